This design comes from an exercise in tuning for small area on the open sky130 flow, not from production work.
RTL that was checked went through simulation tests only; none was proved equivalent to the original.
The runs stand in the order in which they began. Some may have run side by side, so a run need not build on the results above it, and the first need not be the original design.
The series may have gaps, and a smaller design here may also do less where the tests do not look.
For run 1, only the layout was checked, not whether the RTL still works.
The flow treats the clock pin as an ideal source, which a real chip does not have.
Power and IR drop assume default switching activity.

File: constraint.sdc
create_clock -name core_clock -period 11.0 [get_ports {clk}]
set_input_delay 2.2000 -clock core_clock [delete_from_list [all_inputs] [get_ports {clk}]]
set_output_delay 2.2000 -clock core_clock [all_outputs]
set_load 0.01 [all_outputs]
File: design.v
module alu(
    input wire[31:0]src_a, src_b,
    input wire[2:0]alucontrol,
    output reg[31:0]result
);
always @(*) begin
    case (alucontrol)
        3'b000: result = src_a;
        3'b001: result = src_a + src_b;
        3'b100: result = src_a ^ src_b;
        3'b110: result = src_a | src_b;
        3'b111: result = src_a & src_b;
        default: result = 0;
    endcase
end
endmodule
module control(
    input [31:0]instr,
    output reg [11:0]imm12,
    output reg rf_we,
    output reg [2:0]alu_op,
    output reg alu_src,
    output reg mem_we,
    output reg branch,
    output reg jump,
    output reg jump_reg
);
wire [6:0]opcode = instr[6:0];
wire [2:0]funct3 = instr[14:12];
wire [1:0]funct2 = instr[26:25];
wire [4:0]funct5 = instr[31:27];
always @(*) begin
    rf_we = 1'b0;
    alu_op = 3'b0;
    imm12 = 12'b0;
    alu_src = 1'b0;
    mem_we = 1'b0;
    branch = 1'b0;
    jump   = 1'b0;
    jump_reg = 1'b0;
    casez ({funct5, funct2, funct3, opcode})
        17'b?????_??_000_0010011: begin  
            rf_we = 1'b1;
            alu_op = 3'b001;
            imm12 = instr[31:20];
            alu_src = 1'b1;
        end
        17'b?????_??_100_0010011: begin  
            rf_we = 1'b1;
            alu_op = 3'b100;
            imm12 = instr[31:20];
            alu_src = 1'b1;
        end
        17'b?????_??_110_0010011: begin  
            rf_we = 1'b1;
            alu_op = 3'b110;
            imm12 = instr[31:20];
            alu_src = 1'b1;
        end
        17'b?????_??_111_0010011: begin  
            rf_we = 1'b1;
            alu_op = 3'b111;
            imm12 = instr[31:20];
            alu_src = 1'b1;
        end
        17'b00000_00_000_0110011: begin  
            rf_we = 1'b1;
            alu_op = 3'b001;
            alu_src = 1'b0;
        end
        17'b00000_00_100_0110011: begin  
            rf_we = 1'b1;
            alu_op = 3'b100;
            alu_src = 1'b0;
        end
        17'b00000_00_110_0110011: begin  
            rf_we = 1'b1;
            alu_op = 3'b110;
            alu_src = 1'b0;
        end
        17'b00000_00_111_0110011: begin  
            rf_we = 1'b1;
            alu_op = 3'b111;
            alu_src = 1'b0;
        end
        17'b?????_??_010_0100011: begin  
            rf_we = 1'b0;
            alu_op = 3'b001;
            imm12 = {instr[31:25], instr[11:7]};
            alu_src = 1'b1;
            mem_we = 1'b1;
        end
        17'b?????_??_001_1100011: begin  
            imm12 = {instr[31], instr[31], instr[7], instr[30:25], instr[11:9]};
            alu_op = 3'b100;
            branch = 1'b1;
        end
        17'b?????_??_000_1100011: begin  
            imm12 = {instr[31], instr[31], instr[7], instr[30:25], instr[11:9]};
            alu_op = 3'b111;
            branch = 1'b1;
        end
        17'b?????_??_???_1101111: begin  
            rf_we = 1'b1;
            jump = 1'b1;  
            imm12 = {instr[31],instr[19:12],instr[20],instr[30:21], 1'b0};  
        end
        17'b?????_??_???_1100111: begin  
            rf_we = 1'b1;
            jump_reg = 1'b1;  
            imm12 = {instr[31],instr[19:12],instr[20],instr[30:21], 1'b0};  
        end
        default: begin
        end
    endcase
end
endmodule
module reg_file(
    input clk,
    input [4:0]raddr0,    
    input [4:0]raddr1,    
    input [4:0]waddr,     
    input [31:0]wdata,    
    input we,             
    output [31:0]rdata0,  
    output [31:0]rdata1   
);
reg [31:0]x[31:0];
assign rdata0 = (raddr0 != 5'b0) ? x[raddr0] : 32'b0;
assign rdata1 = (raddr1 != 5'b0) ? x[raddr1] : 32'b0;
always @(posedge clk) begin
    if (we) begin
        x[waddr] <= wdata;
    end
end
endmodule
module mem_ctrl(
    input clk,
    input rst,
    input [31:0]addr,
    input [31:0]data,
    input we,
    output reg [15:0]data_out
);
always @(posedge clk) begin
    if (rst) begin
        data_out <= 16'b0;
    end else if (we) begin
        if (addr == 32'h20)
            data_out <= data[15:0];
    end
end
endmodule
module core(
    input clk,
    input rst,
    input [31:0]instr_data,
    input [31:0]last_pc,
    output [31:0]instr_addr,
    output [31:0]mem_addr,
    output [31:0]mem_data,
    output mem_we
);
wire branch;
wire jump;
wire jump_reg;
wire has_imm;
wire [2:0]alu_op;
wire [11:0]imm12;
wire [31:0]alu_result;
wire [31:0]rf_rdata0;
wire [31:0]rf_rdata1;
wire rf_we;
wire [31:0]imm32 = {{20{imm12[11]}}, imm12};
wire cmp_res = alu_result != 0;
wire branch_taken = branch & cmp_res;
reg [31:0]pc;
wire [31:0]branch_target = pc + imm32;
wire [31:0]jump_target = pc + (imm32 >> 2);
wire [31:0]jump_reg_target = rf_rdata0 + (imm32 >> 2);
wire [31:0]pc_target = branch_taken ? branch_target : jump ? jump_target: jump_reg ? jump_reg_target : pc + 1;
wire [31:0]pc_next = (pc == last_pc) ? pc : pc_target;
always @(posedge clk) begin
    if (rst)
        pc <= 32'b0;
    else
        pc <= pc_next;
end
wire [31:0]instr = instr_data;
assign instr_addr = rst ? 32'b0 : pc_next;
wire [4:0]rd = instr[11:7];
wire [4:0]rs1 = instr[19:15];
wire [4:0]rs2 = instr[24:20];
wire [4:0]rf_raddr0 = rs1;
wire [4:0]rf_raddr1 = rs2;
wire [31:0]rf_wdata = alu_result;
wire [4:0]rf_waddr = rd;
assign mem_addr = alu_result;
assign mem_data = rf_rdata1;
wire [31:0]alu_b_src = has_imm ? imm32 : rf_rdata1;
alu alu(
    .src_a(rf_rdata0), .src_b(alu_b_src),
    .alucontrol(alu_op),
    .result(alu_result)
);
reg_file rf(
    .clk(clk),
    .raddr0(rf_raddr0), .rdata0(rf_rdata0),
    .raddr1(rf_raddr1), .rdata1(rf_rdata1),
    .waddr(rf_waddr), .wdata(rf_wdata), .we(rf_we)
);
control control(
    .instr(instr),
    .imm12(imm12),
    .rf_we(rf_we),
    .alu_op(alu_op),
    .alu_src(has_imm),
    .mem_we(mem_we),
    .branch(branch),
    .jump(jump),
    .jump_reg(jump_reg)
);
endmodule
module cpu_top(
    input clk,
    input rst,
    output [31:0]instr_addr,
    input [31:0]instr_data,
    output mem_we,
    output [31:0]mem_addr,
    output [31:0]mem_data,
    output [15:0]data_out
);
mem_ctrl mem_ctrl(
    .clk(clk), .rst(rst), .addr(mem_addr), .data(mem_data),
    .we(mem_we), .data_out(data_out)
);
core core(
    .clk(clk), .rst(rst),
    .instr_data(instr_data), .last_pc(32'd255),
    .instr_addr(instr_addr),
    .mem_addr(mem_addr), .mem_data(mem_data),
    .mem_we(mem_we)
);
endmodule
File: run.sh
#!/bin/bash
# synth_recipe.tcl (not shown) runs the flow's synth.tcl, then flattens the netlist and writes it again
# the make line also repeats each setting of config.mk as NAME=value (left out here)
make -C /OpenROAD-flow-scripts/flow DESIGN_CONFIG=/design/flow/config.mk WORK_HOME=/design/flow/orfs CLKGATE_MAP_FILE= SYNTH_SCRIPT=/design/flow/synth_recipe.tcl finish
File: config.mk
export PLATFORM = sky130hd
export DESIGN_NAME = cpu_top
export DESIGN_NICKNAME = cpu_top
export VERILOG_FILES = /design/flow/design.v
export SDC_FILE = /design/flow/constraint.sdc
export NUM_CORES = 4
export LEC_CHECK = 0
export CAP_MARGIN = 20
export CORE_MARGIN = 2
export CORE_UTILIZATION = 40
export SETUP_SLACK_MARGIN = 0.15
export SLEW_MARGIN = 20
==> flow_metrics.py, run 1 <==
metrics = {
    "run_status": {
        "status": "timing/DRC/antenna clean",
    },
    "floorplanning": {
        "die_height_um": 385,
        "core-area_mm2": 0.144,
        "num_io_pins": 147,
        "die_x_um": 385,
        "dieArea_mm2": 0.149,
        "rows": 139,
        "start_util_pct": 40.4,
    },
    "timing": {
        "hold_viol": 0,
        "fin_crit_sh_pct": 97.8,
        "layout_setup_ws_ns": 0.239,
        "clock.fmax_mhz": 92.9,
        "timing.final.crit_period_ns": 10.76,
        "maxSlewViolCount": 0,
        "rsz0062_at_grt": "yes",
        "worst_pin_slew_ns": 1.14,
        "fin_skew_ns": 0.0525,
        "setup_viol": 0,
        "slew_headroom_pct": 23.9,
    },
    "run": {
        "drv_cap": 0,
    },
    "finish": {
        "multi_input_area_mm2": 0.0256,
        "design_area_mm2": 0.0704,
        "fin_util_pct": 48.9,
        "final_cell_mix": "edfxtp_1 (1024), mux4_2 (547), buf_4 (496), nor2_1 (171), nand2_1 (170)",
        "final_common_cell": "edfxtp_1",
        "regArea_mm2": 0.0317,
        "nNetsFinal": 4554,
        "area_delta_synth_final_pct": 20.9,
        "fill_cells": 12211,
        "drive_gt1_share_pct": 33.3,
    },
    "power_and_ir_drop": {
        "ir_drop_mv": 0.137,
        "leakage_uw": 0.0244,
        "power_density_mw_per_mm2": 145,
    },
    "clocking": {
        "cts_tree": "yes",
        "clock_tree.buffer_depth": 3,
        "root_buffer": "clkbuf_16",
        "path_clk_slew_ns": 0.06,
        "h-tree-depth": 3,
        "clock_latency_ns": 0.76,
        "clock-sinks": 1072,
        "cts_buffers": 113,
    },
    "logic_synthesis": {
        "ys_ff_latch": 1072,
        "syn_avg_cell_area_um2": 15.2,
        "synth-edff-count": 1024,
        "synth_area_mm2": 0.0582,
        "synth_top_family_by_area": "multiplexers",
        "synth_seq_area_share_pct": 54.5,
        "async_reset_ff_share_pct": 0,
        "synth_compound_area_share_pct": 8.18,
        "ys_types": 88,
        "synth-simple-area-share_pct": 5.98,
        "synth_xor_area_share_pct": 1.78,
        "synth_mux_area_share_pct": 23.9,
        "yosysWarnings": 5,
        "synthCells": 3822,
        "synth-adder-area-share_pct": 3.08,
        "ys.flop_type": "edfxtp_1",
    },
    "worst_setup_path": {
        "crit_fanout": 7,
        "worstSetupStartpointType": "input pin",
        "arrival_ns": 8.56,
        "crit_required_ns": 8.80,
        "end_kind": "primary output",
        "cp_slowest_stage_delay_ns": 0.52,
        "critPathKind": "input pin to primary output",
        "slowest_stage": "mux4_2",
        "cp_common_cell": "buf_4",
    },
    "placement": {
        "place_hpwl_um": 136000,
        "post-place-ws_ns": -0.492,
        "gp_congestion": 0.935,
        "place_area_mm2": 0.0658,
        "io_buffers": 146,
    },
    "routing": {
        "num_vias": 40348,
        "postRouteWirelength_um": 209000,
        "avgRoutedWirePerCell_um": 32.7,
        "drt_iter0_drc": 4967,
        "vias_per_cell": 6.32,
        "dr.pass1.iters": 6,
        "final_antenna_net_count": 0,
        "drc": 0,
    },
    "global_route": {
        "antenna_found_initial": 4,
        "grt_first_pass_wirelength_um": 291000,
        "track_usage_pct": 27.7,
        "grt_pass1_vias": 39778,
        "grt_overflow": 0,
        "grt_max_degree": 62,
    },
    "min_path": {
        "hp-class": "flip-flop to flip-flop",
    },
}
==> through the flow <==
step           std cells  total power (uW)  TNS [ns]  hold slack (ns)
2_1_floorplan       3822              5520         0            0.536
3_3_place_gp        6137              6290    -11.01            0.477
3_5_place_dp        6137              6290    -11.53            0.486
4_1_cts             6356             10200         0            0.504
5_1_grt             6378             10500         0            0.529
6_report            6381             10200         0            0.495
==> worst paths after layout <==
kind	from	end	slack, ns	cells after the start
max	instr_data[20]	instr_addr[17]	0.24	27
min reg2reg	mem_ctrl.data_out[2]$_SDFFE_PP0P_	mem_ctrl.data_out[2]$_SDFFE_PP0P_	0.50	2
min	mem_ctrl.data_out[2]$_SDFFE_PP0P_	mem_ctrl.data_out[2]$_SDFFE_PP0P_	0.50	2
max reg2reg	core.rf.x[27][1]$_DFFE_PP_	mem_ctrl.data_out[3]$_SDFFE_PP0P_	3.91	25
==> synthesized netlist by cell type (41+ instances only) <==
master / n / share of area, %
buf_1: 53 / 0.34
clkbuf_1: 153 / 0.99
xor2_1: 51 / 0.77
mux4_2: 547 / 21
a22oi_1: 65 / 0.84
a21oi_1: 176 / 1.5
nor2_1: 209 / 1.3
mux2i_1: 129 / 2.2
ha_1: 137 / 2.9
dfxtp_1: 48 / 1.7
o21ai_0: 107 / 0.92
xnor2_1: 67 / 1.0
inv_1: 118 / 0.76
edfxtp_1: 1024 / 53
nand3_1: 59 / 0.51
a211oi_1: 41 / 0.53
nand2_1: 171 / 1.1
buf_2: 44 / 0.38
==> worst max-delay path: cells and delay by family <==
kind,cells,cell delay (ns)
mux,3,1.20
compound gates,9,1.60
simple gates,6,1.73
buf+inv,8,1.39
fa+ha+maj,1,0.40
==> flip-flops by register name (all words and copies together), names as in the netlist <==
signal	flops
core.pc	32
core.rf.x	1024
mem_ctrl.data_out	16
==> per-layer routing <==
layer  global-route usage, %  vias up  wire length, um
met1                    35.4    20837            78300
met4                    10.7        2             9680
li1                        -    16894                -
met5                       0        -               12
met3                    6.27      440            20700
met2                    45.8     2175            99900
==> kinds of logic after synthesis <==
group | Yosys count
AOI/OAI and AO/OA | 703
buffers and inverters | 379
muxes | 701
adders and majority gates | 141
DFF | 1072
and+or+nand+nor | 708
xor gates and xnor gates | 118
==> area by class of cell <==
cell class	instances	share of cell area, %
sequential	1072	45.1
multi-input combinational	2371	36.5
timing repair buffer	702	9.02
clock buffer	124	4.14
tap	1903	3.38
clock inverter	87	1.29
inverter	119	0.635
antenna	3	0.0107
==> what timing repair did <==
action                                  4_1_cts  5_1_grt
setup buffers                                 5       17
hold buffers                                  0        0
cloned                                        3        5
endpoints found under the setup margin       32       32
resized for setup                            75      109
pin swaps                                     8       24
==> power by group <==
part	switching, uW	total (uW)	leakage, uW	internal, uW
Combinational	974	1700	0.0130	731
Clock	1690	3940	0.00185	2250
Sequential	4.71	4570	0.00959	4570
Total	2670	10200	0.0244	7550
==> inputs of run 2 (changes only) <==
==> design.v (replaced) <==
module bk_add32(
    input [31:0] a,
    input [31:0] b,
    input ci,
    output [31:0] s,
    output [31:0] p,
    output [31:0] g
);
assign p = a ^ b;
assign g = a & b;
wire [31:0] G0, P0, G1, P1, G2, P2, G3, P3, G4, P4, G5, P5, G6, P6, G7, P7, G8, P8;
assign G0 = {g[31:1], g[0] | (p[0] & ci)};
assign P0 = p;
genvar i;
generate
    for (i = 0; i < 32; i = i + 1) begin : up
        if (i % 2 == 1) begin : l0
            assign G1[i] = G0[i] | (P0[i] & G0[i-1]);
            assign P1[i] = P0[i] & P0[i-1];
        end else begin : l0n
            assign G1[i] = G0[i];
            assign P1[i] = P0[i];
        end
        if (i % 4 == 3) begin : l1
            assign G2[i] = G1[i] | (P1[i] & G1[i-2]);
            assign P2[i] = P1[i] & P1[i-2];
        end else begin : l1n
            assign G2[i] = G1[i];
            assign P2[i] = P1[i];
        end
        if (i % 8 == 7) begin : l2
            assign G3[i] = G2[i] | (P2[i] & G2[i-4]);
            assign P3[i] = P2[i] & P2[i-4];
        end else begin : l2n
            assign G3[i] = G2[i];
            assign P3[i] = P2[i];
        end
        if (i % 16 == 15) begin : l3
            assign G4[i] = G3[i] | (P3[i] & G3[i-8]);
            assign P4[i] = P3[i] & P3[i-8];
        end else begin : l3n
            assign G4[i] = G3[i];
            assign P4[i] = P3[i];
        end
        if (i % 16 == 7 && i > 16) begin : d3
            assign G5[i] = G4[i] | (P4[i] & G4[i-8]);
            assign P5[i] = P4[i] & P4[i-8];
        end else begin : d3n
            assign G5[i] = G4[i];
            assign P5[i] = P4[i];
        end
        if (i % 8 == 3 && i > 8) begin : d2
            assign G6[i] = G5[i] | (P5[i] & G5[i-4]);
            assign P6[i] = P5[i] & P5[i-4];
        end else begin : d2n
            assign G6[i] = G5[i];
            assign P6[i] = P5[i];
        end
        if (i % 4 == 1 && i > 4) begin : d1
            assign G7[i] = G6[i] | (P6[i] & G6[i-2]);
            assign P7[i] = P6[i] & P6[i-2];
        end else begin : d1n
            assign G7[i] = G6[i];
            assign P7[i] = P6[i];
        end
        if (i % 2 == 0 && i > 1) begin : d0
            assign G8[i] = G7[i] | (P7[i] & G7[i-1]);
            assign P8[i] = P7[i] & P7[i-1];
        end else begin : d0n
            assign G8[i] = G7[i];
            assign P8[i] = P7[i];
        end
    end
endgenerate
assign s = p ^ {G8[30:0], ci};
endmodule
module alu(
    input [31:0] instr,
    input [31:0] a,
    input [31:0] b,
    output [31:0] sum,
    output [31:0] wdata,
    output cmp_ne,      
    output cmp_and      
);
wire [6:0] op = instr[6:0];
wire [2:0] f3 = instr[14:12];
wire [31:0] immI = {{20{instr[31]}}, instr[31:20]};
wire [31:0] immS = {{20{instr[31]}}, instr[31:25], instr[11:7]};
wire [31:0] immJ2 = {2'b00, {21{instr[20]}}, instr[30:22]};
wire sel_b = op[5] & ~op[2] & (op[4] | op[6]);
wire [31:0] imm = ~op[5] ? immI : (op[6] ? immJ2 : immS);
wire [31:0] opb = sel_b ? b : imm;
wire [31:0] x, n;
bk_add32 add(.a(a), .b(opb), .ci(1'b0), .s(sum), .p(x), .g(n));
wire [31:0] o = x | n;
assign cmp_ne = |x;
assign cmp_and = |n;
assign wdata = op[2] ? a :
               ~f3[2] ? sum :
               ~f3[1] ? x :
               f3[0] ? n : o;
endmodule
module control(
    input [31:0] instr,
    output rf_we,
    output mem_we,
    output bne,
    output beq,
    output jal,
    output jalr
);
wire [6:0] op = instr[6:0];
wire [2:0] f3 = instr[14:12];
wire f3_alu = (f3 == 3'b000) | (f3 == 3'b100) | (f3 == 3'b110) | (f3 == 3'b111);
wire is_opimm = (op == 7'b0010011) & f3_alu;
wire is_op = (op == 7'b0110011) & (instr[31:25] == 7'b0) & f3_alu;
wire is_br = (op == 7'b1100011);
assign mem_we = (op == 7'b0100011) & (f3 == 3'b010);
assign bne = is_br & (f3 == 3'b001);
assign beq = is_br & (f3 == 3'b000);
assign jal = (op == 7'b1101111);
assign jalr = (op == 7'b1100111);
assign rf_we = is_opimm | is_op | jal | jalr;
endmodule
module rf_word(
    input clk,
    input we,
    input we_n,
    input [31:0] d,
    output reg [31:0] q
);
always @(posedge clk)
    q <= (d & {32{we}}) | (q & {32{we_n}});
endmodule
module rf_aoi3(
    input [2:0] s,
    input [95:0] d,
    output [31:0] y
);
assign y = ~((d[31:0] & {32{s[0]}}) | (d[63:32] & {32{s[1]}}) | (d[95:64] & {32{s[2]}}));
endmodule
module rf_nand11(
    input [11*32-1:0] z,
    output [31:0] y
);
assign y = ~(z[31:0] & z[63:32] & z[95:64] & z[127:96] & z[159:128] & z[191:160] &
             z[223:192] & z[255:224] & z[287:256] & z[319:288] & z[351:320]);
endmodule
module rf_rd(
    input [31:1] sel,           
    input [32*32-1:32] regs,    
    output [31:0] rdata
);
wire [11*32-1:0] z;
genvar i;
generate
    for (i = 0; i < 10; i = i + 1) begin : g
        rf_aoi3 a(.s(sel[3*i+3:3*i+1]), .d(regs[96*i+127:96*i+32]), .y(z[32*i +: 32]));
    end
endgenerate
assign z[351:320] = ~(regs[1023:992] & {32{sel[31]}});
rf_nand11 n(.z(z), .y(rdata));
endmodule
module reg_file(
    input clk,
    input [4:0]raddr0,    
    input [4:0]raddr1,    
    input [4:0]waddr,     
    input [31:0]wdata,    
    input we,             
    output [31:0]rdata0,  
    output [31:0]rdata1   
);
wire [32*32-1:32] regs;
wire [31:1] sel0, sel1, wsel;
genvar k;
generate
    for (k = 1; k < 32; k = k + 1) begin : g
        assign sel0[k] = (raddr0 == k);
        assign sel1[k] = (raddr1 == k);
        assign wsel[k] = we & (waddr == k);
        rf_word w(.clk(clk), .we(wsel[k]), .we_n(~wsel[k]), .d(wdata), .q(regs[32*k +: 32]));
    end
endgenerate
rf_rd rd0(.sel(sel0), .regs(regs), .rdata(rdata0));
rf_rd rd1(.sel(sel1), .regs(regs), .rdata(rdata1));
endmodule
module dout_reg(
    input clk,
    input ld,
    input keep,
    input [15:0] d,
    output reg [15:0] q
);
always @(posedge clk)
    q <= (d & {16{ld}}) | (q & {16{keep}});
endmodule
module mem_ctrl(
    input clk,
    input rst,
    input [31:0]addr,
    input [31:0]data,
    input we,
    output [15:0]data_out
);
wire st = we & (addr == 32'h20);
dout_reg r(.clk(clk), .ld(~rst & st), .keep(~rst & ~st), .d(data[15:0]), .q(data_out));
endmodule
module core(
    input clk,
    input rst,
    input [31:0]instr_data,
    output [31:0]instr_addr,
    output [31:0]mem_addr,
    output [31:0]mem_data,
    output mem_we
);
wire [31:0] instr = instr_data;
wire [31:0] a, b, sum, wdata;
wire rf_we, bne, beq, jal, jalr, cmp_ne, cmp_and;
control control(
    .instr(instr), .rf_we(rf_we), .mem_we(mem_we),
    .bne(bne), .beq(beq), .jal(jal), .jalr(jalr)
);
reg_file rf(
    .clk(clk),
    .raddr0(instr[19:15]), .rdata0(a),
    .raddr1(instr[24:20]), .rdata1(b),
    .waddr(instr[11:7]), .wdata(wdata), .we(rf_we)
);
alu alu(
    .instr(instr), .a(a), .b(b),
    .sum(sum), .wdata(wdata), .cmp_ne(cmp_ne), .cmp_and(cmp_and)
);
assign mem_addr = sum;
assign mem_data = b;
reg [31:0] pc;
wire [31:0] immB = {{20{instr[31]}}, instr[31], instr[31], instr[7], instr[30:25], instr[11:9]};
wire [31:0] immJ2 = {2'b00, {21{instr[20]}}, instr[30:22]};
wire take_br = (bne & cmp_ne) | (beq & cmp_and);
wire [31:0] pc_inc, pc_off;
inc32 pcinc(.a(pc), .s(pc_inc));
bk_add32 pcadd(.a(pc), .b(jal ? immJ2 : immB), .ci(1'b0), .s(pc_off), .p(), .g());
wire [31:0] pc_t = (jal | take_br) ? pc_off : pc_inc;
wire halt = (pc == 32'd255);
wire [31:0] pc_next = halt ? 32'd255 : jalr ? sum : pc_t;
assign instr_addr = rst ? 32'b0 : pc_next;
always @(posedge clk)
    pc <= instr_addr;
endmodule
module ha_bit(
    input a,
    input c,
    output s,
    output co
);
assign s = a ^ c;
assign co = a & c;
endmodule
module inc32(
    input [31:0] a,
    output [31:0] s
);
wire [32:0] c;
assign c[0] = 1'b1;
genvar i;
generate
    for (i = 0; i < 32; i = i + 1) begin : b
        ha_bit h(.a(a[i]), .c(c[i]), .s(s[i]), .co(c[i+1]));
    end
endgenerate
endmodule
module cpu_top(
    input clk,
    input rst,
    output [31:0]instr_addr,
    input [31:0]instr_data,
    output mem_we,
    output [31:0]mem_addr,
    output [31:0]mem_data,
    output [15:0]data_out
);
mem_ctrl mem_ctrl(
    .clk(clk), .rst(rst), .addr(mem_addr), .data(mem_data),
    .we(mem_we), .data_out(data_out)
);
core core(
    .clk(clk), .rst(rst),
    .instr_data(instr_data),
    .instr_addr(instr_addr),
    .mem_addr(mem_addr), .mem_data(mem_data),
    .mem_we(mem_we)
);
endmodule
--- a/config.mk
+++ b/config.mk
@@ -9,4 +9,6 @@
 export CORE_MARGIN = 2
-export CORE_UTILIZATION = 40
+export CORE_UTILIZATION = 55
+export GPL_TIMING_DRIVEN = 0
 export SETUP_SLACK_MARGIN = 0.15
 export SLEW_MARGIN = 20
+export SYNTH_HIERARCHICAL = 1
==> run 2 against run 1 <==
Critical path depth fell by 3. Sequential share of layout area fell by 8.4 points. Worst hold slack worse by 0.024 ns. Clock-buffer cell count grew 22. Non-clock buffer count is 51 lower. Cell area is 19% lower. Setup slack got worse by 0.097 ns. Global-route usage rose by 17 points. Critical endpoint is now instr_addr[28]. Clock skew fell by 0.016 ns. Largest cell class is now multi-input gates. Still clean on timing, DRC and antenna.
==> flow_metrics.py, run 2 <==
metrics = {
    "clocking": {
        "clock_tree.buffer_depth": 3,
        "hold_buffers": 0,
        "clock_latency_ns": 0.74,
        "root_buffer": "clkbuf_16",
        "clock-sinks": 1040,
        "path_clk_slew_ns": 0.06,
        "cts_buffers": 108,
        "cts_tree": "yes",
        "h-tree-depth": 3,
    },
    "global_route": {
        "grt_use_met3_pct": 17.4,
        "met2_usage_pct": 64.8,
        "use_met1_pct": 55.8,
        "track_usage_pct": 44.3,
        "grt_max_degree": 31,
        "grt_overflow": 0,
        "antenna_found_initial": 14,
        "grt_first_pass_wirelength_um": 298000,
        "grt-busiest-layer": "met2",
        "grt_pass1_vias": 42536,
    },
    "run_status": {
        "status": "timing/DRC/antenna clean",
    },
    "routing": {
        "vias_per_cell": 7.70,
        "avgRoutedWirePerCell_um": 35.5,
        "final_antenna_net_count": 0,
        "num_vias": 45648,
        "drt_iter0_drc": 9975,
        "drc": 0,
        "dr.pass1.iters": 14,
        "postRouteWirelength_um": 211000,
    },
    "power_and_ir_drop": {
        "ir_drop_mv": 0.162,
        "leakage_uw": 0.0223,
        "p_sw_share_pct": 25.1,
        "p_seq_share_pct": 46.3,
        "p_sw_uw": 2080,
        "combinationalPowerShare_pct": 7.7,
        "pwr-share-clk_pct": 46.0,
        "p_int_uw": 6210,
        "power_density_mw_per_mm2": 146,
    },
    "finish": {
        "reg_top3": "core.rf.g.w.q (992), core.pc (32), mem_ctrl.r.q (16)",
        "final_common_cell": "dfxtp_1",
        "largest_reg_flops": 992,
        "top_register": "core.rf.g.w.q",
        "instances_no_fill": 5925,
        "final_cell_mix": "dfxtp_1 (1040), a22o_1 (946), a222oi_1 (640), buf_6 (352), nand2_1 (176)",
        "drive_gt1_share_pct": 17.8,
        "nNetsFinal": 4828,
        "area_delta_synth_final_pct": 16.6,
        "design_area_mm2": 0.0568,
        "fill_cells": 7188,
    },
    "floorplanning": {
        "num_io_pins": 147,
        "start_util_pct": 55.3,
        "rows": 109,
        "dieArea_mm2": 0.0910,
        "core-area_mm2": 0.0881,
        "die_height_um": 302,
        "die_x_um": 302,
    },
    "worst_setup_path": {
        "worstSetupStartpointType": "input pin",
        "arrival_ns": 8.66,
        "slowest_stage": "fa_1",
        "crit_chain": "clkdlybuf4s15_2, nand3b_1, buf_4, nor2_2, buf_2, a222oi_1, nand4_1, or3_4, mux2_2, inv_1, fa_1, inv_1, fa_1, a211o_1, a211oi_4, o22ai_4, o31ai_4, inv_2, a31o_1, fa_1, nand2_1, o21ai_0, and2_1, clkdlybuf4s50_1",
        "cp_slowest_stage_delay_ns": 0.79,
        "cp_common_cell": "fa_1",
        "path_buf_inv": 7,
        "end_kind": "primary output",
        "crit_required_ns": 8.80,
        "crit_fanout": 11,
        "crit_family": "compound AO/OA/AOI/OAI gates",
        "critPathKind": "input pin to primary output",
    },
    "timing": {
        "hold_viol": 0,
        "clock.fmax_mhz": 92.1,
        "rsz0062_at_grt": "no",
        "fin_crit_sh_pct": 98.7,
        "worst_pin_slew_ns": 1.23,
        "setup_tns_ns": 0,
        "slew_headroom_pct": 17.9,
        "hold_ws_ns": 0.471,
        "setup_viol": 0,
        "maxSlewViolCount": 0,
        "fin_skew_ns": 0.0367,
        "timing.final.crit_period_ns": 10.86,
    },
    "logic_synthesis": {
        "synth_area_mm2": 0.0487,
        "synthCells": 4340,
        "syn_avg_cell_area_um2": 11.2,
        "yosysWarnings": 9,
    },
    "placement": {
        "placed_cells": 5710,
        "place_area_mm2": 0.0529,
        "place_hpwl_um": 159000,
        "gp_congestion": 1.10,
        "io_buffers": 146,
    },
    "run": {
        "drv_cap": 0,
    },
    "min_path": {
        "hp-class": "flip-flop to flip-flop",
    },
}
run 2: metrics by stage:
| stage | util (%) | setup slack (ns) | power (uW) |
|---|---|---|---|
| 4_1_cts | 64.3 | 0.142 | 8260 |
| 3_5_place_dp | 60.0 | -1.32 | 4510 |
| 3_3_place_gp | 58.6 | -2.49 | 4450 |
| 5_1_grt | 64.5 | 0.106 | 8460 |
| 6_report | 64.5 | 0.142 | 8300 |
| 2_1_floorplan | - | 1.96 | 4210 |
run 2: cell type report:
class | count | area, um2 | area share, %
flip-flops and latches | 1040 | 20800 | 36.6
repair buffers | 219 | 2320 | 4.09
multi-input cells | 2810 | 24200 | 42.7
diodes | 9 | 22.5 | 0.0396
inverters | 56 | 210 | 0.370
clock buffers | 146 | 3050 | 5.36
plain buffers | 432 | 4130 | 7.27
clock inverters | 48 | 582 | 1.02
well taps | 1165 | 1460 | 2.56
run 2: final timing paths:
kind | from | end | slack (ns) | cells past startpoint
max | instr_data[22] | instr_addr[28] | 0.14 | 24
min reg2reg | mem_ctrl.r.q[11]$_DFF_P_ | mem_ctrl.r.q[11]$_DFF_P_ | 0.47 | 1
min | mem_ctrl.r.q[11]$_DFF_P_ | mem_ctrl.r.q[11]$_DFF_P_ | 0.47 | 1
max reg2reg | core.pc[0]$_DFF_P_ | core.pc[31]$_DFF_P_ | 4.15 | 35
run 2: what timing repair did:
action                     CTS  global route
gates resized for setup     41            28
setup endpoints to repair   48            29
pin swaps                    2            12
setup buffers                2            12
run 2: power groups by stage:
stage / combinational [uW] / clock, uW / sequential, uW
floorplan: 298 / 0 / 3910
global placement: 525 / 0 / 3920
detailed placement: 593 / 0 / 3920
CTS: 601 / 3820 / 3840
global route: 652 / 3970 / 3840
finish: 637 / 3820 / 3840
run 2: layer usage:
metal / up-vias / wire [um] / share of wire [%]
li1: 19090 / - / -
met1: 22247 / 78900 / 37
met2: 3592 / 88500 / 42
met3: 701 / 30000 / 14
met4: 18 / 12700 / 6.0
met5: - / 410 / 0.19
==> inputs of run 3 (changes only) <==
--- a/design.v
+++ b/design.v
@@ -98,6 +98,20 @@
 assign cmp_and = |n;
-assign wdata = op[2] ? a :
-               ~f3[2] ? sum :
-               ~f3[1] ? x :
-               f3[0] ? n : o;
+wire s_a = op[2];
+wire s_sum = ~op[2] & ~f3[2];
+wire s_x = ~op[2] & f3[2] & ~(f3[1] & f3[0]);
+wire s_n = ~op[2] & f3[2] & f3[1];
+wb_sel wsel(.a(a), .sum(sum), .x(x), .n(n), .s_a(s_a), .s_sum(s_sum), .s_x(s_x), .s_n(s_n), .y(wdata));
+endmodule
+module wb_sel(
+    input [31:0] a,
+    input [31:0] sum,
+    input [31:0] x,
+    input [31:0] n,
+    input s_a,
+    input s_sum,
+    input s_x,
+    input s_n,
+    output [31:0] y
+);
+assign y = (a & {32{s_a}}) | (sum & {32{s_sum}}) | (x & {32{s_x}}) | (n & {32{s_n}});
 endmodule
@@ -129,7 +143,7 @@
     input we_n,
-    input [31:0] d,
-    output reg [31:0] q
+    input [15:0] d,
+    output reg [15:0] q
 );
 always @(posedge clk)
-    q <= (d & {32{we}}) | (q & {32{we_n}});
+    q <= (d & {16{we}}) | (q & {16{we_n}});
 endmodule
@@ -137,13 +151,13 @@
     input [2:0] s,
-    input [95:0] d,
-    output [31:0] y
+    input [47:0] d,
+    output [15:0] y
 );
-assign y = ~((d[31:0] & {32{s[0]}}) | (d[63:32] & {32{s[1]}}) | (d[95:64] & {32{s[2]}}));
+assign y = ~((d[15:0] & {16{s[0]}}) | (d[31:16] & {16{s[1]}}) | (d[47:32] & {16{s[2]}}));
 endmodule
 module rf_nand11(
-    input [11*32-1:0] z,
-    output [31:0] y
+    input [11*16-1:0] z,
+    output [15:0] y
 );
-assign y = ~(z[31:0] & z[63:32] & z[95:64] & z[127:96] & z[159:128] & z[191:160] &
-             z[223:192] & z[255:224] & z[287:256] & z[319:288] & z[351:320]);
+assign y = ~(z[15:0] & z[31:16] & z[47:32] & z[63:48] & z[79:64] & z[95:80] &
+             z[111:96] & z[127:112] & z[143:128] & z[159:144] & z[175:160]);
 endmodule
@@ -151,6 +165,6 @@
     input [31:1] sel,           
-    input [32*32-1:32] regs,    
-    output [31:0] rdata
+    input [32*16-1:16] regs,    
+    output [15:0] rdata
 );
-wire [11*32-1:0] z;
+wire [11*16-1:0] z;
 genvar i;
@@ -158,19 +172,19 @@
     for (i = 0; i < 10; i = i + 1) begin : g
-        rf_aoi3 a(.s(sel[3*i+3:3*i+1]), .d(regs[96*i+127:96*i+32]), .y(z[32*i +: 32]));
+        rf_aoi3 a(.s(sel[3*i+3:3*i+1]), .d(regs[48*i+63:48*i+16]), .y(z[16*i +: 16]));
     end
 endgenerate
-assign z[351:320] = ~(regs[1023:992] & {32{sel[31]}});
+assign z[175:160] = ~(regs[511:496] & {16{sel[31]}});
 rf_nand11 n(.z(z), .y(rdata));
 endmodule
-module reg_file(
+module rf_half(
     input clk,
-    input [4:0]raddr0,    
-    input [4:0]raddr1,    
-    input [4:0]waddr,     
-    input [31:0]wdata,    
-    input we,             
-    output [31:0]rdata0,  
-    output [31:0]rdata1   
+    input [4:0]raddr0,
+    input [4:0]raddr1,
+    input [4:0]waddr,
+    input [15:0]wdata,
+    input we,
+    output [15:0]rdata0,
+    output [15:0]rdata1
 );
-wire [32*32-1:32] regs;
+wire [32*16-1:16] regs;
 wire [31:1] sel0, sel1, wsel;
@@ -182,3 +196,3 @@
         assign wsel[k] = we & (waddr == k);
-        rf_word w(.clk(clk), .we(wsel[k]), .we_n(~wsel[k]), .d(wdata), .q(regs[32*k +: 32]));
+        rf_word w(.clk(clk), .we(wsel[k]), .we_n(~wsel[k]), .d(wdata), .q(regs[16*k +: 16]));
     end
@@ -188,2 +202,21 @@
 endmodule
+module reg_file(
+    input clk,
+    input [4:0]raddr0,    
+    input [4:0]raddr1,    
+    input [4:0]waddr,     
+    input [31:0]wdata,    
+    input we,             
+    output [31:0]rdata0,  
+    output [31:0]rdata1   
+);
+rf_half lo(
+    .clk(clk), .raddr0(raddr0), .raddr1(raddr1), .waddr(waddr),
+    .wdata(wdata[15:0]), .we(we), .rdata0(rdata0[15:0]), .rdata1(rdata1[15:0])
+);
+rf_half hi(
+    .clk(clk), .raddr0(raddr0), .raddr1(raddr1), .waddr(waddr),
+    .wdata(wdata[31:16]), .we(we), .rdata0(rdata0[31:16]), .rdata1(rdata1[31:16])
+);
+endmodule
 module dout_reg(
@@ -244,6 +277,11 @@
 bk_add32 pcadd(.a(pc), .b(jal ? immJ2 : immB), .ci(1'b0), .s(pc_off), .p(), .g());
-wire [31:0] pc_t = (jal | take_br) ? pc_off : pc_inc;
 wire halt = (pc == 32'd255);
-wire [31:0] pc_next = halt ? 32'd255 : jalr ? sum : pc_t;
-assign instr_addr = rst ? 32'b0 : pc_next;
+wire go = ~rst & ~halt;
+wire tk = jal | take_br;
+pc_sel psel(
+    .off(pc_off), .inc(pc_inc), .jr(sum),
+    .s_off(go & ~jalr & tk), .s_inc(go & ~jalr & ~tk), .s_jr(go & jalr),
+    .s_255(~rst & halt),
+    .y(instr_addr)
+);
 always @(posedge clk)
@@ -273,2 +311,14 @@
 endmodule
+module pc_sel(
+    input [31:0] off,
+    input [31:0] inc,
+    input [31:0] jr,
+    input s_off,
+    input s_inc,
+    input s_jr,
+    input s_255,
+    output [31:0] y
+);
+assign y = (off & {32{s_off}}) | (inc & {32{s_inc}}) | (jr & {32{s_jr}}) | {24'b0, {8{s_255}}};
+endmodule
 module cpu_top(
==> flow/run.sh (new file) <==
#!/bin/bash
# Own flow: the standard layout (standard.sh, standard synthesis unchanged)
# with a few ORFS settings changed:
#  - buffers that ABC inserted during synthesis are removed at floorplan and
#    every gate is set to its smallest drive strength there (downsize.tcl);
#    the resizer's repair steps later size up only what timing, slew and
#    capacitance need
#  - ports are buffered with sky130_fd_sc_hd__buf_1 instead of a delay cell
#  - repair uses buffers up to buf_6 only (dontuse.tcl)
#  - CTS uses small sink clusters driven by clkbuf_4 and no dummy loads
# Each tool's output goes to standard.log (make) and ORFS's own logs under
# orfs/logs.
set -euo pipefail
WORK=$(cd "$(dirname "${BASH_SOURCE[0]}")/.." && pwd)
cd "$WORK"
export REMOVE_ABC_BUFFERS=1
export POST_FLOORPLAN_TCL="$WORK/flow/downsize.tcl"
export PRE_RESIZE_TCL="$WORK/flow/dontuse.tcl"
export PRE_CTS_TCL="$WORK/flow/dontuse.tcl"
export PRE_GLOBAL_ROUTE_TCL="$WORK/flow/dontuse.tcl"
export BUFFER_PORTS_ARGS="-buffer_cell sky130_fd_sc_hd__buf_1"
export CTS_ARGS="-sink_clustering_enable -repair_clock_nets -dont_use_dummy_load -sink_clustering_size ${OF_CTS_SIZE:-11} -sink_clustering_max_diameter ${OF_CTS_DIAM:-40} -buf_list {sky130_fd_sc_hd__clkbuf_4}"
bash standard.sh > "$WORK/standard.log" 2>&1
==> flow/dontuse.tcl (new file) <==
set_dont_use [get_lib_cells {sky130_fd_sc_hd__buf_8 sky130_fd_sc_hd__buf_12 sky130_fd_sc_hd__buf_16 sky130_fd_sc_hd__bufbuf_8 sky130_fd_sc_hd__bufbuf_16 sky130_fd_sc_hd__bufinv_8 sky130_fd_sc_hd__bufinv_16}]
==> flow/downsize.tcl (new file) <==
# Set every combinational gate to the smallest drive strength of its kind
# (same function, same footprint). Flip-flops, taps and tie cells are left.
set db [ord::get_db]
set block [ord::get_db_block]
set n 0
foreach inst [$block getInsts] {
  set m [$inst getMaster]
  set name [$m getName]
  if {![regexp {^(sky130_fd_sc_hd__[a-z0-9]+)_([0-9]+)$} $name -> base size]} { continue }
  if {[regexp {^sky130_fd_sc_hd__(df|edf|sdf|dl|tap|conb|fill|decap|clk)} $base]} { continue }
  foreach s {1 2} {
    if {$s >= $size} { break }
    set nm [$db findMaster "${base}_$s"]
    if {$nm != "NULL" && [$nm getWidth] < [$m getWidth]} {
      $inst swapMaster $nm
      incr n
      break
    }
  }
}
puts "downsize.tcl: downsized $n instances"
==> standard.sh (new file) <==
#!/bin/bash
# synth_recipe.tcl (not shown) runs the flow's synth.tcl, then flattens the netlist and writes it again
# the make line also repeats each setting of config.mk as NAME=value (left out here)
make -C /OpenROAD-flow-scripts/flow DESIGN_CONFIG=/design/flow/config.mk WORK_HOME=/design/flow/orfs CLKGATE_MAP_FILE= SYNTH_SCRIPT=/design/flow/synth_recipe.tcl "${@:-finish}"
--- a/config.mk
+++ b/config.mk
@@ -7,3 +7,3 @@
 export LEC_CHECK = 0
-export CAP_MARGIN = 20
+export CAP_MARGIN = 5
 export CORE_MARGIN = 2
@@ -11,4 +11,4 @@
 export GPL_TIMING_DRIVEN = 0
-export SETUP_SLACK_MARGIN = 0.15
-export SLEW_MARGIN = 20
+export SETUP_SLACK_MARGIN = 0.4
+export SLEW_MARGIN = 5
 export SYNTH_HIERARCHICAL = 1
removed: run.sh
==> run 3 against run 2 <==
The layout now fails its checks (capacitance limit, slew limit). Synthesized cell count rose by 2.5%. Worst hold slack improved by 0.010 ns. Die area rose by 1.2%. Fmax rose by 2.3%. Core utilization fell by 9.2 points. First-iteration DRC count rose by 1.6%. Cell count fell by 6.4%. Via count fell by 3.3%. Global-route usage fell by 2.5 points. Largest cell class unchanged.
==> flow_metrics.py, run 3 <==
metrics = {
    "finish": {
        "reg_top3": "core.rf.hi.g.w.q (496), core.rf.lo.g.w.q (496), core.pc (32)",
        "drive_gt1_share_pct": 9.10,
        "nNetsFinal": 4526,
        "final_common_cell": "dfxtp_1",
        "instances_no_fill": 5546,
        "final_cell_mix": "dfxtp_1 (1039), a22o_1 (1008), a222oi_1 (664), nand2_1 (161), clkbuf_4 (151)",
        "area_delta_synth_final_pct": -0.634,
    },
    "run_status": {
        "violations": "capacitance limit, slew limit",
        "status": "failed layout checks",
    },
    "global_route": {
        "grt_pass1_vias": 39883,
        "antenna_found_initial": 21,
        "track_usage_pct": 41.9,
        "grt_overflow": 0,
        "grt_first_pass_wirelength_um": 285000,
        "grt_max_degree": 39,
    },
    "floorplanning": {
        "dieArea_mm2": 0.0921,
        "rows": 109,
        "die_height_um": 304,
        "core-area_mm2": 0.0886,
        "die_x_um": 304,
        "num_io_pins": 147,
        "start_util_pct": 55.7,
    },
    "routing": {
        "postRouteWirelength_um": 200000,
        "drc": 0,
        "drt_iter0_drc": 10134,
        "final_antenna_net_count": 0,
        "dr.pass1.iters": 17,
        "num_vias": 44158,
        "avgRoutedWirePerCell_um": 36.1,
        "vias_per_cell": 7.96,
    },
    "placement": {
        "place_hpwl_um": 133000,
        "post-place-ws_ns": -0.931,
        "placed_cells": 5367,
        "gp_congestion": 1.02,
        "io_buffers": 146,
    },
    "timing": {
        "hold_viol": 0,
        "worst_pin_slew_ns": 1.57,
        "layout_setup_ws_ns": 0.384,
        "timing.final.crit_period_ns": 10.62,
        "fin_skew_ns": 0.171,
        "fin_crit_sh_pct": 96.5,
        "rsz0062_at_grt": "yes",
        "clock.fmax_mhz": 94.2,
        "setup_viol": 0,
        "setup_tns_ns": 0,
        "maxSlewViolCount": 9,
        "slew_headroom_pct": -5.18,
    },
    "clocking": {
        "clock-sinks": 1040,
        "clock_latency_ns": 1.19,
        "cts_buffers": 149,
        "cts_tree": "yes",
        "hold_buffers": 0,
        "path_clk_slew_ns": 0.08,
    },
    "worst_setup_path": {
        "crit_chain": "buf_4, nand3b_1, nor2_2, a222oi_1, nand4_1, or3_4, mux2_2, inv_1, fa_1, inv_1, fa_1, a211o_1, a211oi_4, o22ai_4, o31ai_4, inv_2, a31o_1, fa_1, xor2_4, a222oi_1, inv_1, buf_1",
        "path_buf_inv": 6,
        "slowest_stage": "a222oi_1",
        "crit_fanout": 19,
        "crit_required_ns": 8.80,
        "worstSetupStartpointType": "input pin",
        "cp_slowest_stage_delay_ns": 0.58,
        "critPathKind": "input pin to primary output",
        "reg2reg_slack_ns": 3.93,
        "end_kind": "primary output",
        "arrival_ns": 8.42,
        "crit_family": "compound AO/OA/AOI/OAI gates",
    },
    "power_and_ir_drop": {
        "ir_drop_mv": 0.104,
        "leakage_uw": 0.0184,
        "power_density_mw_per_mm2": 128,
        "power.total_uw": 6260,
    },
    "logic_synthesis": {
        "syn_avg_cell_area_um2": 11.1,
        "yosysWarnings": 9,
        "synth_area_mm2": 0.0493,
        "synthCells": 4447,
    },
    "run": {
        "drv_cap": 2,
    },
    "min_path": {
        "hp-class": "flip-flop to flip-flop",
    },
}
[run 3: cell types whose count changed in the layout (fill, tap and decap cells not counted), moves of 72 or more]
cell / previous run / this run
a22oi_1: 0 / 72
clkdlybuf4s50_1: 141 / 0
buf_1: 1 / 131
nor2_2: 13 / 86
clkbuf_4: 1 / 151
clkbuf_16: 108 / 0
buf_6: 352 / 42
[run 3: layout make-up]
| type | instances | area (um2) |
|---|---|---|
| sequential | 1040 | 20800 |
| clock buffer | 149 | 1120 |
| fill | 7918 | 39600 |
| inverter | 79 | 297 |
| multi-input combinational | 2888 | 24100 |
| timing repair buffer | 207 | 1180 |
| antenna | 18 | 45.0 |
| tap | 1165 | 1460 |
[run 3: path summary, 6_finish.rpt]
kind / startpoint / endpoint / cells after the start
setup / recovery: instr_data[23] / instr_addr[29] / 22
hold / removal: mem_ctrl.r.q[15]$_DFF_P_ / mem_ctrl.r.q[15]$_DFF_P_ / 1
setup reg to reg: core.rf.lo.g[1].w.q[0]$_DFF_P_ / mem_ctrl.r.q[7]$_DFF_P_ / 21
hold reg to reg: mem_ctrl.r.q[15]$_DFF_P_ / mem_ctrl.r.q[15]$_DFF_P_ / 1
[run 3: what timing repair did]
item,4_1_cts,5_1_grt
setup buffers,0,1
hold endpoints to repair,0,0
gates resized for setup,42,25
endpoints found under the setup margin,53,37
cloned,0,1
pin swaps,4,9
[run 3: per-stage QoR]
step           hold WS (ns)  utilization [%]  cell area, um2
6_report              0.482             55.3           49000
3_3_place_gp          0.452             52.7           46700
3_5_place_dp          0.456             53.6           47500
4_1_cts               0.479             54.9           48700
2_1_floorplan         0.461                -           44900
5_1_grt               0.497             55.3           49000
[run 3: routing by layer]
metal / GRT usage, % / wire length, um / up-vias
li1: - / - / 18576
met1: 55.7 / 75900 / 21475
met2: 59.6 / 82500 / 3454
met3: 12.3 / 26600 / 627
met4: 25.6 / 14700 / 26
met5: 0 / 214 / -
[run 3: worst reg2reg max path: stages, from the launching register on]
cell	delay (ns)
dfxtp_1	0.34
a222oi_1	0.72
nand4_1	0.50
or3_4	0.55
mux2_2	0.30
inv_1	0.08
fa_1	0.18
inv_1	0.05
fa_1	0.42
a211o_1	0.33
a211oi_4	0.32
o22ai_4	0.18
o31ai_4	0.25
inv_2	0.09
a31o_1	0.23
fa_1	0.55
nor4_1	0.37
nand4_1	0.21
nor4_2	0.55
buf_2	0.34
buf_2	0.29
a22o_1	0.18
[run 3: power breakdown]
| group | leakage [uW] | internal, uW | switching [uW] | total (uW) |
|---|---|---|---|---|
| sequential | 0.00838 | 3790 | 25.7 | 3820 |
| clock | 0.000686 | 621 | 1310 | 1930 |
| combinational | 0.00937 | 115 | 393 | 508 |
| total | 0.0184 | 4530 | 1730 | 6260 |
==> inputs of run 4 (changes only) <==
--- a/design.v
+++ b/design.v
@@ -143,7 +143,7 @@
     input we_n,
-    input [15:0] d,
-    output reg [15:0] q
+    input [31:0] d,
+    output reg [31:0] q
 );
 always @(posedge clk)
-    q <= (d & {16{we}}) | (q & {16{we_n}});
+    q <= (d & {32{we}}) | (q & {32{we_n}});
 endmodule
@@ -151,13 +151,13 @@
     input [2:0] s,
-    input [47:0] d,
-    output [15:0] y
+    input [95:0] d,
+    output [31:0] y
 );
-assign y = ~((d[15:0] & {16{s[0]}}) | (d[31:16] & {16{s[1]}}) | (d[47:32] & {16{s[2]}}));
+assign y = ~((d[31:0] & {32{s[0]}}) | (d[63:32] & {32{s[1]}}) | (d[95:64] & {32{s[2]}}));
 endmodule
 module rf_nand11(
-    input [11*16-1:0] z,
-    output [15:0] y
+    input [11*32-1:0] z,
+    output [31:0] y
 );
-assign y = ~(z[15:0] & z[31:16] & z[47:32] & z[63:48] & z[79:64] & z[95:80] &
-             z[111:96] & z[127:112] & z[143:128] & z[159:144] & z[175:160]);
+assign y = ~(z[31:0] & z[63:32] & z[95:64] & z[127:96] & z[159:128] & z[191:160] &
+             z[223:192] & z[255:224] & z[287:256] & z[319:288] & z[351:320]);
 endmodule
@@ -165,6 +165,6 @@
     input [31:1] sel,           
-    input [32*16-1:16] regs,    
-    output [15:0] rdata
+    input [32*32-1:32] regs,    
+    output [31:0] rdata
 );
-wire [11*16-1:0] z;
+wire [11*32-1:0] z;
 genvar i;
@@ -172,19 +172,19 @@
     for (i = 0; i < 10; i = i + 1) begin : g
-        rf_aoi3 a(.s(sel[3*i+3:3*i+1]), .d(regs[48*i+63:48*i+16]), .y(z[16*i +: 16]));
+        rf_aoi3 a(.s(sel[3*i+3:3*i+1]), .d(regs[96*i+127:96*i+32]), .y(z[32*i +: 32]));
     end
 endgenerate
-assign z[175:160] = ~(regs[511:496] & {16{sel[31]}});
+assign z[351:320] = ~(regs[1023:992] & {32{sel[31]}});
 rf_nand11 n(.z(z), .y(rdata));
 endmodule
-module rf_half(
+module reg_file(
     input clk,
-    input [4:0]raddr0,
-    input [4:0]raddr1,
-    input [4:0]waddr,
-    input [15:0]wdata,
-    input we,
-    output [15:0]rdata0,
-    output [15:0]rdata1
+    input [4:0]raddr0,    
+    input [4:0]raddr1,    
+    input [4:0]waddr,     
+    input [31:0]wdata,    
+    input we,             
+    output [31:0]rdata0,  
+    output [31:0]rdata1   
 );
-wire [32*16-1:16] regs;
+wire [32*32-1:32] regs;
 wire [31:1] sel0, sel1, wsel;
@@ -196,3 +196,3 @@
         assign wsel[k] = we & (waddr == k);
-        rf_word w(.clk(clk), .we(wsel[k]), .we_n(~wsel[k]), .d(wdata), .q(regs[16*k +: 16]));
+        rf_word w(.clk(clk), .we(wsel[k]), .we_n(~wsel[k]), .d(wdata), .q(regs[32*k +: 32]));
     end
@@ -202,21 +202,2 @@
 endmodule
-module reg_file(
-    input clk,
-    input [4:0]raddr0,    
-    input [4:0]raddr1,    
-    input [4:0]waddr,     
-    input [31:0]wdata,    
-    input we,             
-    output [31:0]rdata0,  
-    output [31:0]rdata1   
-);
-rf_half lo(
-    .clk(clk), .raddr0(raddr0), .raddr1(raddr1), .waddr(waddr),
-    .wdata(wdata[15:0]), .we(we), .rdata0(rdata0[15:0]), .rdata1(rdata1[15:0])
-);
-rf_half hi(
-    .clk(clk), .raddr0(raddr0), .raddr1(raddr1), .waddr(waddr),
-    .wdata(wdata[31:16]), .we(we), .rdata0(rdata0[31:16]), .rdata1(rdata1[31:16])
-);
-endmodule
 module dout_reg(
--- a/flow/run.sh
+++ b/flow/run.sh
@@ -9,3 +9,3 @@
 #  - repair uses buffers up to buf_6 only (dontuse.tcl)
-#  - CTS uses small sink clusters driven by clkbuf_4 and no dummy loads
+#  - CTS uses larger sink clusters with clkbuf_8 and no dummy loads
 # Each tool's output goes to standard.log (make) and ORFS's own logs under
@@ -21,3 +21,3 @@
 export BUFFER_PORTS_ARGS="-buffer_cell sky130_fd_sc_hd__buf_1"
-export CTS_ARGS="-sink_clustering_enable -repair_clock_nets -dont_use_dummy_load -sink_clustering_size ${OF_CTS_SIZE:-11} -sink_clustering_max_diameter ${OF_CTS_DIAM:-40} -buf_list {sky130_fd_sc_hd__clkbuf_4}"
+export CTS_ARGS="-sink_clustering_enable -repair_clock_nets -dont_use_dummy_load -sink_clustering_size ${OF_CTS_SIZE:-18} -sink_clustering_max_diameter ${OF_CTS_DIAM:-50} -buf_list {sky130_fd_sc_hd__clkbuf_8}"
 bash standard.sh > "$WORK/standard.log" 2>&1
==> run 4 against run 3 <==
The run now finishes clean. Clock-buffer cell count shrank 34. Highest routed layer unchanged. Worst hold slack lost 0.0096 ns. Sequential power is essentially flat. Critical path depth shrank 2. Critical endpoint is now instr_addr[21]. Flip-flop and latch count is the same.
==> flow_metrics.py, run 4 <==
metrics = {
    "run_status": {
        "status": "timing/DRC/antenna clean",
    },
    "finish": {
        "fill_cells": 7343,
        "drive_gt1_share_pct": 12.0,
        "nNetsFinal": 4419,
        "fin_util_pct": 58.0,
        "area_delta_synth_final_pct": 4.40,
        "final_common_cell": "dfxtp_1",
        "reg_top3": "core.rf.g.w.q (992), core.pc (32), mem_ctrl.r.q (16)",
        "final_cell_mix": "dfxtp_1 (1040), a22o_1 (1008), a222oi_1 (664), nand4_1 (145), buf_1 (140)",
        "top_register": "core.rf.g.w.q",
        "largest_reg_flops": 992,
    },
    "logic_synthesis": {
        "synthCells": 4255,
        "syn_avg_cell_area_um2": 11.3,
        "synth_area_mm2": 0.0483,
        "yosysWarnings": 9,
    },
    "global_route": {
        "grt_use_met3_pct": 25.1,
        "grt_first_pass_wirelength_um": 321000,
        "antenna_found_initial": 37,
        "track_usage_pct": 48.9,
        "use_met1_pct": 57.4,
        "grt_overflow": 0,
        "grt_pass1_vias": 44265,
        "grt-busiest-layer": "met2",
        "grt_max_degree": 39,
        "met2_usage_pct": 68.1,
    },
    "routing": {
        "dr.pass1.iters": 14,
        "num_vias": 46538,
        "drc": 0,
        "avgRoutedWirePerCell_um": 42.1,
        "final_antenna_net_count": 0,
        "postRouteWirelength_um": 229000,
        "vias_per_cell": 8.56,
        "drt_iter0_drc": 10758,
    },
    "placement": {
        "gp_congestion": 1.02,
        "io_buffers": 146,
        "place_hpwl_um": 149000,
    },
    "min_path": {
        "hp-class": "flip-flop to flip-flop",
    },
    "timing": {
        "slew_headroom_pct": 13.9,
        "hold_viol": 0,
        "maxSlewViolCount": 0,
        "setup_tns_ns": 0,
        "timing.final.crit_period_ns": 10.77,
        "fin_crit_sh_pct": 97.9,
        "rsz0062_at_grt": "no",
        "setup_viol": 0,
        "worst_pin_slew_ns": 1.29,
        "clock.fmax_mhz": 92.8,
        "hold_ws_ns": 0.472,
        "fin_skew_ns": 0.123,
    },
    "worst_setup_path": {
        "slowest_stage": "xor2_2",
        "reg2reg_depth": 18,
        "crit_fanout": 19,
        "end_kind": "primary output",
        "cp-endpoint": "instr_addr[21]",
        "arrival_ns": 8.57,
        "cp_slowest_stage_delay_ns": 0.68,
        "crit_required_ns": 8.80,
        "crit_chain": "clkbuf_4, or3b_4, nor2_4, buf_6, a222oi_1, nand4_1, or3_1, inv_1, a21oi_1, ha_1, and2_1, a221oi_1, o22ai_4, nor2_1, o21ai_0, fa_1, xor2_2, a222oi_1, inv_1, buf_1",
        "reg2reg_from": "core.rf.g[7].w.q[14]$_DFF_P_",
        "critPathKind": "input pin to primary output",
        "r2r_end": "mem_ctrl.r.q[6]$_DFF_P_",
        "worstSetupStartpointType": "input pin",
        "reg2reg_slack_ns": 3.96,
        "timing.critical_path.from": "instr_data[22]",
    },
    "floorplanning": {
        "die_x_um": 300,
        "num_io_pins": 147,
        "core-area_mm2": 0.0869,
        "dieArea_mm2": 0.0901,
        "start_util_pct": 55.5,
        "die_height_um": 300,
        "rows": 108,
    },
    "clocking": {
        "hold_buffers": 0,
        "clock_latency_ns": 0.89,
        "path_clk_slew_ns": 0.05,
        "cts_buffers": 115,
        "clock-sinks": 1040,
        "cts_tree": "yes",
    },
    "power_and_ir_drop": {
        "ir_drop_mv": 0.102,
        "leakage_uw": 0.0189,
        "power_density_mw_per_mm2": 131,
    },
    "run": {
        "drv_cap": 0,
    },
}
## run 4: final cells by class
type                            instances  area [um2]  share of cell area (%)
Antenna cell                           24        60.1                   0.119
Sequential cell                      1040       20800                    41.3
Tap cell                             1155        1450                    2.87
Inverter                               79         297                   0.588
Multi-Input combinational cell       2715       24000                    47.6
Clock buffer                          115        1580                    3.14
Timing Repair Buffer                  307        2220                    4.41
## run 4: report_power, final
part | internal [uW] | switching, uW
combinational | 117 | 419
clock | 919 | 1350
sequential | 3800 | 26.6
## run 4: timing repair
item	in CTS	in global routing
buffers inserted	14	19
endpoints found under the hold margin	0	0
resized for setup	35	37
endpoints found under the setup margin	83	46
pin swaps	6	25
cloned	0	1
## run 4: metal layers
layer	wire length [um]	up-vias
met3	41100	1253
met1	76200	22569
met2	90700	4605
met5	542	-
li1	-	18071
met4	20500	40
## run 4: worst min-delay path by stage
stage                            startpoint                           end  slack [ns]  cells after the start
3_5_place_dp        mem_ctrl.r.q[8]$_DFF_P_       mem_ctrl.r.q[8]$_DFF_P_        0.46                      1
5_1_grt             mem_ctrl.r.q[8]$_DFF_P_       mem_ctrl.r.q[8]$_DFF_P_        0.50                      1
6_report            mem_ctrl.r.q[5]$_DFF_P_       mem_ctrl.r.q[5]$_DFF_P_        0.47                      1
4_1_cts             mem_ctrl.r.q[5]$_DFF_P_       mem_ctrl.r.q[5]$_DFF_P_        0.47                      1
2_1_floorplan  core.rf.g[11].w.q[0]$_DFF_P_  core.rf.g[11].w.q[0]$_DFF_P_        0.46                      1
3_3_place_gp        mem_ctrl.r.q[2]$_DFF_P_       mem_ctrl.r.q[2]$_DFF_P_        0.45                      1
## run 4: critical path: cells and delay by family
family,cells,cell delay (ns)
adder cells (fa/ha/maj),2,0.75
AND/OR/NAND/NOR,6,2.34
XOR/XNOR,1,0.68
buffers and inverters,5,1.00
AO/OA/AOI/OAI,6,1.52
## run 4: per-stage QoR
stage                     instances  power, uW  setup slack [ns]  instance area [um2]
final                          5435       6630             0.229                50400
after detailed placement       5262       4390             -1.60                48200
after floorplan                3834       4140              1.56                44100
after CTS                      5391       6560             0.400                50000
after global placement         5135       4340             -3.28                45800
after global routing           5414       6760             0.358                50300
==> inputs of run 5 (changes only) <==
--- a/design.v
+++ b/design.v
@@ -143,7 +143,7 @@
     input we_n,
-    input [31:0] d,
-    output reg [31:0] q
+    input [15:0] d,
+    output reg [15:0] q
 );
 always @(posedge clk)
-    q <= (d & {32{we}}) | (q & {32{we_n}});
+    q <= (d & {16{we}}) | (q & {16{we_n}});
 endmodule
@@ -151,13 +151,13 @@
     input [2:0] s,
-    input [95:0] d,
-    output [31:0] y
+    input [47:0] d,
+    output [15:0] y
 );
-assign y = ~((d[31:0] & {32{s[0]}}) | (d[63:32] & {32{s[1]}}) | (d[95:64] & {32{s[2]}}));
+assign y = ~((d[15:0] & {16{s[0]}}) | (d[31:16] & {16{s[1]}}) | (d[47:32] & {16{s[2]}}));
 endmodule
 module rf_nand11(
-    input [11*32-1:0] z,
-    output [31:0] y
+    input [11*16-1:0] z,
+    output [15:0] y
 );
-assign y = ~(z[31:0] & z[63:32] & z[95:64] & z[127:96] & z[159:128] & z[191:160] &
-             z[223:192] & z[255:224] & z[287:256] & z[319:288] & z[351:320]);
+assign y = ~(z[15:0] & z[31:16] & z[47:32] & z[63:48] & z[79:64] & z[95:80] &
+             z[111:96] & z[127:112] & z[143:128] & z[159:144] & z[175:160]);
 endmodule
@@ -165,6 +165,6 @@
     input [31:1] sel,           
-    input [32*32-1:32] regs,    
-    output [31:0] rdata
+    input [32*16-1:16] regs,    
+    output [15:0] rdata
 );
-wire [11*32-1:0] z;
+wire [11*16-1:0] z;
 genvar i;
@@ -172,8 +172,34 @@
     for (i = 0; i < 10; i = i + 1) begin : g
-        rf_aoi3 a(.s(sel[3*i+3:3*i+1]), .d(regs[96*i+127:96*i+32]), .y(z[32*i +: 32]));
+        rf_aoi3 a(.s(sel[3*i+3:3*i+1]), .d(regs[48*i+63:48*i+16]), .y(z[16*i +: 16]));
     end
 endgenerate
-assign z[351:320] = ~(regs[1023:992] & {32{sel[31]}});
+assign z[175:160] = ~(regs[511:496] & {16{sel[31]}});
 rf_nand11 n(.z(z), .y(rdata));
 endmodule
+module rf_half(
+    input clk,
+    input [3:0] r0_lo_n,
+    input [7:0] r0_hi_n,
+    input [3:0] r1_lo_n,
+    input [7:0] r1_hi_n,
+    input [3:0] w_lo_n,
+    input [7:0] w_hi_n,
+    input [15:0]wdata,
+    output [15:0]rdata0,
+    output [15:0]rdata1
+);
+wire [32*16-1:16] regs;
+wire [31:1] sel0, sel1, wsel;
+genvar k;
+generate
+    for (k = 1; k < 32; k = k + 1) begin : g
+        assign sel0[k] = ~(r0_hi_n[k/4] | r0_lo_n[k%4]);
+        assign sel1[k] = ~(r1_hi_n[k/4] | r1_lo_n[k%4]);
+        assign wsel[k] = ~(w_hi_n[k/4] | w_lo_n[k%4]);
+        rf_word w(.clk(clk), .we(wsel[k]), .we_n(~wsel[k]), .d(wdata), .q(regs[16*k +: 16]));
+    end
+endgenerate
+rf_rd rd0(.sel(sel0), .regs(regs), .rdata(rdata0));
+rf_rd rd1(.sel(sel1), .regs(regs), .rdata(rdata1));
+endmodule
 module reg_file(
@@ -188,15 +214,29 @@
 );
-wire [32*32-1:32] regs;
-wire [31:1] sel0, sel1, wsel;
-genvar k;
+wire [3:0] r0_lo_n, r1_lo_n, w_lo_n;
+wire [7:0] r0_hi_n, r1_hi_n, w_hi_n;
+genvar i;
 generate
-    for (k = 1; k < 32; k = k + 1) begin : g
-        assign sel0[k] = (raddr0 == k);
-        assign sel1[k] = (raddr1 == k);
-        assign wsel[k] = we & (waddr == k);
-        rf_word w(.clk(clk), .we(wsel[k]), .we_n(~wsel[k]), .d(wdata), .q(regs[32*k +: 32]));
+    for (i = 0; i < 4; i = i + 1) begin : pd_lo
+        assign r0_lo_n[i] = ~(raddr0[1:0] == i);
+        assign r1_lo_n[i] = ~(raddr1[1:0] == i);
+        assign w_lo_n[i] = ~(we & (waddr[1:0] == i));
+    end
+    for (i = 0; i < 8; i = i + 1) begin : pd_hi
+        assign r0_hi_n[i] = ~(raddr0[4:2] == i);
+        assign r1_hi_n[i] = ~(raddr1[4:2] == i);
+        assign w_hi_n[i] = ~(waddr[4:2] == i);
     end
 endgenerate
-rf_rd rd0(.sel(sel0), .regs(regs), .rdata(rdata0));
-rf_rd rd1(.sel(sel1), .regs(regs), .rdata(rdata1));
+rf_half lo(
+    .clk(clk),
+    .r0_lo_n(r0_lo_n), .r0_hi_n(r0_hi_n), .r1_lo_n(r1_lo_n), .r1_hi_n(r1_hi_n),
+    .w_lo_n(w_lo_n), .w_hi_n(w_hi_n),
+    .wdata(wdata[15:0]), .rdata0(rdata0[15:0]), .rdata1(rdata1[15:0])
+);
+rf_half hi(
+    .clk(clk),
+    .r0_lo_n(r0_lo_n), .r0_hi_n(r0_hi_n), .r1_lo_n(r1_lo_n), .r1_hi_n(r1_hi_n),
+    .w_lo_n(w_lo_n), .w_hi_n(w_hi_n),
+    .wdata(wdata[31:16]), .rdata0(rdata0[31:16]), .rdata1(rdata1[31:16])
+);
 endmodule
--- a/flow/run.sh
+++ b/flow/run.sh
@@ -9,3 +9,3 @@
 #  - repair uses buffers up to buf_6 only (dontuse.tcl)
-#  - CTS uses larger sink clusters with clkbuf_8 and no dummy loads
+#  - CTS uses larger sink clusters driven by clkbuf_8 and no dummy loads
 # Each tool's output goes to standard.log (make) and ORFS's own logs under
--- a/config.mk
+++ b/config.mk
@@ -7,8 +7,9 @@
 export LEC_CHECK = 0
-export CAP_MARGIN = 5
+export CAP_MARGIN = 15
 export CORE_MARGIN = 2
-export CORE_UTILIZATION = 55
+export CORE_UTILIZATION = 62
 export GPL_TIMING_DRIVEN = 0
+export PLACE_DENSITY = 0.68
 export SETUP_SLACK_MARGIN = 0.4
-export SLEW_MARGIN = 5
+export SLEW_MARGIN = 15
 export SYNTH_HIERARCHICAL = 1
==> run 5 against run 4 <==
Still clean on timing, DRC and antenna. Sequential share of layout area increased by 0.93 points. Clock skew decreased by 0.027 ns. Die area decreased by 9.8%. Critical path depth increased by 2. Register-to-register slack improved by 0.19 ns. Cell count decreased by 1.5%. Non-clock buffer count decreased by 68.
==> flow_metrics.py, run 5 <==
metrics = {
    "placement": {
        "place_area_mm2": 0.0471,
        "place_hpwl_um": 124000,
        "io_buffers": 146,
        "gp_congestion": 1.02,
    },
    "floorplanning": {
        "start_util_pct": 62.3,
        "die_height_um": 285,
        "rows": 103,
        "core-area_mm2": 0.0786,
        "num_io_pins": 147,
        "dieArea_mm2": 0.0813,
        "die_x_um": 285,
    },
    "routing": {
        "drt_iter0_drc": 9273,
        "num_vias": 43895,
        "postRouteWirelength_um": 189000,
        "drc": 0,
        "dr.pass1.iters": 14,
        "avgRoutedWirePerCell_um": 35.2,
        "final_antenna_net_count": 0,
        "vias_per_cell": 8.20,
    },
    "worst_setup_path": {
        "slowest_stage": "a222oi_1",
        "worstSetupStartpointType": "input pin",
        "crit_chain": "buf_1, or3b_4, nor2_1, clkbuf_4, a222oi_1, nand4_1, or3_1, inv_1, fa_1, inv_1, fa_1, a211o_1, a211oi_2, o22ai_1, o31ai_2, inv_2, a31o_1, fa_1, xor2_4, a222oi_1, inv_1, buf_1",
        "crit_required_ns": 8.80,
        "timing.critical_path.from": "instr_data[17]",
        "crit_fanout": 13,
        "critPathKind": "input pin to primary output",
        "arrival_ns": 8.38,
        "cp_slowest_stage_delay_ns": 0.74,
        "end_kind": "primary output",
        "reg2reg_from": "core.pc[0]$_DFF_P_",
    },
    "power_and_ir_drop": {
        "power_density_mw_per_mm2": 132,
        "p_sw_uw": 1710,
        "combinationalPowerShare_pct": 7.8,
        "pwr-share-clk_pct": 33.7,
        "ir_drop_mv": 0.110,
        "p_sw_share_pct": 26.2,
        "leakage_uw": 0.0185,
        "p_int_uw": 4810,
        "p_seq_share_pct": 58.6,
    },
    "global_route": {
        "grt_overflow": 0,
        "grt_first_pass_wirelength_um": 274000,
        "track_usage_pct": 44.5,
        "grt_pass1_vias": 40220,
        "use_met1_pct": 57.6,
        "grt-busiest-layer": "met2",
        "grt_max_degree": 39,
        "antenna_found_initial": 9,
        "met2_usage_pct": 63.8,
        "grt_use_met3_pct": 12.7,
    },
    "finish": {
        "area_delta_synth_final_pct": 0.580,
        "drive_gt1_share_pct": 10.8,
        "nNetsFinal": 4460,
        "reg_top3": "core.rf.hi.g.w.q (496), core.rf.lo.g.w.q (496), core.pc (32)",
        "final_cell_mix": "dfxtp_1 (1040), a22o_1 (1008), a222oi_1 (664), nor2_2 (153), nand4_1 (144)",
        "design_area_mm2": 0.0493,
        "final_common_cell": "dfxtp_1",
    },
    "timing": {
        "hold_viol": 0,
        "slew_headroom_pct": 12.9,
        "setup_tns_ns": 0,
        "clock.fmax_mhz": 94.5,
        "timing.final.crit_period_ns": 10.58,
        "worst_pin_slew_ns": 1.30,
        "fin_skew_ns": 0.0956,
        "rsz0062_at_grt": "yes",
        "fin_crit_sh_pct": 96.2,
        "maxSlewViolCount": 0,
        "setup_viol": 0,
    },
    "logic_synthesis": {
        "syn_avg_cell_area_um2": 11.2,
        "synth_area_mm2": 0.0490,
        "yosysWarnings": 9,
        "synthCells": 4375,
    },
    "clocking": {
        "clock_latency_ns": 0.83,
        "clock-sinks": 1040,
        "cts_buffers": 112,
        "cts_tree": "yes",
        "path_clk_slew_ns": 0.06,
    },
    "min_path": {
        "hp-start": "mem_ctrl.r.q[7]$_DFF_P_",
        "hp-class": "flip-flop to flip-flop",
    },
    "run_status": {
        "status": "timing/DRC/antenna clean",
    },
    "run": {
        "drv_cap": 0,
    },
}
[run 5: timing repair]
action                     4_1_cts  5_1_grt
hold endpoints to repair         0        0
cloned                           0        0
hold buffers                     0        0
pin swaps                        8       16
buffers inserted                29        9
setup endpoints to repair       43       30
resized for setup               32       19
[run 5: final timing paths]
check	cells past startpoint	slack, ns	to
min	1	0.48	mem_ctrl.r.q[7]$_DFF_P_
max reg2reg	34	4.15	core.pc[31]$_DFF_P_
min reg2reg	1	0.48	mem_ctrl.r.q[7]$_DFF_P_
max	22	0.42	instr_addr[29]
[run 5: worst max-delay path, delay by kind of cell]
kind / cells / cell delay (ns)
adders and majority gates: 3 / 1.03
xor gates and xnor gates: 1 / 0.31
buffers and inverters: 7 / 1.23
and+or+nand+nor: 4 / 1.31
AOI/OAI and AO/OA: 7 / 2.27
[run 5: area by class of cell]
cell class | instances | area (um2)
inverters | 79 | 297
flip-flops and latches | 1040 | 20800
repair buffers | 239 | 1360
well taps | 1050 | 1310
clock buffers | 112 | 1540
fillers | 6570 | 29300
multi-input cells | 2827 | 23900
diodes | 6 | 15.0
[run 5: layer usage]
metal / wire length (um) / up-vias
met4: 16700 / 10
li1: - / 18252
met5: 105 / -
met2: 77900 / 3735
met1: 67100 / 21137
met3: 26900 / 761
[run 5: through the flow]
step	utilization [%]	std cells	worst slack (ns)	total power [uW]	hold slack [ns]
after global placement	58.8	5142	-1.81	4330	0.451
final	62.7	5353	0.423	6520	0.481
after detailed placement	60.0	5189	-0.794	4360	0.453
after CTS	62.3	5330	0.412	6500	0.476
after floorplan	-	3946	1.86	4150	0.461
after global routing	62.7	5349	0.376	6690	0.488
[run 5: power by group through the flow]
| stage | combinational (uW) | clock [uW] | sequential [uW] |
|---|---|---|---|
| CTS | 473 | 2200 | 3820 |
| global route | 517 | 2340 | 3820 |
| global placement | 426 | 0 | 3910 |
| detailed placement | 459 | 0 | 3910 |
| finish | 507 | 2200 | 3820 |
| floorplan | 246 | 0 | 3900 |
==> inputs of run 6 (changes only) <==
--- a/config.mk
+++ b/config.mk
@@ -9,5 +9,4 @@
 export CORE_MARGIN = 2
-export CORE_UTILIZATION = 62
+export CORE_UTILIZATION = 55
 export GPL_TIMING_DRIVEN = 0
-export PLACE_DENSITY = 0.68
 export SETUP_SLACK_MARGIN = 0.4
==> run 6 against run 5 <==
Clock-buffer cell count up 8. Sequential share of layout area is 0.28 points lower. Total power is 1.7% higher. Die area is 13% higher. Critical path depth fell by 3. Clock skew shrank 0.0033 ns. Flip-flop and latch count is the same. Still clean on timing, DRC and antenna. Clock power is 5% higher. Register-to-register slack got worse by 0.22 ns.
==> flow_metrics.py, run 6 <==
metrics = {
    "finish": {
        "final_cell_mix": "dfxtp_1 (1040), a22o_1 (1008), a222oi_1 (664), nor2_2 (153), nand4_1 (144)",
        "drive_gt1_share_pct": 11.0,
        "reg_top3": "core.rf.hi.g.w.q (496), core.rf.lo.g.w.q (496), core.pc (32)",
        "final_common_cell": "dfxtp_1",
        "area_delta_synth_final_pct": 1.24,
        "nNetsFinal": 4468,
        "fin_util_pct": 56.1,
        "instances_no_fill": 5476,
    },
    "timing": {
        "worst_pin_slew_ns": 1.37,
        "setup_viol": 0,
        "maxSlewViolCount": 0,
        "fin_skew_ns": 0.0923,
        "timing.final.crit_period_ns": 10.66,
        "setup_tns_ns": 0,
        "clock.fmax_mhz": 93.8,
        "rsz0062_at_grt": "yes",
        "hold_viol": 0,
        "hold_ws_ns": 0.474,
        "fin_crit_sh_pct": 97.0,
        "slew_headroom_pct": 8.37,
    },
    "placement": {
        "gp_congestion": 0.984,
        "placed_cells": 5311,
        "place_hpwl_um": 132000,
        "io_buffers": 146,
    },
    "worst_setup_path": {
        "critPathKind": "input pin to primary output",
        "reg2reg_from": "core.rf.lo.g[1].w.q[2]$_DFF_P_",
        "crit_chain": "buf_2, nand2_4, nor2_2, a222oi_1, nand4_1, or3_1, mux2_1, ha_1, a211o_1, a211oi_4, o22ai_4, o31ai_2, inv_2, a31o_1, fa_1, xor2_4, a222oi_1, inv_1, buf_1",
        "crit_fanout": 16,
        "crit_required_ns": 8.80,
        "reg2reg_depth": 18,
        "end_kind": "primary output",
        "timing.critical_path.from": "instr_data[20]",
        "arrival_ns": 8.46,
        "cp-endpoint": "instr_addr[27]",
        "cp_slowest_stage_delay_ns": 0.73,
        "reg2reg_slack_ns": 3.93,
        "r2r_end": "mem_ctrl.r.q[9]$_DFF_P_",
        "slowest_stage": "or3_1",
        "cp_common_cell": "a222oi_1",
        "worstSetupStartpointType": "input pin",
    },
    "clocking": {
        "cts_buffers": 120,
        "clock-sinks": 1040,
        "cts_tree": "yes",
        "hold_buffers": 0,
        "path_clk_slew_ns": 0.06,
        "clock_latency_ns": 0.85,
    },
    "routing": {
        "dr.pass1.iters": 14,
        "drt_iter0_drc": 9031,
        "num_vias": 43343,
        "postRouteWirelength_um": 196000,
        "final_antenna_net_count": 0,
        "vias_per_cell": 7.92,
        "avgRoutedWirePerCell_um": 35.8,
        "drc": 0,
    },
    "floorplanning": {
        "rows": 109,
        "num_io_pins": 147,
        "start_util_pct": 55.4,
        "die_height_um": 302,
        "die_x_um": 302,
        "dieArea_mm2": 0.0915,
        "core-area_mm2": 0.0884,
    },
    "power_and_ir_drop": {
        "power_density_mw_per_mm2": 134,
        "leakage_uw": 0.0186,
        "ir_drop_mv": 0.129,
    },
    "global_route": {
        "grt_first_pass_wirelength_um": 277000,
        "track_usage_pct": 40.8,
        "grt_max_degree": 39,
        "grt_overflow": 0,
        "antenna_found_initial": 8,
        "grt_pass1_vias": 39040,
    },
    "logic_synthesis": {
        "synth_area_mm2": 0.0490,
        "syn_avg_cell_area_um2": 11.2,
        "synthCells": 4375,
        "yosysWarnings": 9,
    },
    "min_path": {
        "hp-class": "flip-flop to flip-flop",
    },
    "run": {
        "drv_cap": 0,
    },
    "run_status": {
        "status": "timing/DRC/antenna clean",
    },
}
run 6: area by class of cell:
class,count,area (um2)
Inverter,79,297
Tap cell,1165,1460
Antenna cell,6,15.0
Clock buffer,120,1650
Multi-Input combinational cell,2827,24000
Fill cell,7779,38800
Timing Repair Buffer,239,1400
Sequential cell,1040,20800
run 6: worst min path at each step:
stage	startpoint	endpoint	slack [ns]	cells after the start
after CTS	mem_ctrl.r.q[1]$_DFF_P_	mem_ctrl.r.q[1]$_DFF_P_	0.47	1
after floorplan	core.rf.hi.g[11].w.q[0]$_DFF_P_	core.rf.hi.g[11].w.q[0]$_DFF_P_	0.46	1
after global routing	mem_ctrl.r.q[15]$_DFF_P_	mem_ctrl.r.q[15]$_DFF_P_	0.49	1
after detailed placement	mem_ctrl.r.q[15]$_DFF_P_	mem_ctrl.r.q[15]$_DFF_P_	0.45	1
final	mem_ctrl.r.q[1]$_DFF_P_	mem_ctrl.r.q[1]$_DFF_P_	0.47	1
after global placement	mem_ctrl.r.q[3]$_DFF_P_	mem_ctrl.r.q[3]$_DFF_P_	0.45	1
run 6: per-layer routing:
layer	up-vias	wire length (um)	global-route usage (%)
met2	3295	82600	59.7
met5	-	62	0.104
met4	5	14600	25.2
li1	18256	-	-
met3	569	23500	8.82
met1	21218	75100	54.9
run 6: power by group:
group / switching [uW] / internal [uW]
clock: 1340 / 958
combinational: 392 / 124
sequential: 25.7 / 3800
total: 1760 / 4880
run 6: worst max-delay path, delay by kind of cell:
kind | cells | cell delay [ns]
AO/OA/AOI/OAI | 7 | 2.28
XOR/XNOR | 1 | 0.21
adder cells (fa/ha/maj) | 2 | 0.78
buffers and inverters | 4 | 0.51
multiplexers | 1 | 0.43
AND/OR/NAND/NOR | 4 | 2.02
run 6: stage by stage:
| step | setup WS [ns] | area (um2) | total power [uW] |
|---|---|---|---|
| after global placement | -2.56 | 46400 | 4340 |
| after global routing | 0.365 | 49600 | 6810 |
| after detailed placement | -0.809 | 47400 | 4380 |
| after floorplan | 1.86 | 44600 | 4150 |
| after CTS | 0.437 | 49200 | 6620 |
| final | 0.335 | 49600 | 6630 |
run 6: timing repair:
action | 4_1_cts | 5_1_grt
buffers inserted | 16 | 16
resized for setup | 27 | 22
endpoints found under the setup margin | 52 | 30
pin swaps | 4 | 11
gates cloned | 0 | 0
==> inputs of run 7 (changes only) <==
--- a/config.mk
+++ b/config.mk
@@ -9,5 +9,6 @@
 export CORE_MARGIN = 2
-export CORE_UTILIZATION = 55
+export CORE_UTILIZATION = 62
 export GPL_TIMING_DRIVEN = 0
-export SETUP_SLACK_MARGIN = 0.4
+export PLACE_DENSITY = 0.68
+export SETUP_SLACK_MARGIN = 0.3
 export SLEW_MARGIN = 15
==> run 7 against run 6 <==
Register-to-register slack better by 0.22 ns. Cell area down 0.78%. Fmax down 0.44%. Critical path depth unchanged. Largest cell class unchanged.
==> flow_metrics.py, run 7 <==
metrics = {
    "global_route": {
        "grt_overflow": 0,
        "grt_first_pass_wirelength_um": 273000,
        "grt_pass1_vias": 40173,
        "antenna_found_initial": 8,
        "grt_max_degree": 39,
        "track_usage_pct": 44.3,
    },
    "clocking": {
        "clock-sinks": 1040,
        "cts_tree": "yes",
        "cts_buffers": 112,
        "clock_latency_ns": 0.82,
        "hold_buffers": 0,
        "path_clk_slew_ns": 0.07,
    },
    "routing": {
        "dr.pass1.iters": 14,
        "postRouteWirelength_um": 189000,
        "drt_iter0_drc": 9534,
        "num_vias": 43771,
        "avgRoutedWirePerCell_um": 35.3,
        "vias_per_cell": 8.18,
        "drc": 0,
        "final_antenna_net_count": 0,
    },
    "finish": {
        "final_common_cell": "dfxtp_1",
        "area_delta_synth_final_pct": 0.447,
        "fill_cells": 6559,
        "nNetsFinal": 4455,
        "final_cell_mix": "dfxtp_1 (1040), a22o_1 (1008), a222oi_1 (664), nor2_2 (150), nand4_1 (144)",
        "reg_top3": "core.rf.hi.g.w.q (496), core.rf.lo.g.w.q (496), core.pc (32)",
        "design_area_mm2": 0.0492,
        "drive_gt1_share_pct": 10.5,
    },
    "timing": {
        "hold_viol": 0,
        "layout_setup_ws_ns": 0.288,
        "worst_pin_slew_ns": 1.29,
        "maxSlewViolCount": 0,
        "fin_skew_ns": 0.0944,
        "slew_headroom_pct": 13.5,
        "clock.fmax_mhz": 93.4,
        "hold_ws_ns": 0.476,
        "rsz0062_at_grt": "yes",
        "fin_crit_sh_pct": 97.4,
        "timing.final.crit_period_ns": 10.71,
        "setup_viol": 0,
    },
    "floorplanning": {
        "die_x_um": 285,
        "die_height_um": 285,
        "num_io_pins": 147,
        "rows": 103,
        "dieArea_mm2": 0.0813,
        "core-area_mm2": 0.0786,
        "start_util_pct": 62.3,
    },
    "worst_setup_path": {
        "crit_required_ns": 8.80,
        "reg2reg_depth": 34,
        "critPathKind": "input pin to primary output",
        "r2r_end": "core.pc[31]$_DFF_P_",
        "reg2reg_from": "core.pc[0]$_DFF_P_",
        "arrival_ns": 8.51,
        "reg2reg_slack_ns": 4.15,
        "worstSetupStartpointType": "input pin",
        "end_kind": "primary output",
        "crit_fanout": 23,
    },
    "power_and_ir_drop": {
        "leakage_uw": 0.0184,
        "power_density_mw_per_mm2": 132,
        "ir_drop_mv": 0.110,
    },
    "min_path": {
        "hold-path-cell-count": 1,
        "hp-start": "mem_ctrl.r.q[13]$_DFF_P_",
        "hp-class": "flip-flop to flip-flop",
        "hold_end": "mem_ctrl.r.q[13]$_DFF_P_",
    },
    "placement": {
        "gp_congestion": 1.02,
        "place_area_mm2": 0.0471,
        "post-place-ws_ns": -0.794,
        "io_buffers": 146,
        "place_hpwl_um": 124000,
    },
    "logic_synthesis": {
        "synthCells": 4375,
        "yosysWarnings": 9,
        "synth_area_mm2": 0.0490,
        "syn_avg_cell_area_um2": 11.2,
    },
    "run_status": {
        "status": "timing/DRC/antenna clean",
    },
    "run": {
        "drv_cap": 0,
    },
}
## run 7: changes by cell type in the layout (fill, tap and decap cells not counted), moves of 4 or more
cell      before  now
clkbuf_2       4    0
xor2_2         5    0
buf_4         11   15
xor2_1        14   18
clkbuf_8     120  112
nor2_1        48   52
buf_6         50   43
## run 7: cell type report
type	count	area [um2]	area share [%]
well taps	1050	1310	2.67
flip-flops and latches	1040	20800	42.3
diodes	6	15.0	0.0305
inverters	79	297	0.602
multi-input cells	2827	23900	48.6
repair buffers	234	1320	2.68
clock buffers	112	1540	3.13
## run 7: worst max-delay path, cell delays in order
cell      delay [ns]
buf_2           0.25
nand2b_4        0.31
buf_4           0.35
nor2_1          0.34
a222oi_1        0.79
nand4_1         0.45
or3_1           0.65
a21o_1          0.22
ha_1            0.40
nor4_1          0.40
nand4_1         0.13
or2_2           0.31
a221oi_1        0.41
nand2_1         0.17
a21oi_4         0.35
buf_6           0.28
a222oi_1        0.12
inv_1           0.17
buf_1           0.18
## run 7: layer usage
metal / track usage, % / part of all wire, %
met2: 63.8 / 41
met4: 30.6 / 8.7
met3: 12.5 / 14
met5: 0.291 / 0.039
met1: 57.6 / 36
## run 7: how the worst max path moves through the flow
| stage | startpoint | end | slack, ns |
|---|---|---|---|
| final | instr_data[20] | instr_addr[28] | 0.29 |
| after global routing | instr_data[20] | instr_addr[27] | 0.28 |
| after CTS | instr_data[16] | instr_addr[29] | 0.31 |
| after detailed placement | instr_data[20] | instr_addr[27] | -0.79 |
| after global placement | instr_data[20] | mem_ctrl.r.q[15]$_DFF_P_ | -1.81 |
| after floorplan | instr_data[21] | instr_addr[27] | 1.86 |
## run 7: metrics by stage
| stage | utilization [%] | total power [uW] | setup TNS [ns] | cells |
|---|---|---|---|---|
| 6_report | 62.6 | 6520 | 0 | 5348 |
| 5_1_grt | 62.6 | 6680 | 0 | 5344 |
| 4_1_cts | 62.2 | 6490 | 0 | 5323 |
| 3_5_place_dp | 60.0 | 4360 | -8.26 | 5189 |
| 3_3_place_gp | 58.8 | 4330 | -123.48 | 5142 |
| 2_1_floorplan | - | 4150 | 0 | 3946 |
## run 7: power breakdown
group	leakage (uW)	total, uW	switching [uW]	internal, uW
registers	0.00838	3820	25.9	3800
logic	0.00926	505	385	119
clock network	0.000805	2190	1300	898
total	0.0184	6520	1710	4810
## run 7: repair_timing
item | in CTS | in global routing
setup endpoints to repair | 41 | 26
pin swaps | 4 | 14
hold endpoints to repair | 0 | 0
gates resized for setup | 27 | 10
cloned | 0 | 0
buffers inserted | 22 | 13

-- static timing again, ports no longer ideal --
The results above use ideal ports. As a check the final layouts listed here were re-extracted and re-timed, cells and wires unchanged. Step 1 assumes that a clkbuf_16 drives the clock port and a buf_2 every other input. Step 2 also shifts input and output timing later by t, the mid clock arrival at the registers, as if the neighbouring blocks saw the same clock. Slacks: ideal / step 1 / step 2; pairs: ideal / step 1.
run | shift t [ns] | setup slack, ns | worst data-port slew with drivers (ns)
run 1 | 0.815 | 0.239 / 0.154 / 0.154 | 0.08
run 2 | 0.789 | 0.142 / 0.099 / 0.099 | 0.06
run 3 | 1.168 | 0.384 / 0.272 / 0.272 | 0.11
run 4 | 0.894 | 0.229 / 0.202 / 0.202 | 0.17
run 5 | 0.849 | 0.423 / 0.390 / 0.390 | 0.09
run 6 | 0.871 | 0.335 / 0.315 / 0.315 | 0.07
run 7 | 0.840 | 0.288 / 0.244 / 0.244 | 0.09
For run 3, which loses most, drivers alone change the setup slack by -0.112 ns; drivers and shift together by -0.112 ns.
